From an optimization exercise on the open Yosys and OpenROAD flow, aimed at small area and a short achievable clock period; shortcuts taken in it are not production practice. RTL that was checked went through simulation tests only; none was proved equivalent to the original. Runs are listed by start time; runs that overlapped did not see each other's results, and the first one shown may already differ from the original design. The series may have gaps, and a smaller design here may also do less where the tests do not look. No functional check of the RTL was part of runs 2, 3 and 6 to 10.

==> flow/design.v <==
`timescale 1ns/1ps
module costas #
    (
        parameter integer C_S00_AXIS_TDATA_WIDTH    = 32,
        parameter integer C_M00_AXIS_TDATA_WIDTH    = 32
    )
    (
        input  wire                          s00_axis_aclk,
        input  wire                          s00_axis_aresetn,
        input  wire                          s00_axis_tlast,
        input  wire                          s00_axis_tvalid,
        input  wire [C_S00_AXIS_TDATA_WIDTH-1 : 0] s00_axis_tdata,
        input  wire [(C_S00_AXIS_TDATA_WIDTH/8)-1: 0] s00_axis_tstrb,
        output reg                           s00_axis_tready,
        input  wire                          m00_axis_aclk,
        input  wire                          m00_axis_aresetn,
        input  wire                          m00_axis_tready,
        output reg                           m00_axis_tvalid,
        output reg                           m00_axis_tlast,
        output reg [C_M00_AXIS_TDATA_WIDTH-1 : 0] m00_axis_tdata,
        output reg [(C_M00_AXIS_TDATA_WIDTH/8)-1: 0] m00_axis_tstrb
    );
    localparam integer STAGES = 16;
    function automatic logic signed [15:0] CORDIC_ANGLES(input integer idx);
        case (idx)
            0: CORDIC_ANGLES = 16'd8192;
            1: CORDIC_ANGLES = 16'd4836;
            2: CORDIC_ANGLES = 16'd2555;
            3: CORDIC_ANGLES = 16'd1297;
            4: CORDIC_ANGLES = 16'd651;
            5: CORDIC_ANGLES = 16'd326;
            6: CORDIC_ANGLES = 16'd163;
            7: CORDIC_ANGLES = 16'd81;
            8: CORDIC_ANGLES = 16'd41;
            9: CORDIC_ANGLES = 16'd20;
            10: CORDIC_ANGLES = 16'd10;
            11: CORDIC_ANGLES = 16'd5;
            12: CORDIC_ANGLES = 16'd3;
            13: CORDIC_ANGLES = 16'd1;
            14: CORDIC_ANGLES = 16'd1;
            default: CORDIC_ANGLES = 16'd0;
        endcase
    endfunction
    logic signed [31:0] freq;
    logic signed [31:0] error;
    logic signed [31:0] beta_error;
    logic signed [15:0] phase;
    logic signed [31:0] new_freq;
    logic signed [15:0] new_phase;
    logic signed [15:0] phase_inc;
    logic signed [31:0] unscaled_new_phase;
    logic signed [31:0] px [0:STAGES];
    logic signed [31:0] py [0:STAGES];
    logic signed [15:0] pz [0:STAGES];
    logic pvalid [0:STAGES];
    logic plast  [0:STAGES];
    logic [3:0] pstrb  [0:STAGES];
    logic signed [15:0] x0;
    logic signed [15:0] y0;
    assign x0 = s00_axis_tdata[15:0];
    assign y0 = s00_axis_tdata[31:16];
    always @(posedge s00_axis_aclk) begin
        if (!s00_axis_aresetn) begin
            for (integer i=0; i <= STAGES; i=i+1) begin
                px[i] <= 0;
                py[i] <= 0;
                pz[i] <= 0;
                pvalid[i] <= 0;
                plast[i] <= 0;
                pstrb[i] <= 0;
            end
            phase <= 0;
            freq <= 0;
        end else begin
            if (s00_axis_tvalid && s00_axis_tready) begin
                if ($signed(-phase) > $signed(16384) || $signed(-phase) < $signed(-16384)) begin
                    px[0] <= $signed(-x0 * $signed(39796));
                    py[0] <= $signed(-y0 * $signed(39796));
                    pz[0] <= -phase + 32768;
                end else begin
                    px[0] <= $signed(x0 * $signed(39796));
                    py[0] <= $signed(y0 * $signed(39796));
                    pz[0] <= -phase;
                end
                pvalid[0] <= 1;
                plast[0]  <= s00_axis_tlast;
                pstrb[0]  <= s00_axis_tstrb;
            end else begin
                pvalid[0] <= 0;
                plast[0]  <= 0;
                pstrb[0]  <= 0;
            end
            for (integer i = 0; i < STAGES; i = i + 1) begin
                if (pz[i] > 0) begin
                    px[i+1] <= $signed(px[i] - $signed(py[i] >>> i));
                    py[i+1] <= $signed(py[i] + $signed(px[i] >>> i));
                    pz[i+1] <= $signed($signed(pz[i]) - $signed(CORDIC_ANGLES(i)));
                end else begin
                    px[i+1] <= $signed(px[i] + $signed(py[i] >>> i));
                    py[i+1] <= $signed(py[i] - $signed(px[i] >>> i));
                    pz[i+1] <= $signed($signed(pz[i]) + $signed(CORDIC_ANGLES(i)));
                end
                pvalid[i+1] <= pvalid[i];
                plast[i+1] <= plast[i];
                pstrb[i+1] <= pstrb[i];
            end
            if(pvalid[STAGES]) begin
                freq <= new_freq;
                phase <= new_phase;
            end
        end
    end
    logic signed [31:0] final_x;
    logic signed [31:0] final_y;
    always_comb begin
        s00_axis_tready = m00_axis_tready;
        final_x = px[STAGES] >>> 16;
        final_y = py[STAGES] >>> 16;
        error = final_x * final_y;
        beta_error = ((error * 20) >>> 10);
        new_freq = (freq + beta_error);
        unscaled_new_phase = new_freq + (error >>> 1);
        phase_inc = ($signed({{6{unscaled_new_phase[31]}}, unscaled_new_phase}) * 11) >>> 10;
        new_phase = phase + phase_inc[15:0];
        m00_axis_tdata = {final_y[15:0], final_x[15:0]};
        m00_axis_tvalid = pvalid[STAGES];
        m00_axis_tstrb = pstrb[STAGES];
        m00_axis_tlast = plast[STAGES];
    end
endmodule
==> flow/run.sh <==
#!/bin/bash
# synth_recipe.tcl (not shown) runs the flow's synth.tcl, then flattens the netlist and writes it again
# the make line also repeats each setting of config.mk as NAME=value (left out here)
make -C /OpenROAD-flow-scripts/flow DESIGN_CONFIG=/design/flow/config.mk WORK_HOME=/design/flow/orfs CLKGATE_MAP_FILE= SYNTH_SCRIPT=/design/flow/synth_recipe.tcl finish
==> flow/config.mk <==
export PLATFORM = sky130hd
export DESIGN_NAME = costas
export DESIGN_NICKNAME = costas
export VERILOG_FILES = /design/flow/design.v
export SDC_FILE = /design/flow/constraint.sdc
export NUM_CORES = 4
export LEC_CHECK = 0
export CAP_MARGIN = 20
export CORE_MARGIN = 2
export CORE_UTILIZATION = 40
export SLEW_MARGIN = 20
==> flow/constraint.sdc <==
create_clock -name core_clock -period 14.5 [get_ports {s00_axis_aclk}]
set_input_delay 2.9000 -clock core_clock [delete_from_list [all_inputs] [get_ports {s00_axis_aclk}]]
set_output_delay 2.9000 -clock core_clock [all_outputs]
set_load 0.01 [all_outputs]
==> impl_metrics.toml, run 1 <==
[detailed_routing]
wire_per_inst_um = 16.6
viasPerCell = 5.21
antenna_left = 0
firstDrtPassIters = 6
drc = 0
drt-total-wl_um = 362000
vias = 114000
drt_iter0_drc = 6166

[synth]
synth_xor_area_share_pct = 11.3
yosys_register_bits = 1444
synthesis.area_sq_mm = 0.142
synth.top_cell.area_share_pct = 20.4
yosys.area.top_type = "dfxtp_1"
synth_enable_flop_cells = 0
yosys-top-cells-count = "1,942 x ha_1, 1,815 x nor2_1, 1,748 x inv_1, 1,444 x dfxtp_1, 1,307 x a21oi_1"
synth_nets = 19700
synth_ff_type = "dfxtp_1"
ys_seq_area_share_pct = 20.4
synthTopCellsByArea = "dfxtp_1 20%, ha_1 17%, fa_1 11%"
yosysUniqueCellTypes = 106
synth.avg_cell_area_sq_um = 8.36
ys_warn_count = 7
synthMuxAreaShare_pct = 1.23
synth_cells = 16900
synthAdderAreaFrac_pct = 28.6
synth_top_family_by_area = "adder cells"
synth-simple-area-share_pct = 17.1
ys_async_sr_fraction_pct = 0
synth_compound_area_share_pct = 15.5
synth.most_common_cell = "ha_1"

[sta]
slew_headroom_pct = 24.7
period_share_pct = 95.5
worst_pin_slew_ns = 1.12
slew_violations = 0
finalHoldViolCount = 0
min_period_ns = 13.85
skew_ns = 0.0539
final-setup-viol-count = 0
clock.fmax_ghz = 0.0722

[clocking]
cts-htree-levels = 4
path_clk_slew_ns = 0.06
numCtsBuffers = 178
clkLatencyLatePin_ns = 0.88
cts.sinks = 1444
root_buffer = "clkbuf_16"
clk_path_buf_depth = 4
cts_tree = "yes"
cts_hold_buf = 0

[layout]
fillers = 35500
drive_above_1_share_pct = 4.48
fin_area_sq_mm = 0.155
final_nets = 19800
syn2layout_area_growth_pct = 9.39

[grt]
grt_most_used_layer = "met2"
grt_first_pass_wirelength_um = 588000
grtUsageTotal_pct = 19.9
use_met3_pct = 2.11
use_met2_pct = 33.9
grt_pass1_vias = 110000
antenna_found_initial = 5
grt_max_degree = 185
grt-ovfl-total = 0
use_met1_pct = 27.0

[worst_setup_path]
critPathMaxStageDelay_ns = 0.55
required_ns = 15.24
worstSetupPathType = "register to register"
crit_slowest_cell = "fa_1"
start_kind = "register"
r2r-start = "py[16][20]"
reg2reg_to = "phase[15]"
rr_worst_depth = 66
critPathArrivalTime_ns = 14.59
endpoint_kind = "register"
rrSetupSlack_ns = 0.65
crit_fanout = 5

[floorplanning]
fp.dieH_um = 599
pin_count = 82
die_w_um = 599
initial_core_util_pct = 40.2
core_sq_mm = 0.352
die_area_sq_mm = 0.359
std_cell_rows = 218

[status]
outcome = "timing/DRC/antenna clean"

[worst_hold_path]
hold_class = "register to register"
hold_depth = 1
hp-start = "pstrb[14][3]"
min_to = "pstrb[15][3]"

[placed_design]
hpwl_um = 293000
place_congestion = 0.901
placed_area_sq_mm = 0.148
port_buffers = 79

[flow_run]
maxCapViolCount = 0
## logic make-up (layout without fill, tap and decap cells)
group,Yosys count,after routing
other,0,4
AND/OR/NAND/NOR,5087,5087
AO/OA/AOI/OAI,3507,3507
flip-flops,1444,1444
multiplexers,168,168
adder cells (fa/ha/maj),2753,2753
XOR/XNOR,1829,1829
buffers and inverters,2157,2356
## flip-flops by register name, indices dropped and copies added (netlist names)
register,cells
pstrb,68
py,523
phase,16
pz,256
plast,17
px,521
pvalid,17
freq,26
## stage by stage
stage	setup TNS, ns	setup slack [ns]	hold WS (ns)	instances	util [%]
6_report	0	0.649	0.420	21900	43.9
5_1_grt	-0.0374	-0.0374	0.436	21900	43.9
4_1_cts	0	0.0273	0.426	21900	43.8
3_5_place_dp	0	0.157	0.417	21500	42.1
3_3_place_gp	0	0.134	0.413	21500	42.1
2_1_floorplan	0	0.683	0.412	16900	-
## cell usage in the layout (no fill, tap or decap), types with 258 or more instances in the layout
cell type and instances:
nand2_1 1034, ha_1 1938, o21ai_0 644, inv_1 1748, nand2b_1 258, nor3_1 383
and2_1 431, xor2_1 804, dfxtp_1 1435, xnor2_1 1014, a21oi_1 1296, nand3_1 260
a21o_1 362, nor2_1 1811, fa_1 808
## how the worst max path moves through the flow
stage	from	endpoint	slack, ns	cells after the start
2_1_floorplan	py[16][17]	phase[15]	0.68	65
3_3_place_gp	px[16][21]	phase[15]	0.13	67
3_5_place_dp	px[16][21]	phase[15]	0.16	67
4_1_cts	px[16][21]	phase[15]	0.03	67
5_1_grt	py[16][20]	phase[15]	-0.04	68
6_report	py[16][20]	phase[15]	0.65	66
## final cells by class
class                           instances  area [sq um]  area share (%)
Multi-Input combinational cell      13300        105000            67.7
Inverter                             1755          6600            4.26
Antenna cell                            4          10.0         0.00646
Clock inverter                         91          1260           0.812
Tap cell                             4730          5920            3.82
Timing Repair Buffer                  277          2320            1.50
Clock buffer                          233          4980            3.22
Sequential cell                      1444         28900            18.7
## worst max-delay path: cells and delay by family (launching register included)
kind	cells	cell delay, ns
DFF	1	0.33
and+or+nand+nor	16	2.49
xor gates and xnor gates	7	1.26
buffers and inverters	10	0.81
muxes	1	0.15
adders and majority gates	15	5.57
AOI/OAI and AO/OA	17	3.13
## timing repair
| action | CTS | global route |
|---|---|---|
| setup endpoints to repair | 0 | 4 |
| setup buffers | 0 | 15 |
| gates resized for setup | 0 | 71 |
| endpoints found under the hold margin | 0 | 0 |
## layer usage
metal,wire length [um],part of all wire [%],vias up
met3,13500,3.7,444
li1,-,-,57600
met1,171000,47,54100
met4,7760,2.1,0
met2,170000,47,1756
met5,0,0,-
Power of run 1 is left out: the tool's default activity adds up to more than one toggle a clock period on the data nets, which glitch-free logic cannot reach.
--- run 2: outline of the changes from run 1 ---
flow/design.v: 130 -> 10191 lines; modules unchanged: 0
  costas: edited, 129 -> 10190 lines, shown in part
==> module costas as of run 2, first 41 of 10190 lines <==
module costas #
    (
        parameter integer C_S00_AXIS_TDATA_WIDTH    = 32,
        parameter integer C_M00_AXIS_TDATA_WIDTH    = 32
    )
    (
        input  wire                          s00_axis_aclk,
        input  wire                          s00_axis_aresetn,
        input  wire                          s00_axis_tlast,
        input  wire                          s00_axis_tvalid,
        input  wire [C_S00_AXIS_TDATA_WIDTH-1 : 0] s00_axis_tdata,
        input  wire [(C_S00_AXIS_TDATA_WIDTH/8)-1: 0] s00_axis_tstrb,
        output reg                           s00_axis_tready,
        input  wire                          m00_axis_aclk,
        input  wire                          m00_axis_aresetn,
        input  wire                          m00_axis_tready,
        output reg                           m00_axis_tvalid,
        output reg                           m00_axis_tlast,
        output reg [C_M00_AXIS_TDATA_WIDTH-1 : 0] m00_axis_tdata,
        output reg [(C_M00_AXIS_TDATA_WIDTH/8)-1: 0] m00_axis_tstrb
    );
    localparam integer STAGES = 16;
    wire clk = s00_axis_aclk;
    wire rst = !s00_axis_aresetn;
    always_comb s00_axis_tready = m00_axis_tready;
    logic       v  [0:STAGES];
    logic       l  [0:STAGES];
    logic [3:0] sb [0:STAGES];
    always_ff @(posedge clk) begin
        if (rst) begin
            for (integer i = 0; i <= STAGES; i = i + 1) v[i] <= 1'b0;
        end else begin
            v[0] <= s00_axis_tvalid & m00_axis_tready;
            for (integer i = 0; i < STAGES; i = i + 1) v[i+1] <= v[i];
        end
    end
    always_ff @(posedge clk) begin
        l[0]  <= s00_axis_tlast;
        sb[0] <= s00_axis_tstrb;
        for (integer i = 0; i < STAGES; i = i + 1) begin
            l[i+1]  <= l[i];
==> run 2 against run 1 <==
Compared with the run above: synthesized area fell by 26%; hold slack worse by 0.10 ns; critical path depth shrank 30; die area fell by 26%; cell area shrank 25%; maximum frequency rose by 41%; synthesized cell count shrank 34%; clock skew increased by 0.011 ns; via count decreased by 36%; worst setup slack gained 4.1 ns; global-route usage fell by 2.7 points.
==> impl_metrics.toml, run 2 <==
[grt]
grt_pass1_vias = 75500
grt-ovfl-total = 0
grtUsageTotal_pct = 17.2
antenna_found_initial = 2
grt_first_pass_wirelength_um = 381000
use_met1_pct = 21.7
use_met2_pct = 31.1
grt_max_degree = 92
use_met3_pct = 1.96
grt_most_used_layer = "met2"

[layout]
largest_register_ffs = 68
drive_above_1_share_pct = 4.15
syn2layout_area_growth_pct = 9.90
multi_input_area_sq_mm = 0.0699
register_area_sq_mm = 0.0270
final_nets = 13300
largest_register = "sb"
final_common_cell = "inv_1"
final_cell_mix = "1,929 x inv_1, 1,342 x dfxtp_1, 1,281 x xnor2_1"
fillers = 24900

[worst_setup_path]
crit_slowest_cell = "o21bai_2"
start_kind = "register"
critPathMaxStageDelay_ns = 0.63
endpoint_kind = "register"
worstSetupPathType = "register to register"
cp_num_buf_inv = 4
crit_fanout = 59
critPathArrivalTime_ns = 10.46
crit_family = "compound AO/OA/AOI/OAI gates"
required_ns = 15.17

[detailed_routing]
vias = 72800
firstDrtPassIters = 6
wire_per_inst_um = 15.5
drc = 0
antenna_left = 0
drt-total-wl_um = 229000
viasPerCell = 4.91
drt_iter0_drc = 3143

[sta]
final-setup-viol-count = 0
min_period_ns = 9.79
tns_ns = 0
worst_pin_slew_ns = 1.08
finalHoldViolCount = 0
slew_headroom_pct = 28.2
period_share_pct = 67.5
rsz0062_at_grt = "false"
slew_violations = 0
clock.fmax_ghz = 0.102
fin_hold_ws_ns = 0.318
skew_ns = 0.0649

[synth]
synth.most_common_cell = "inv_1"
yosysUniqueCellTypes = 97
synth_cells = 11200
yosys-top-cells-count = "1,930 x inv_1, 1,349 x dfxtp_1, 1,283 x xnor2_1, 1,267 x ha_1, 845 x fa_1"
ys_seq_area_share_pct = 25.7
yosys_register_bits = 1349
yosys.area.top_type = "dfxtp_1"
synth_ff_type = "dfxtp_1"
synth.avg_cell_area_sq_um = 9.41
synth_nets = 13300
ys_async_sr_fraction_pct = 0
synthTopCellsByArea = "dfxtp_1 26%, fa_1 16%, ha_1 15%"
ys_warn_count = 4
synthesis.area_sq_mm = 0.105
synth.top_cell.area_share_pct = 25.7
synth_enable_flop_cells = 0

[clocking]
cts_tree = "yes"
cts.sinks = 1349
numCtsBuffers = 166
cts_hold_buf = 0
clkLatencyLatePin_ns = 0.83
cts_resized = 0
path_clk_slew_ns = 0.06
postCtsSetupBuffers = 0
clk_path_buf_depth = 4
root_buffer = "clkbuf_16"
cts-htree-levels = 4

[floorplanning]
core_sq_mm = 0.262
pin_count = 82
die_w_um = 517
fp.dieH_um = 517
initial_core_util_pct = 40.1
die_area_sq_mm = 0.267
std_cell_rows = 188

[placed_design]
place_congestion = 0.889
port_buffers = 79
hpwl_um = 186000

[flow_run]
maxCapViolCount = 0

[worst_hold_path]
hold_class = "register to register"

[status]
outcome = "timing/DRC/antenna clean"
-- run 2: kinds of logic after synthesis --
family                   after synthesis  synth area share, %
flip-flops                          1349                 25.7
multiplexers                          62                0.615
XOR/XNOR                            1656                 13.8
AND/OR/NAND/NOR                     1804                 8.29
AO/OA/AOI/OAI                       1907                 11.8
adder cells (fa/ha/maj)             2171                 31.7
buffers and inverters               2223                 8.01
-- run 2: path summary, 6_finish.rpt --
kind                  from  endpoint  slack, ns  depth (start not counted)
hold reg to reg   sb[7][3]  sb[8][3]       0.32                          0
setup / recovery  phase[0]   py2[31]       4.71                         36
hold / removal    sb[7][3]  sb[8][3]       0.32                          0
setup reg to reg  phase[0]   py2[31]       4.71                         36
-- run 2: area by class of cell --
class                   count  area share (%)
flip-flops and latches   1349            23.4
repair buffers            144            1.10
inverters                1932            6.28
diodes                      2         0.00433
clock buffers             201            3.93
well taps                3515            3.81
multi-input cells        7600            60.5
clock inverters            87           0.999
-- run 2: worst register-to-register path: cells and delay by family (launching register included) --
kind / cells / cell delay (ns)
AOI/OAI and AO/OA: 14 / 3.81
xor gates and xnor gates: 4 / 0.60
adders and majority gates: 6 / 2.32
DFF: 1 / 0.40
and+or+nand+nor: 8 / 1.76
buffers and inverters: 4 / 0.80
-- run 2: routing by layer --
layer / routed length [um] / part of all wire, %
met1: 102000 / 44
met2: 115000 / 50
met3: 7030 / 3.1
met4: 5720 / 2.5
met5: 0 / 0
-- run 2: metrics by stage --
| stage | cell area (sq um) | setup slack (ns) | utilization, % | instances |
|---|---|---|---|---|
| detailed placement | 110000 | 4.63 | 41.9 | 14500 |
| global placement | 110000 | 4.65 | 41.9 | 14500 |
| CTS | 116000 | 4.59 | 44.1 | 14800 |
| floorplan | 105000 | 6.26 | - | 11200 |
| global route | 116000 | 4.02 | 44.1 | 14800 |
| finish | 116000 | 4.71 | 44.1 | 14800 |
Power of run 2 is left out for the same reason.
--- run 3: outline of the changes from run 2 ---
flow/design.v: 10191 -> 10278 lines; modules unchanged: 0
  costas: edited, 10190 -> 10277 lines, shown in part
==> module costas, changes in run 3, first 50 of 16205 lines <==
@@ -62,21 +62,19 @@
     logic signed [2:0]  z14;
-    logic               z15;                
+    logic rd2, rd3, rd4, rd5, rd6, rd7, rd8, rd9, rd10, rd11, rd12, rd13, rd14, rd15;
     logic [15:0] fx, fy;                    
-    logic [29:0] err;                       
-    logic [25:0] bq, wq;
+    logic [29:0] es, ec;                    
+    logic [25:0] bq, e1q;                   
     logic ve, vq;
     logic [15:0] phase;
-    logic [25:0] freq;
-    wire [15:0] np = -phase;
-    wire fold = ($signed(np) > 16'sd16384) || ($signed(np) < -16'sd16384);
-    wire [15:0] z0 = fold ? (np ^ 16'h8000) : np;
-    wire d0 = $signed(z0) > 0;
-    wire [15:0] z1 = d0 ? z0 - 16'd8192 : z0 + 16'd8192;
-    wire d1 = $signed(z1) > 0;
-    wire [15:0] z2f = d1 ? z1 - 16'd4836 : z1 + 16'd4836;
-    wire a3 = d0 ^ d1;
+    logic [25:0] gq;                        
+    logic c_fold, c_d0, c_d1, c_a3;         
+    wire fold = c_fold;
+    wire d0 = c_d0;
+    wire d1 = c_d1;
+    wire [13:0] z2f = ~phase[13:0] + (d1 ? 14'h0d1d : 14'h32e5);
+    wire a3 = c_a3;
     wire b3 = ~a3;
     wire nx_x = fold;
-    wire ny_x = fold ^ d0;
-    wire nx_y = ~(fold ^ d0);
+    wire ny_x = phase[15];
+    wire nx_y = ~phase[15];
     wire ny_y = fold;
@@ -86,16 +84,2 @@
     wire [16:0] dxy = {xr[15], xr} - {yr[15], yr};
-    wire rd2  = $signed(z2)  > 0;
-    wire rd3  = $signed(z3)  > 0;
-    wire rd4  = $signed(z4)  > 0;
-    wire rd5  = $signed(z5)  > 0;
-    wire rd6  = $signed(z6)  > 0;
-    wire rd7  = $signed(z7)  > 0;
-    wire rd8  = $signed(z8)  > 0;
-    wire rd9  = $signed(z9)  > 0;
-    wire rd10 = $signed(z10) > 0;
-    wire rd11 = $signed(z11) > 0;
-    wire rd12 = $signed(z12) > 0;
-    wire rd13 = $signed(z13) > 0;
-    wire rd14 = $signed(z14) > 0;
-    wire rd15 = z15;
removed: flow/run.sh
==> flow/flow/run.sh (new file) <==
#!/bin/bash
# Own layout flow: the standard ORFS flow (standard.sh), unchanged synthesis
# script, with these differences in how the layout is made:
#  - port buffers are plain buffers (buf_2) instead of the default choice, so the
#    combinational m00_axis_tready -> s00_axis_tready path is not slowed by delay cells;
#  - ABC maps for a 6 ns delay target, and timing repair aims for the clock
#    period the design can reach (setup margin), not just for the 14.5 ns constraint.
# The clock, its period and the I/O constraints are the standard flow's (constraint.sdc).
# Each tool's output is in orfs/logs/; make's own output is in flow_make.log.
set -euo pipefail
export BUFFER_PORTS_ARGS="-buffer_cell sky130_fd_sc_hd__buf_2"
export ABC_CLOCK_PERIOD_IN_PS=${ABC_CLOCK_PERIOD_IN_PS:-6000}
export SETUP_SLACK_MARGIN=${SETUP_SLACK_MARGIN:-8.4}
bash standard.sh > flow_make.log 2>&1
==> flow/standard.sh (new file) <==
#!/bin/bash
# synth_recipe.tcl (not shown) runs the flow's synth.tcl, then flattens the netlist and writes it again
# the make line also repeats each setting of config.mk as NAME=value (left out here)
make -C /OpenROAD-flow-scripts/flow DESIGN_CONFIG=/design/flow/config.mk WORK_HOME=/design/flow/orfs CLKGATE_MAP_FILE= SYNTH_SCRIPT=/design/flow/synth_recipe.tcl "${@:-finish}"
--- a/flow/config.mk
+++ b/flow/config.mk
@@ -9,3 +9,3 @@
 export CORE_MARGIN = 2
-export CORE_UTILIZATION = 40
+export CORE_UTILIZATION = 50
 export SLEW_MARGIN = 20
==> run 3 against run 2 <==
Compared with the run above: final cell count decreased by 1.7%; clock skew decreased by 0.038 ns; synthesized cell count increased by 3.6%; worst setup slack improved by 3.7 ns; cell area increased by 2.6%; sequential cell count increased by 36; non-clock buffer count increased by 13; global-route usage increased by 5.4 points; maximum frequency increased by 61%.
==> impl_metrics.toml, run 3 <==
[detailed_routing]
antenna_left = 0
wire_per_inst_um = 17.1
viasPerCell = 5.19
drt-total-wl_um = 249000
firstDrtPassIters = 5
drt_iter0_drc = 3257
drc = 0
vias = 75600

[grt]
grt-ovfl-total = 0
grt_max_degree = 89
grt_pass1_vias = 78800
grt_first_pass_wirelength_um = 408000
antenna_found_initial = 2
grtUsageTotal_pct = 22.6

[clocking]
clkLatencyLatePin_ns = 0.82
clk_path_buf_depth = 3
path_clk_slew_ns = 0.06
cts.sinks = 1385
root_buffer = "clkbuf_16"
numCtsBuffers = 161
cts_tree = "yes"
cts-htree-levels = 4
cts_hold_buf = 0

[layout]
post-route-util_pct = 54.6
fillers = 19400
drive_above_1_share_pct = 4.64
register_area_sq_mm = 0.0278
final_common_cell = "inv_1"
syn2layout_area_growth_pct = 8.51
multi_input_area_sq_mm = 0.0727
largest_register_ffs = 68
largest_register = "sb"
final_cell_mix = "2,087 x inv_1, 1,347 x dfxtp_1, 1,281 x ha_1"
final_nets = 13900
stdcell_count = 14600

[status]
outcome = "timing/DRC/antenna clean"

[flow_run]
maxCapViolCount = 0

[floorplanning]
std_cell_rows = 171
core_sq_mm = 0.217
pin_count = 82
die_area_sq_mm = 0.222
initial_core_util_pct = 50.3
fp.dieH_um = 471
die_w_um = 471

[worst_setup_path]
required_ns = 15.15
crit_fanout = 5
start_kind = "register"
critPathMaxStageDelay_ns = 0.54
worstSetupPathType = "register to register"
critPathMostFrequentCell = "inv_1"
critPathArrivalTime_ns = 6.74
crit_slowest_cell = "fa_2"
endpoint_kind = "register"

[synth]
ys_seq_area_share_pct = 25.4
synth_nets = 13900
synthTopCellsByArea = "dfxtp_1 25%, fa_1 18%, ha_1 15%"
yosysUniqueCellTypes = 90
yosys_register_bits = 1385
synth.avg_cell_area_sq_um = 9.44
synth.top_cell.area_share_pct = 25.4
synth_enable_flop_cells = 0
synth.most_common_cell = "inv_1"
ys_warn_count = 4
synth_cells = 11600
yosys.area.top_type = "dfxtp_1"
ys_async_sr_fraction_pct = 0
synthesis.area_sq_mm = 0.109
yosys-top-cells-count = "2,100 x inv_1, 1,385 x dfxtp_1, 1,290 x ha_1, 1,160 x xnor2_1, 968 x fa_1"
synth_ff_type = "dfxtp_1"

[sta]
finalHoldViolCount = 0
worst_pin_slew_ns = 1.03
slew_headroom_pct = 31.4
min_period_ns = 6.09
slew_violations = 0
period_share_pct = 42.0
tns_ns = 0
rsz0062_at_grt = "true"
clock.fmax_ghz = 0.164
skew_ns = 0.0266
final-setup-viol-count = 0

[placed_design]
port_buffers = 79
hpwl_um = 202000
dp.cells = 14300
place_congestion = 0.882

[worst_hold_path]
hold_class = "register to register"
==> run 3: area by class of cell <==
| cell class | count | area share (%) |
|---|---|---|
| repair buffers | 157 | 0.871 |
| diodes | 1 | 0.00211 |
| flip-flops and latches | 1385 | 23.4 |
| clock inverters | 72 | 0.827 |
| multi-input cells | 7785 | 61.3 |
| well taps | 2854 | 3.01 |
| inverters | 2105 | 6.66 |
| clock buffers | 220 | 3.87 |
==> run 3: what timing repair did <==
| item | in CTS | in global routing |
|---|---|---|
| setup endpoints to repair | 10 | 8 |
| cloned | 0 | 0 |
| setup buffers | 7 | 9 |
| pin swaps | 9 | 11 |
| gates resized for setup | 40 | 25 |
==> run 3: metal layers <==
| layer | vias up | part of all wire [%] | global-route usage, % |
|---|---|---|---|
| met5 | - | 0 | 0 |
| met4 | 0 | 3.2 | 7.25 |
| met3 | 408 | 2.9 | 2.54 |
| met2 | 1116 | 51 | 41.1 |
| met1 | 36700 | 43 | 27.7 |
| li1 | 37400 | - | - |
==> run 3: kinds of logic (layout without fill, tap and decap cells) <==
logic type                 after synthesis  after routing  share of synthesized area [%]
adders and majority gates             2302           2302                           32.9
muxes                                   47             47                          0.432
and+or+nand+nor                       1745           1745                           7.87
DFF                                   1385           1385                           25.4
buffers and inverters                 2404           2554                           8.27
other                                    0              1                              0
AOI/OAI and AO/OA                     2013           2013                           11.7
xor gates and xnor gates              1678           1678                           13.5
==> run 3: worst max-delay path, delay by kind of cell, from the launching register on <==
| kind | cells | cell delay, ns |
|---|---|---|
| adders and majority gates | 5 | 1.89 |
| AOI/OAI and AO/OA | 9 | 1.62 |
| and+or+nand+nor | 4 | 1.06 |
| buffers and inverters | 5 | 0.65 |
| DFF | 1 | 0.35 |
| muxes | 1 | 0.18 |
| xor gates and xnor gates | 1 | 0.15 |
==> run 3: final timing paths <==
check	startpoint	endpoint	slack, ns	cells past startpoint
setup / recovery	bq[8]	c_d0	8.41	25
hold / removal	sb[14][0]	sb[15][0]	0.31	0
setup reg to reg	bq[8]	c_d0	8.41	25
hold reg to reg	sb[14][0]	sb[15][0]	0.31	0
==> run 3: through the flow <==
step | instance area, sq um | worst slack, ns | hold WS, ns
global route | 119000 | 8.12 | 0.322
detailed placement | 113000 | 7.48 | 0.312
finish | 119000 | 8.41 | 0.313
floorplan | 109000 | 8.58 | 0.310
CTS | 118000 | 8.33 | 0.318
global placement | 113000 | 7.48 | 0.310
Power of run 3 is left out for the same reason.
==> run 4: changes to the inputs <==
--- a/flow/design.v
+++ b/flow/design.v
@@ -92,2 +92,3 @@
     wire [15:0] phase_d;
+    wire p4000_n;                           
     wire [13:0] z3n  = rd2  ? z2  - 14'sd2555 : z2  + 14'sd2555;
@@ -10214,2 +10215,125 @@
     assign phase_d = {_k10071, _k10070, _k10069, _k10068, _k10067, _k10066, _k10065, _k10064, _k10063, _k10062, _k10061, _k10060, _k10059, _k10058, _k10057, _k10056};
+    wire _k10072 = _k9745 ^ e1q[0];
+    wire _k10073 = _k9746 ^ _k9747;
+    wire _k10074 = _k9748 ^ _k9749;
+    wire _k10075 = _k9750 ^ _k9751;
+    wire _k10076 = _k9752 ^ _k9753;
+    wire _k10077 = _k9754 ^ _k9755;
+    wire _k10078 = _k9756 ^ _k9757;
+    wire _k10079 = _k9758 ^ _k9759;
+    wire _k10080 = _k9760 ^ _k9761;
+    wire _k10081 = _k9762 ^ _k9763;
+    wire _k10082 = 1'b0 ^ 1'b0;
+    wire _k10083 = _k9745 & e1q[0];
+    wire _k10084 = _k9746 & _k9747;
+    wire _k10085 = _k9748 & _k9749;
+    wire _k10086 = _k9750 & _k9751;
+    wire _k10087 = _k9752 & _k9753;
+    wire _k10088 = _k9754 & _k9755;
+    wire _k10089 = _k9756 & _k9757;
+    wire _k10090 = _k9758 & _k9759;
+    wire _k10091 = _k9760 & _k9761;
+    wire _k10092 = _k9762 & _k9763;
+    wire _k10093 = 1'b0 & 1'b0;
+    wire _k10094 = _k10084 | (_k10073 & _k10083);
+    wire _k10095 = _k10073 & _k10072;
+    wire _k10096 = _k10085 | (_k10074 & _k10084);
+    wire _k10097 = _k10074 & _k10073;
+    wire _k10098 = _k10086 | (_k10075 & _k10085);
+    wire _k10099 = _k10075 & _k10074;
+    wire _k10100 = _k10087 | (_k10076 & _k10086);
+    wire _k10101 = _k10076 & _k10075;
+    wire _k10102 = _k10088 | (_k10077 & _k10087);
+    wire _k10103 = _k10077 & _k10076;
+    wire _k10104 = _k10089 | (_k10078 & _k10088);
+    wire _k10105 = _k10078 & _k10077;
+    wire _k10106 = _k10090 | (_k10079 & _k10089);
+    wire _k10107 = _k10079 & _k10078;
+    wire _k10108 = _k10091 | (_k10080 & _k10090);
+    wire _k10109 = _k10080 & _k10079;
+    wire _k10110 = _k10092 | (_k10081 & _k10091);
+    wire _k10111 = _k10081 & _k10080;
+    wire _k10112 = _k10093 | (_k10082 & _k10092);
+    wire _k10113 = _k10082 & _k10081;
+    wire _k10114 = _k10096 | (_k10097 & _k10083);
+    wire _k10115 = _k10097 & _k10072;
+    wire _k10116 = _k10098 | (_k10099 & _k10094);
+    wire _k10117 = _k10099 & _k10095;
+    wire _k10118 = _k10100 | (_k10101 & _k10096);
+    wire _k10119 = _k10101 & _k10097;
+    wire _k10120 = _k10102 | (_k10103 & _k10098);
+    wire _k10121 = _k10103 & _k10099;
+    wire _k10122 = _k10104 | (_k10105 & _k10100);
+    wire _k10123 = _k10105 & _k10101;
+    wire _k10124 = _k10106 | (_k10107 & _k10102);
+    wire _k10125 = _k10107 & _k10103;
+    wire _k10126 = _k10108 | (_k10109 & _k10104);
+    wire _k10127 = _k10109 & _k10105;
+    wire _k10128 = _k10110 | (_k10111 & _k10106);
+    wire _k10129 = _k10111 & _k10107;
+    wire _k10130 = _k10112 | (_k10113 & _k10108);
+    wire _k10131 = _k10113 & _k10109;
+    wire _k10132 = _k10118 | (_k10119 & _k10083);
+    wire _k10133 = _k10119 & _k10072;
+    wire _k10134 = _k10120 | (_k10121 & _k10094);
+    wire _k10135 = _k10121 & _k10095;
+    wire _k10136 = _k10122 | (_k10123 & _k10114);
+    wire _k10137 = _k10123 & _k10115;
+    wire _k10138 = _k10124 | (_k10125 & _k10116);
+    wire _k10139 = _k10125 & _k10117;
+    wire _k10140 = _k10126 | (_k10127 & _k10118);
+    wire _k10141 = _k10127 & _k10119;
+    wire _k10142 = _k10128 | (_k10129 & _k10120);
+    wire _k10143 = _k10129 & _k10121;
+    wire _k10144 = _k10130 | (_k10131 & _k10122);
+    wire _k10145 = _k10131 & _k10123;
+    wire _k10146 = _k10140 | (_k10141 & _k10083);
+    wire _k10147 = _k10141 & _k10072;
+    wire _k10148 = _k10142 | (_k10143 & _k10094);
+    wire _k10149 = _k10143 & _k10095;
+    wire _k10150 = _k10144 | (_k10145 & _k10114);
+    wire _k10151 = _k10145 & _k10115;
+    wire _k10152 = _k10073 ^ _k10083;
+    wire _k10153 = _k10074 ^ _k10094;
+    wire _k10154 = _k10075 ^ _k10114;
+    wire _k10155 = _k10076 ^ _k10116;
+    wire _k10156 = _k10077 ^ _k10132;
+    wire _k10157 = _k10078 ^ _k10134;
+    wire _k10158 = _k10079 ^ _k10136;
+    wire _k10159 = _k10080 ^ _k10138;
+    wire _k10160 = _k10081 ^ _k10146;
+    wire _k10161 = _k10082 ^ _k10148;
+    wire _k10162 = _k9764 ^ _k9765;
+    wire _k10163 = _k9766 ^ _k9767;
+    wire _k10164 = _k9768 ^ _k9769;
+    wire _k10165 = _k9770 ^ _k9771;
+    wire _k10166 = _k9772 ^ _k9773;
+    wire _k10167 = _k9774 ^ _k9775;
+    wire _k10168 = _k9776 ^ _k9777;
+    wire _k10169 = _k9778 ^ _k9779;
+    wire _k10170 = _k9780 ^ _k9781;
+    wire _k10171 = _k9782 ^ _k9783;
+    wire _k10172 = _k9784 ^ _k9785;
+    wire _k10173 = _k9786 ^ _k9787;
+    wire _k10174 = _k9788 ^ _k9789;
+    wire _k10175 = _k9790 ^ _k9791;
+    wire _k10176 = _k9792 ^ _k9793 ^ 1'b1;
+    wire _k10177 = _k9794 ^ _k9795;
+    wire _k10178 = ~(_k10161 ^ _k10162);
+    wire _k10179 = ~(((_k9764 & _k9765) | (_k9764 & _k10162) | (_k9765 & _k10162)) ^ _k10163);
+    wire _k10180 = ~(((_k9766 & _k9767) | (_k9766 & _k10163) | (_k9767 & _k10163)) ^ _k10164);
+    wire _k10181 = ~(((_k9768 & _k9769) | (_k9768 & _k10164) | (_k9769 & _k10164)) ^ _k10165);
+    wire _k10182 = ~(((_k9770 & _k9771) | (_k9770 & _k10165) | (_k9771 & _k10165)) ^ _k10166);
+    wire _k10183 = ~(((_k9772 & _k9773) | (_k9772 & _k10166) | (_k9773 & _k10166)) ^ _k10167);
+    wire _k10184 = ~(((_k9774 & _k9775) | (_k9774 & _k10167) | (_k9775 & _k10167)) ^ _k10168);
+    wire _k10185 = ~(((_k9776 & _k9777) | (_k9776 & _k10168) | (_k9777 & _k10168)) ^ _k10169);
+    wire _k10186 = ~(((_k9778 & _k9779) | (_k9778 & _k10169) | (_k9779 & _k10169)) ^ _k10170);
+    wire _k10187 = ~(((_k9780 & _k9781) | (_k9780 & _k10170) | (_k9781 & _k10170)) ^ _k10171);
+    wire _k10188 = ~(((_k9782 & _k9783) | (_k9782 & _k10171) | (_k9783 & _k10171)) ^ _k10172);
+    wire _k10189 = ~(((_k9784 & _k9785) | (_k9784 & _k10172) | (_k9785 & _k10172)) ^ _k10173);
+    wire _k10190 = ~(((_k9786 & _k9787) | (_k9786 & _k10173) | (_k9787 & _k10173)) ^ _k10174);
+    wire _k10191 = ~(((_k9788 & _k9789) | (_k9788 & _k10174) | (_k9789 & _k10174)) ^ _k10175);
+    wire _k10192 = ~(((_k9790 & _k9791) | (_k9790 & _k10175) | (_k9791 & _k10175)) ^ _k10176);
+    wire _k10193 = ~(((_k9792 & _k9793) | (_k9792 & _k10176) | (_k9793 & _k10176)) ^ _k10177);
+    assign p4000_n = _k10178 & _k10179 & _k10180 & _k10181 & _k10182 & _k10183 & _k10184 & _k10185 & _k10186 & _k10187 & _k10188 & _k10189 & _k10190 & _k10191 & _k10192 & _k10193;
     always_ff @(posedge clk) begin
@@ -10244,3 +10368,2 @@
     end
-    wire p4000_n = (phase_d == 16'h4000);
     wire fold_n = (phase_d[15] ^ phase_d[14]) & ~p4000_n;
==> flow/flow/run.sh (replaced) <==
#!/bin/bash
# Own layout flow: the standard ORFS flow (standard.sh) with these changes in
# how the layout is made (the clock, its period and the I/O constraints stay
# the standard flow's constraint.sdc):
#  - synthesis is synth_recipe.tcl with Yosys's generic "abc -fast" skipped
#    (synth -noabc), so extract_fa sees the design's own adder structure; the
#    rest of the script (fsm/share skipped, flatten, renames) is unchanged;
#  - port buffers are plain buffers (buf_2) rather than delay cells, so the
#    combinational m00_axis_tready -> s00_axis_tready path stays short;
#  - ABC maps for a 6 ns delay target, and timing repair aims for the period
#    the design can reach (setup margin) rather than only the 14.5 ns clock.
# Every tool's output is in orfs/logs/ (one log per step); make's own output is
# in flow_make.log.
set -euo pipefail
sed '1s/-noshare/-noshare -noabc/' synth_recipe.tcl > flow_synth.tcl
sed "s#SYNTH_SCRIPT=[^ ]*synth_recipe.tcl#SYNTH_SCRIPT=$PWD/flow_synth.tcl#" standard.sh > flow_standard.sh
grep -q "SYNTH_SCRIPT=$PWD/flow_synth.tcl" flow_standard.sh
export BUFFER_PORTS_ARGS="-buffer_cell sky130_fd_sc_hd__buf_2"
export ABC_CLOCK_PERIOD_IN_PS=${ABC_CLOCK_PERIOD_IN_PS:-6000}
export SETUP_SLACK_MARGIN=${SETUP_SLACK_MARGIN:-8.45}

bash flow_standard.sh > flow_make.log 2>&1
--- a/flow/config.mk
+++ b/flow/config.mk
@@ -9,3 +9,3 @@
 export CORE_MARGIN = 2
-export CORE_UTILIZATION = 50
+export CORE_UTILIZATION = 55
 export SLEW_MARGIN = 20
==> run 4 against run 3 <==
Compared with the run above: register-to-register slack improved by 0.33 ns; non-clock buffer count fell by 4; utilization up 5.7 points; maximum frequency increased by 1.1%; synthesized cell count fell by 16%; global-route usage increased by 2.4 points; count of clock-buffer cells in the layout fell by 4; critical path depth decreased by 23; critical endpoint is now s00_axis_tready; first-iteration DRC count shrank 6.8%; worst setup slack better by 0.064 ns.
==> impl_metrics.toml, run 4 <==
[status]
outcome = "timing/DRC/antenna clean"

[synth]
synth.avg_cell_area_sq_um = 10.7
synth.top_cell.area_share_pct = 26.9
synthTopCellsByArea = "dfxtp_1 27%, fa_1 20%, ha_1 16%"
yosys.area.top_type = "dfxtp_1"
ys_async_sr_fraction_pct = 0
yosys_register_bits = 1385
yosysUniqueCellTypes = 85
ys_warn_count = 4
synth_nets = 12000
synthesis.area_sq_mm = 0.103
yosys-top-cells-count = "1,385 x dfxtp_1, 1,323 x ha_1, 1,006 x fa_1, 927 x xor2_1, 724 x xnor2_1"
synth.most_common_cell = "dfxtp_1"
synth_enable_flop_cells = 0
synth_ff_type = "dfxtp_1"
ys_seq_area_share_pct = 26.9
synth_cells = 9677

[floorplanning]
die_area_sq_mm = 0.191
std_cell_rows = 158
fp.dieH_um = 437
pin_count = 82
die_w_um = 437
core_sq_mm = 0.186
initial_core_util_pct = 55.5

[clocking]
cts.sinks = 1385
root_buffer = "clkbuf_16"
clkLatencyLatePin_ns = 0.82
clk_path_buf_depth = 3
cts_tree = "yes"
cts_hold_buf = 0
cts-htree-levels = 4
path_clk_slew_ns = 0.06
numCtsBuffers = 159

[grt]
use_met3_pct = 2.90
grt_pass1_vias = 71900
use_met1_pct = 30.2
grt-ovfl-total = 0
antenna_found_initial = 2
grt_first_pass_wirelength_um = 384000
grtUsageTotal_pct = 25.0
grt_max_degree = 81
grt_most_used_layer = "met2"
use_met2_pct = 45.7

[worst_setup_path]
critPathMaxStageDelay_ns = 0.13
cp-startpoint = "m00_axis_tready"
cp.depth = 2
critPathArrivalTime_ns = 3.13
crit_slowest_cell = "buf_2"
crit_family = "buffers and inverters"
path_cells = "buf_2 > buf_2"
rrSetupSlack_ns = 8.74
rr_worst_depth = 16
worstSetupPathType = "primary input to output port"
start_kind = "primary input"
critPathMostFrequentCell = "buf_2"
reg2reg_to = "px2[30]"
crit_fanout = 2
cp_num_buf_inv = 2
r2r-start = "c_fold"
required_ns = 11.60
endpoint_kind = "output port"

[detailed_routing]
antenna_left = 0
firstDrtPassIters = 6
drc = 0
drt-total-wl_um = 236000
wire_per_inst_um = 19.1
vias = 67700
viasPerCell = 5.49
drt_iter0_drc = 3034

[layout]
stdcell_count = 12300
final_common_cell = "dfxtp_1"
final_nets = 12100
final_cell_mix = "1,366 x dfxtp_1, 1,323 x ha_1, 1,006 x fa_1"
syn2layout_area_growth_pct = 8.57
fillers = 15600
diodes = 0
largest_register_ffs = 68
drive_above_1_share_pct = 5.41
largest_register = "sb"

[placed_design]
place_congestion = 0.889
hpwl_um = 193000
port_buffers = 79
dp.cells = 12000
dp_slack_ns = 8.36

[sta]
slew_headroom_pct = 31.2
tns_ns = 0
min_period_ns = 6.03
slew_violations = 0
skew_ns = 0.0279
finalHoldViolCount = 0
period_share_pct = 41.6
worst_pin_slew_ns = 1.03
rsz0062_at_grt = "true"
final-setup-viol-count = 0
clock.fmax_ghz = 0.166
worst_slack_ns = 8.47

[worst_hold_path]
hp-start = "l[9]"
hold_class = "register to register"
min_to = "l[10]"
hold_depth = 0

[flow_run]
maxCapViolCount = 0
[run 4: what timing repair did]
item | in CTS | in global routing
gates resized for setup | 2 | 3
setup buffers | 0 | 1
setup endpoints to repair | 2 | 10
[run 4: how the worst max path moves through the flow]
stage	to	slack (ns)
4_1_cts	px2[30]	8.43
3_3_place_gp	px2[30]	8.39
3_5_place_dp	px2[30]	8.36
5_1_grt	py2[30]	8.40
2_1_floorplan	s00_axis_tready	8.58
6_report	s00_axis_tready	8.47
[run 4: metal layers]
layer / vias up / routed length, um
li1: 33200 / -
met1: 33000 / 98300
met2: 1006 / 122000
met3: 420 / 6770
met4: 0 / 8940
met5: - / 0
[run 4: kinds of logic (layout without fill, tap and decap cells)]
| group | after synthesis | in the layout | share of synthesized area, % |
|---|---|---|---|
| compound gates | 1957 | 1957 | 12.9 |
| flops | 1385 | 1385 | 26.9 |
| mux | 26 | 26 | 0.255 |
| fa+ha+maj | 2349 | 2349 | 35.8 |
| xor+xnor | 1651 | 1651 | 14.0 |
| buf+inv | 793 | 964 | 2.90 |
| simple gates | 1516 | 1516 | 7.27 |
[run 4: final cells by class]
| class | instances | area, sq um | share of cell area (%) |
|---|---|---|---|
| well taps | 2480 | 3100 | 2.77 |
| clock buffers | 216 | 4540 | 4.05 |
| clock inverters | 79 | 1140 | 1.01 |
| flip-flops and latches | 1385 | 27800 | 24.8 |
| repair buffers | 153 | 975 | 0.870 |
| multi-input cells | 7499 | 72500 | 64.8 |
| inverters | 516 | 1940 | 1.73 |
[run 4: metrics by stage]
step,hold slack [ns],util (%),area (sq um)
floorplan,0.310,-,103000
global placement,0.310,57.2,106000
detailed placement,0.312,57.2,106000
CTS,0.323,60.2,112000
global route,0.331,60.3,112000
finish,0.324,60.3,112000
Power of run 4 is left out for the same reason.
==> run 5: changes to the inputs <==
--- a/flow/flow/run.sh
+++ b/flow/flow/run.sh
@@ -20,2 +20,4 @@
 export SETUP_SLACK_MARGIN=${SETUP_SLACK_MARGIN:-8.45}
+# clock tree: larger sink clusters, clkbuf_8 buffers, no dummy loads
+export CTS_ARGS="-sink_clustering_enable -repair_clock_nets -dont_use_dummy_load -sink_clustering_size 30 -buf_list sky130_fd_sc_hd__clkbuf_8"
 
==> run 5 against run 4 <==
Compared with the run above: critical path depth unchanged; sequential share of layout area grew 0.56 points; wire length shrank 0.33%; hold slack got worse by 0.018 ns; final cell count is 0.49% lower; die area is the same; non-clock buffer count stayed put; global-route usage decreased by 0.079 points; worst setup slack hardly changed.
==> impl_metrics.toml, run 5 <==
[worst_setup_path]
start_kind = "primary input"
cp_num_buf_inv = 2
crit_slowest_cell = "buf_2"
worstSetupPathType = "primary input to output port"
critPathMostFrequentCell = "buf_2"
path_cells = "buf_2 > buf_2"
endpoint_kind = "output port"
required_ns = 11.60
crit_fanout = 2
critPathArrivalTime_ns = 3.13
crit_family = "buffers and inverters"
critPathMaxStageDelay_ns = 0.13

[detailed_routing]
drt-total-wl_um = 235000
vias = 67600
firstDrtPassIters = 6
antenna_left = 0
drt_iter0_drc = 2768
wire_per_inst_um = 19.1
drc = 0
viasPerCell = 5.51

[grt]
grtUsageTotal_pct = 25.0
grt-ovfl-total = 0
use_met3_pct = 3.10
use_met1_pct = 30.0
use_met2_pct = 45.4
antenna_found_initial = 2
grt_max_degree = 81
grt_most_used_layer = "met2"
grt_first_pass_wirelength_um = 383000
grt_pass1_vias = 72000

[synth]
synth_ff_type = "dfxtp_1"
ys_async_sr_fraction_pct = 0
ys_seq_area_share_pct = 26.9
yosys.area.top_type = "dfxtp_1"
ys_warn_count = 4
synthesis.area_sq_mm = 0.103
synth.most_common_cell = "dfxtp_1"
yosysUniqueCellTypes = 85
synth_enable_flop_cells = 0
synth.top_cell.area_share_pct = 26.9
yosys-top-cells-count = "1,385 x dfxtp_1, 1,323 x ha_1, 1,006 x fa_1, 927 x xor2_1, 724 x xnor2_1"
synthTopCellsByArea = "dfxtp_1 27%, fa_1 20%, ha_1 16%"
yosys_register_bits = 1385
synth.avg_cell_area_sq_um = 10.7
synth_cells = 9677
synth_nets = 12000

[clocking]
clkLatencyLatePin_ns = 0.96
path_clk_slew_ns = 0.06
numCtsBuffers = 232
clk_path_buf_depth = 3
cts.sinks = 1385
cts-htree-levels = 4
root_buffer = "clkbuf_8"
cts_tree = "yes"

[floorplanning]
std_cell_rows = 158
die_w_um = 437
pin_count = 82
initial_core_util_pct = 55.5
die_area_sq_mm = 0.191
core_sq_mm = 0.186
fp.dieH_um = 437

[sta]
slew_violations = 0
worst_slack_ns = 8.47
worst_pin_slew_ns = 1.05
skew_ns = 0.0800
clock.fmax_ghz = 0.166
finalHoldViolCount = 0
slew_headroom_pct = 30.1
period_share_pct = 41.6
tns_ns = 0
rsz0062_at_grt = "true"
min_period_ns = 6.03
final-setup-viol-count = 0

[layout]
drive_above_1_share_pct = 5.09
final_nets = 12200
final_common_cell = "dfxtp_1"
largest_register_ffs = 68
fillers = 15900
post-route-util_pct = 58.9
syn2layout_area_growth_pct = 6.18
largest_register = "sb"
final_cell_mix = "1,366 x dfxtp_1, 1,323 x ha_1, 1,006 x fa_1"

[placed_design]
hpwl_um = 193000
dp_slack_ns = 8.36
port_buffers = 79
place_congestion = 0.889

[status]
outcome = "timing/DRC/antenna clean"

[flow_run]
maxCapViolCount = 0

[worst_hold_path]
hold_class = "register to register"
==> run 5: cell count changes in the layout (fill, tap and decap cells not counted) <==
cell,change
clkinv_8,-6
inv_16,-1
clkbuf_16,-164
clkinvlp_4,-12
clkbuf_8,+208
inv_4,-1
clkinv_4,-5
clkbuf_1,-28
bufinv_16,-23
inv_6,-2
diode_2,+3
clkinv_2,-28
clkinv_16,-1
==> run 5: area by class of cell <==
type                    count  area (sq um)  share of cell area, %
well taps                2480          3100                   2.83
multi-input cells        7499         72500                   66.2
clock buffers             232          3190                   2.92
inverters                 516          1940                   1.77
flip-flops and latches   1385         27800                   25.4
repair buffers            153           975                  0.890
diodes                      3          7.51                0.00685
==> run 5: per-stage QoR <==
step	instances	instance area, sq um	hold WS [ns]
final	12300	110000	0.306
after global routing	12300	110000	0.318
after CTS	12300	109000	0.312
after detailed placement	12000	106000	0.312
after global placement	12000	106000	0.310
after floorplan	9677	103000	0.310
==> run 5: cell families after synthesis <==
group                      after synthesis  share of synthesized area, %
xor gates and xnor gates              1651                          14.0
AOI/OAI and AO/OA                     1957                          12.9
buffers and inverters                  793                          2.90
and+or+nand+nor                       1516                          7.27
muxes                                   26                         0.255
adders and majority gates             2349                          35.8
DFF                                   1385                          26.9
==> run 5: final timing paths <==
path              startpoint               to  slack [ns]  cells after the start
max reg2reg           c_fold          px2[30]        8.77                     16
min                     l[4]             l[5]        0.31                      0
min reg2reg             l[4]             l[5]        0.31                      0
max          m00_axis_tready  s00_axis_tready        8.47                      2
==> run 5: worst register-to-register path, cell delays in order, from the launching register on <==
cell and delay, ns:
dfxtp_4 0.69, ha_1 0.41, inv_1 0.07, fa_1 0.44, fa_1 0.57, fa_1 0.46
ha_1 0.32, a211oi_1 0.24, nor2_1 0.11, o41a_1 0.38, o31ai_1 0.40, a31oi_1 0.18
a221oi_1 0.54, o2111ai_1 0.22, a21oi_1 0.26, o21ai_0 0.16, xor2_1 0.16
==> run 5: layer usage <==
layer	wire length, um	vias up	share of wire [%]
met5	0	-	0
met4	9030	0	3.8
met3	7100	456	3.0
met2	121000	1061	52
met1	97800	32900	42
li1	-	33200	-
==> run 5: repair_timing <==
| action | 4_1_cts | 5_1_grt |
|---|---|---|
| endpoints found under the setup margin | 2 | 10 |
| resized for setup | 2 | 3 |
| pin swaps | 0 | 0 |
| hold buffers | 0 | 0 |
| endpoints found under the hold margin | 0 | 0 |
| setup buffers | 0 | 1 |
| gates cloned | 0 | 0 |
Power of run 5 is left out for the same reason.
--- run 6: outline of the changes from run 5 ---
flow/design.v: 10401 -> 9477 lines; modules unchanged: 0
  costas: edited, 10400 -> 9476 lines, shown in part
==> module costas as of run 6, first 41 of 9476 lines <==
module costas #
    (
        parameter integer C_S00_AXIS_TDATA_WIDTH    = 32,
        parameter integer C_M00_AXIS_TDATA_WIDTH    = 32
    )
    (
        input  wire                          s00_axis_aclk,
        input  wire                          s00_axis_aresetn,
        input  wire                          s00_axis_tlast,
        input  wire                          s00_axis_tvalid,
        input  wire [C_S00_AXIS_TDATA_WIDTH-1 : 0] s00_axis_tdata,
        input  wire [(C_S00_AXIS_TDATA_WIDTH/8)-1: 0] s00_axis_tstrb,
        output reg                           s00_axis_tready,
        input  wire                          m00_axis_aclk,
        input  wire                          m00_axis_aresetn,
        input  wire                          m00_axis_tready,
        output reg                           m00_axis_tvalid,
        output reg                           m00_axis_tlast,
        output reg [C_M00_AXIS_TDATA_WIDTH-1 : 0] m00_axis_tdata,
        output reg [(C_M00_AXIS_TDATA_WIDTH/8)-1: 0] m00_axis_tstrb
    );
    localparam integer STAGES = 16;
    wire clk = s00_axis_aclk;
    wire rst = !s00_axis_aresetn;
    always_comb s00_axis_tready = m00_axis_tready;
    logic       v  [0:STAGES];
    logic       l  [0:STAGES];
    logic [3:0] sb [0:STAGES];
    always_ff @(posedge clk) begin
        if (rst) begin
            for (integer i = 0; i <= STAGES; i = i + 1) v[i] <= 1'b0;
        end else begin
            v[0] <= s00_axis_tvalid & m00_axis_tready;
            for (integer i = 0; i < STAGES; i = i + 1) v[i+1] <= v[i];
        end
    end
    always_ff @(posedge clk) begin
        l[0]  <= s00_axis_tlast;
        sb[0] <= s00_axis_tstrb;
        for (integer i = 0; i < STAGES; i = i + 1) begin
            l[i+1]  <= l[i];
--- a/flow/flow/run.sh
+++ b/flow/flow/run.sh
@@ -7,3 +7,3 @@
 #    rest of the script (fsm/share skipped, flatten, renames) is unchanged;
-#  - port buffers are plain buffers (buf_2) rather than delay cells, so the
+#  - port buffers are plain buffers (buf_4) rather than delay cells, so the
 #    combinational m00_axis_tready -> s00_axis_tready path stays short;
@@ -17,3 +17,3 @@
 grep -q "SYNTH_SCRIPT=$PWD/flow_synth.tcl" flow_standard.sh
-export BUFFER_PORTS_ARGS="-buffer_cell sky130_fd_sc_hd__buf_2"
+export BUFFER_PORTS_ARGS="-buffer_cell sky130_fd_sc_hd__buf_4"
 export ABC_CLOCK_PERIOD_IN_PS=${ABC_CLOCK_PERIOD_IN_PS:-6000}
==> run 6 against run 5 <==
Compared with the run above: final cell count rose by 0.51%; utilization is 0.23 points lower; still clean; via count increased by 1.5%; worst setup slack worse by 0.014 ns; wire length shrank 0.15%; count of clock-buffer cells in the layout increased by 7; sequential cell count unchanged.
==> impl_metrics.toml, run 6 <==
[clocking]
cts_hold_buf = 0
root_buffer = "clkbuf_8"
clkLatencyLatePin_ns = 0.98
cts.sinks = 1385
cts_tree = "yes"
clk_path_buf_depth = 3
path_clk_slew_ns = 0.06
cts-htree-levels = 4
numCtsBuffers = 239

[worst_setup_path]
reg2reg_to = "px11[31]"
cp_num_buf_inv = 2
crit_fanout = 2
rr_worst_depth = 20
worstSetupPathType = "primary input to output port"
crit_slowest_cell = "buf_4"
critPathArrivalTime_ns = 3.14
required_ns = 11.60
critPathMostFrequentCell = "buf_4"
critPathMaxStageDelay_ns = 0.13
start_kind = "primary input"
endpoint_kind = "output port"
r2r-start = "rd10"
path_cells = "buf_4 > buf_4"
crit_family = "buffers and inverters"
rrSetupSlack_ns = 8.76

[synth]
yosys-top-cells-count = "1,385 x dfxtp_1, 1,104 x ha_1, 925 x xor2_1, 896 x xnor2_1, 880 x fa_1"
yosysUniqueCellTypes = 102
synth.most_common_cell = "dfxtp_1"
synthesis.area_sq_mm = 0.101
synth.avg_cell_area_sq_um = 10.2
ys_warn_count = 4
synth_ff_type = "dfxtp_1"
yosys_register_bits = 1385
synth.top_cell.area_share_pct = 27.5
synth_nets = 11900
ys_async_sr_fraction_pct = 0
synth_enable_flop_cells = 0
synthTopCellsByArea = "dfxtp_1 28%, fa_1 17%, ha_1 14%"
synth_cells = 9913
yosys.area.top_type = "dfxtp_1"
ys_seq_area_share_pct = 27.5

[floorplanning]
initial_core_util_pct = 55.2
core_sq_mm = 0.183
fp.dieH_um = 432
die_area_sq_mm = 0.187
std_cell_rows = 157
die_w_um = 432
pin_count = 82

[layout]
multi_input_area_sq_mm = 0.0701
final_nets = 12000
fillers = 15700
final_common_cell = "dfxtp_1"
drive_above_1_share_pct = 5.37
largest_register = "sb"
largest_register_ffs = 68
final_cell_mix = "1,366 x dfxtp_1, 1,104 x ha_1, 924 x xor2_1"
syn2layout_area_growth_pct = 6.39
register_area_sq_mm = 0.0278
fin_area_sq_mm = 0.107

[status]
outcome = "timing/DRC/antenna clean"

[sta]
slew_headroom_pct = 26.5
period_share_pct = 41.7
worst_pin_slew_ns = 1.10
fin_hold_ws_ns = 0.300
final-setup-viol-count = 0
worst_slack_ns = 8.46
min_period_ns = 6.04
skew_ns = 0.106
tns_ns = 0
clock.fmax_ghz = 0.166
slew_violations = 0
finalHoldViolCount = 0
rsz0062_at_grt = "false"

[grt]
grt_max_degree = 81
grt-ovfl-total = 0
antenna_found_initial = 3
grtUsageTotal_pct = 25.2
grt_pass1_vias = 70700
grt_first_pass_wirelength_um = 377000

[placed_design]
dp_slack_ns = 7.57
placed_area_sq_mm = 0.104
hpwl_um = 188000
place_congestion = 0.885
port_buffers = 79

[worst_hold_path]
hold_depth = 0
hp-start = "sb[2][0]"
min_to = "sb[3][0]"
hold_class = "register to register"

[detailed_routing]
drc = 0
viasPerCell = 5.57
wire_per_inst_um = 19.0
drt_iter0_drc = 2977
antenna_left = 0
vias = 68600
firstDrtPassIters = 6
drt-total-wl_um = 235000

[flow_run]
maxCapViolCount = 0
[run 6: changes by cell type after synthesis, sizes merged, moves of 45 or more]
cell    previous run  this run
nor2             288       446
inv              515       466
nand3            108       173
or3               27        72
nor3              49       185
nor2b            172       117
a21o             509       327
fa              1006       880
nand2            511       576
ha              1323      1104
clkbuf           202       273
and3              21        94
xnor2            724       896
[run 6: logic make-up after synthesis]
| kind of cell | Yosys count | share of synthesized area, % |
|---|---|---|
| AND/OR/NAND/NOR | 2047 | 9.88 |
| flip-flops | 1385 | 27.5 |
| AO/OA/AOI/OAI | 1753 | 11.5 |
| XOR/XNOR | 1821 | 15.8 |
| multiplexers | 77 | 0.777 |
| adder cells (fa/ha/maj) | 2005 | 31.4 |
| buffers and inverters | 825 | 3.10 |
[run 6: cell type report]
cell class | instances | area share (%)
inverter | 467 | 1.64
tap | 2385 | 2.78
timing repair buffer | 149 | 1.23
sequential | 1385 | 25.9
antenna | 3 | 0.00700
multi-input combinational | 7703 | 65.4
clock buffer | 239 | 3.07
[run 6: layer usage]
layer	vias up	GRT usage [%]	wire [um]
li1	33700	-	-
met1	33400	30.2	97300
met2	1180	46.2	121000
met3	411	3.00	7250
met4	0	9.15	8700
met5	-	0	0
[run 6: worst register-to-register path, stage by stage (launching register included)]
cell	delay, ns
dfxtp_4	0.41
buf_12	0.18
xor2_1	0.18
fa_1	0.39
fa_1	0.45
a21o_1	0.19
a21o_1	0.20
a21o_1	0.22
a2111oi_4	0.40
o311ai_2	0.20
a21o_1	0.25
a21oi_2	0.17
o21ai_1	0.13
nor4_2	0.37
o41ai_2	0.18
fa_2	0.44
or3_1	0.39
nor3_1	0.13
a31oi_1	0.06
or4_1	0.51
xnor2_1	0.14
[run 6: through the flow]
stage	std cells	utilization, %
after floorplan	9913	-
after global placement	12100	56.7
after detailed placement	12100	56.7
after CTS	12300	58.5
after global routing	12300	58.7
final	12300	58.7
[run 6: worst max path at each step]
stage,from,to,slack (ns),depth (start not counted)
after global routing,m00_axis_tready,s00_axis_tready,8.45,2
after CTS,rd8,px9[28],8.46,20
final,m00_axis_tready,s00_axis_tready,8.46,2
after floorplan,rd10,px11[31],8.42,22
after detailed placement,rd10,px11[31],7.57,20
after global placement,rd10,px11[31],7.63,20
[run 6: repair_timing]
item	4_1_cts	5_1_grt
gates resized for setup	22	41
setup buffers	1	5
gates cloned	1	3
pin swaps	0	2
setup endpoints to repair	48	52
Power of run 6 is left out for the same reason.
==> run 7: changes to the inputs <==
--- a/flow/config.mk
+++ b/flow/config.mk
@@ -7,2 +7,3 @@
 export LEC_CHECK = 0
+export ABC_AREA = 1
 export CAP_MARGIN = 20
==> run 7 against run 6 <==
Compared with the run above: critical path depth unchanged; maximum frequency about the same; final cell count up 14%; hold slack worse by 0.016 ns; still clean; count of clock-buffer cells in the layout down 5; cell area up 1.6%; synthesized area up 1.8%.
==> impl_metrics.toml, run 7 <==
[status]
outcome = "timing/DRC/antenna clean"

[worst_setup_path]
critPathMostFrequentCell = "buf_4"
critPathMaxStageDelay_ns = 0.13
reg2reg_to = "px2[24]"
critPathArrivalTime_ns = 3.14
path_cells = "buf_4 > buf_4"
crit_family = "buffers and inverters"
rr_worst_depth = 15
crit_fanout = 2
r2r-start = "c_a3"
required_ns = 11.60
worstSetupPathType = "primary input to output port"
rrSetupSlack_ns = 8.97
crit_slowest_cell = "buf_4"
endpoint_kind = "output port"
cp_num_buf_inv = 2
start_kind = "primary input"

[floorplanning]
fp.dieH_um = 436
std_cell_rows = 158
die_w_um = 436
die_area_sq_mm = 0.190
pin_count = 82
core_sq_mm = 0.185
initial_core_util_pct = 55.4

[synth]
synth.most_common_cell = "nand2_1"
yosysUniqueCellTypes = 68
synthTopCellsByArea = "dfxtp_1 27%, fa_1 17%, ha_1 13%"
yosys.area.top_type = "dfxtp_1"
synth_ff_type = "dfxtp_1"
synth_nets = 13500
ys_async_sr_fraction_pct = 0
synth_enable_flop_cells = 0
synth.top_cell.area_share_pct = 27.0
synthesis.area_sq_mm = 0.103
yosys-top-cells-count = "2,290 x nand2_1, 1,385 x dfxtp_1, 1,185 x xor2_1, 1,104 x ha_1, 1,094 x inv_1"
synth_cells = 11400
yosys_register_bits = 1385
ys_warn_count = 4
ys_seq_area_share_pct = 27.0
synth.avg_cell_area_sq_um = 8.97

[clocking]
cts_tree = "yes"
root_buffer = "clkbuf_8"
clk_path_buf_depth = 3
cts-htree-levels = 4
postCtsSetupBuffers = 0
path_clk_slew_ns = 0.05
cts_hold_buf = 0
numCtsBuffers = 234
cts.sinks = 1385
cts_resized = 0
clkLatencyLatePin_ns = 0.98

[detailed_routing]
wire_per_inst_um = 18.3
viasPerCell = 5.34
antenna_left = 0
drt-total-wl_um = 257000
firstDrtPassIters = 7
drc = 0
vias = 75000
drt_iter0_drc = 4344

[worst_hold_path]
hp-start = "l[15]"
hold_class = "register to register"
hold_depth = 0
min_to = "l[16]"

[grt]
grt-ovfl-total = 0
grt_first_pass_wirelength_um = 412000
grt_pass1_vias = 76400
grt_max_degree = 64
grtUsageTotal_pct = 27.2
antenna_found_initial = 2

[sta]
slew_headroom_pct = 29.7
rsz0062_at_grt = "false"
clock.fmax_ghz = 0.165
finalHoldViolCount = 0
worst_pin_slew_ns = 1.05
final-setup-viol-count = 0
slew_violations = 0
min_period_ns = 6.04
period_share_pct = 41.7
skew_ns = 0.105
tns_ns = 0

[layout]
largest_register_ffs = 68
final_nets = 13600
final_cell_mix = "2,290 x nand2_1, 1,367 x dfxtp_1, 1,185 x xor2_1"
syn2layout_area_growth_pct = 6.15
final_common_cell = "nand2_1"
drive_above_1_share_pct = 5.16
largest_register = "sb"
fillers = 16800

[placed_design]
hpwl_um = 212000
port_buffers = 79
place_congestion = 0.917

[flow_run]
maxCapViolCount = 0
[run 7: cell types whose count changed in the layout (fill, tap and decap cells not counted), moves of 117 or more]
cell,change
xor2_1,+261
inv_1,+627
nand2_1,+1715
a21o_1,-260
nor2b_1,-117
xnor2_1,-423
nand3_1,+305
[run 7: worst max path at each step]
stage / start / to / slack, ns / cells after the start
after global routing: m00_axis_tready / s00_axis_tready / 8.45 / 2
after detailed placement: m00_axis_tready / s00_axis_tready / 8.46 / 2
after CTS: m00_axis_tready / s00_axis_tready / 8.46 / 2
after floorplan: m00_axis_tready / s00_axis_tready / 8.58 / 1
after global placement: m00_axis_tready / s00_axis_tready / 8.46 / 2
final: m00_axis_tready / s00_axis_tready / 8.46 / 2
[run 7: cells by family (layout without fill, tap and decap cells)]
family / count (synthesis) / count (layout) / synth area share (%)
other cells: 0 / 2 / 0
flops: 1385 / 1385 / 27.0
compound gates: 1373 / 1373 / 7.75
xor+xnor: 1666 / 1666 / 14.3
fa+ha+maj: 1984 / 1984 / 30.6
buf+inv: 1349 / 1487 / 5.09
simple gates: 3684 / 3684 / 15.2
[run 7: through the flow]
stage                     instances  util [%]  hold WS [ns]  cell area (sq um)  setup slack, ns
after detailed placement      13800      57.0         0.312             106000             8.46
after floorplan               11400         -         0.310             103000             8.58
after global routing          14100      58.8         0.296             109000             8.45
final                         14100      58.8         0.284             109000             8.46
after global placement        13800      57.0         0.310             106000             8.46
after CTS                     14100      58.7         0.289             109000             8.46
[run 7: final cells by class]
class,count,area [sq um],area share (%)
Antenna cell,2,5.00,0.00459
Clock buffer,234,3220,2.96
Inverter,1133,4260,3.91
Multi-Input combinational cell,8707,69700,64.0
Sequential cell,1385,27800,25.5
Tap cell,2480,3100,2.85
Timing Repair Buffer,120,901,0.827
[run 7: layer usage]
layer	GRT usage, %	routed length (um)	up-vias
met5	0	0	-
met4	8.94	8400	0
met3	3.57	10300	415
met2	48.3	129000	1474
met1	34.1	110000	35900
li1	-	-	37200
Power of run 7 is left out for the same reason.
==> run 8: changes to the inputs <==
--- a/flow/flow/run.sh
+++ b/flow/flow/run.sh
@@ -7,3 +7,3 @@
 #    rest of the script (fsm/share skipped, flatten, renames) is unchanged;
-#  - port buffers are plain buffers (buf_4) rather than delay cells, so the
+#  - port buffers are clkbuf_2 cells rather than delay cells, so the
 #    combinational m00_axis_tready -> s00_axis_tready path stays short;
@@ -17,3 +17,3 @@
 grep -q "SYNTH_SCRIPT=$PWD/flow_synth.tcl" flow_standard.sh
-export BUFFER_PORTS_ARGS="-buffer_cell sky130_fd_sc_hd__buf_4"
+export BUFFER_PORTS_ARGS="-buffer_cell sky130_fd_sc_hd__clkbuf_2"
 export ABC_CLOCK_PERIOD_IN_PS=${ABC_CLOCK_PERIOD_IN_PS:-6000}
@@ -21,3 +21,3 @@
 # clock tree: larger sink clusters, clkbuf_8 buffers, no dummy loads
-export CTS_ARGS="-sink_clustering_enable -repair_clock_nets -dont_use_dummy_load -sink_clustering_size 30 -buf_list sky130_fd_sc_hd__clkbuf_8"
+export CTS_ARGS="-sink_clustering_enable -repair_clock_nets -dont_use_dummy_load -sink_clustering_size 20 -sink_clustering_max_diameter 80 -buf_list sky130_fd_sc_hd__clkbuf_8"
 
--- a/flow/config.mk
+++ b/flow/config.mk
@@ -7,3 +7,2 @@
 export LEC_CHECK = 0
-export ABC_AREA = 1
 export CAP_MARGIN = 20
==> run 8 against run 7 <==
Compared with the run above: wire length fell by 10%; sequential cell count did not move; maximum frequency rose by 0.73%; register-to-register slack got worse by 0.32 ns; final cell count fell by 13%; die area fell by 1.8%.
==> impl_metrics.toml, run 8 <==
[worst_setup_path]
endpoint_kind = "output port"
critPathArrivalTime_ns = 3.10
path_cells = "clkbuf_2 > clkbuf_2"
critPathMostFrequentCell = "clkbuf_2"
start_kind = "primary input"
crit_fanout = 2
cp_num_buf_inv = 2
critPathMaxStageDelay_ns = 0.12
crit_slowest_cell = "clkbuf_2"
rr_worst_depth = 20
worstSetupPathType = "primary input to output port"
required_ns = 11.60
cp.depth = 2
crit_family = "buffers and inverters"

[sta]
rsz0062_at_grt = "true"
skew_ns = 0.0915
clock.fmax_ghz = 0.167
period_share_pct = 41.4
tns_ns = 0
min_period_ns = 6.00
slew_violations = 0
slew_headroom_pct = 27.7
finalHoldViolCount = 0
worst_pin_slew_ns = 1.08
final-setup-viol-count = 0

[grt]
grt-ovfl-total = 0
antenna_found_initial = 1
grt_pass1_vias = 69200
grt_max_degree = 91
grt_first_pass_wirelength_um = 372000
grtUsageTotal_pct = 24.8

[synth]
ys_seq_area_share_pct = 27.5
synth.top_cell.area_share_pct = 27.5
synth_ff_type = "dfxtp_1"
synth.avg_cell_area_sq_um = 10.2
synth_nets = 11900
synthesis.area_sq_mm = 0.101
synthTopCellsByArea = "dfxtp_1 28%, fa_1 17%, ha_1 14%"
synth.most_common_cell = "dfxtp_1"
ys_warn_count = 4
yosys-top-cells-count = "1,385 x dfxtp_1, 1,104 x ha_1, 925 x xor2_1, 896 x xnor2_1, 880 x fa_1"
ys_async_sr_fraction_pct = 0
yosys.area.top_type = "dfxtp_1"
yosys_register_bits = 1385
yosysUniqueCellTypes = 102
synth_cells = 9913
synth_enable_flop_cells = 0

[detailed_routing]
drc = 0
drt_iter0_drc = 2884
drt-total-wl_um = 231000
vias = 67400
viasPerCell = 5.53
antenna_left = 0
wire_per_inst_um = 18.9
firstDrtPassIters = 8

[clocking]
clkLatencyLatePin_ns = 0.85
cts-htree-levels = 3
clk_path_buf_depth = 3
cts.sinks = 1385
numCtsBuffers = 102
cts_tree = "yes"
path_clk_slew_ns = 0.12
root_buffer = "clkbuf_8"
cts_hold_buf = 0

[floorplanning]
std_cell_rows = 157
core_sq_mm = 0.183
die_w_um = 432
pin_count = 82
initial_core_util_pct = 55.2
fp.dieH_um = 432
die_area_sq_mm = 0.187

[layout]
final_common_cell = "dfxtp_1"
largest_register_ffs = 68
syn2layout_area_growth_pct = 4.27
largest_register = "sb"
fillers = 16000
drive_above_1_share_pct = 4.02
final_cell_mix = "1,365 x dfxtp_1, 1,104 x ha_1, 924 x xor2_1"
final_nets = 11800

[placed_design]
place_congestion = 0.869
port_buffers = 79
hpwl_um = 188000

[worst_hold_path]
hold_class = "register to register"
hold_depth = 0

[status]
outcome = "timing/DRC/antenna clean"

[flow_run]
maxCapViolCount = 0
[run 8: worst paths after layout]
kind | start | to | slack (ns)
worst min-delay path | sb[15][1] | sb[16][1] | 0.30
worst max register to register | rd10 | px11[31] | 8.65
worst min register to register | sb[15][1] | sb[16][1] | 0.30
worst max-delay path | m00_axis_tready | s00_axis_tready | 8.50
[run 8: metal layers]
metal	part of all wire, %	vias to the layer above	track usage, %
met3	2.3	309	2.20
met5	0	-	0
met1	42	32800	30.3
met2	52	857	46.0
met4	3.3	0	7.50
li1	-	33400	-
[run 8: cells by family after synthesis]
family | Yosys count | synth area share (%)
multiplexers | 77 | 0.777
adder cells (fa/ha/maj) | 2005 | 31.4
XOR/XNOR | 1821 | 15.8
buffers and inverters | 825 | 3.10
AO/OA/AOI/OAI | 1753 | 11.5
AND/OR/NAND/NOR | 2047 | 9.88
flip-flops | 1385 | 27.5
[run 8: cell type report]
type                    count  area [sq um]  share of cell area (%)
well taps                2385          2980                    2.84
clock buffers             102          1400                    1.34
multi-input cells        7703         70100                    66.7
repair buffers            149          1090                    1.04
inverters                 467          1750                    1.67
diodes                      1          2.50                 0.00238
flip-flops and latches   1385         27800                    26.4
[run 8: stage by stage]
| stage | cell area (sq um) | util, % | hold WS (ns) | instances | setup slack [ns] |
|---|---|---|---|---|---|
| after global routing | 105000 | 57.5 | 0.333 | 12200 | 8.31 |
| after floorplan | 101000 | - | 0.310 | 9913 | 8.42 |
| after detailed placement | 103000 | 56.6 | 0.312 | 12100 | 7.45 |
| after global placement | 103000 | 56.6 | 0.310 | 12100 | 7.57 |
| final | 105000 | 57.5 | 0.297 | 12200 | 8.50 |
| after CTS | 105000 | 57.4 | 0.298 | 12200 | 8.30 |
[run 8: what timing repair did]
action                     4_1_cts  5_1_grt
setup endpoints to repair       38       51
pin swaps                        0        1
buffers inserted                 0        4
resized for setup               22       38
gates cloned                     0        2
[run 8: worst reg2reg max path, stage by stage (launching register included)]
cell and delay [ns]:
dfxtp_4 0.41, buf_16 0.19, xor2_1 0.21, fa_1 0.40, fa_1 0.45, a21o_1 0.20, a21o_1 0.20, a21o_1 0.23
a2111oi_4 0.42, o311ai_2 0.21, a21o_1 0.25, a21oi_1 0.19, o21ai_0 0.19, nor4_2 0.23, o41ai_1 0.19, fa_2 0.50
or3_1 0.39, nor3_1 0.16, a31oi_1 0.06, or4_1 0.49, xnor2_1 0.13
Power of run 8 is left out for the same reason.
==> run 9: changes to the inputs <==
--- a/flow/flow/run.sh
+++ b/flow/flow/run.sh
@@ -21,3 +21,3 @@
 # clock tree: larger sink clusters, clkbuf_8 buffers, no dummy loads
-export CTS_ARGS="-sink_clustering_enable -repair_clock_nets -dont_use_dummy_load -sink_clustering_size 20 -sink_clustering_max_diameter 80 -buf_list sky130_fd_sc_hd__clkbuf_8"
+export CTS_ARGS="-sink_clustering_enable -repair_clock_nets -dont_use_dummy_load -sink_clustering_size 30 -sink_clustering_max_diameter 80 -buf_list sky130_fd_sc_hd__clkbuf_16"
 
==> run 9 against run 8 <==
Compared with the run above: maximum frequency unchanged; hold slack worse by 0.027 ns; synthesized cell count unchanged; global-route usage about the same; count of clock-buffer cells in the layout down 4; critical path depth unchanged; synthesized area unchanged; register-to-register slack better by 0.03 ns; via count up 0.21%; wire length up 0.24%; critical path type unchanged; critical endpoint unchanged.
==> impl_metrics.toml, run 9 <==
[clocking]
numCtsBuffers = 98
clk_path_buf_depth = 3
cts-htree-levels = 3
cts_hold_buf = 0
cts.sinks = 1385
path_clk_slew_ns = 0.11
cts_tree = "yes"
clkLatencyLatePin_ns = 0.76
root_buffer = "clkbuf_16"

[synth]
synth_top_family_by_area = "adder cells"
synth_compound_area_share_pct = 11.5
yosys-top-cells-count = "1,385 x dfxtp_1, 1,104 x ha_1, 925 x xor2_1, 896 x xnor2_1, 880 x fa_1"
ys_warn_count = 4
synthTopCellsByArea = "dfxtp_1 28%, fa_1 17%, ha_1 14%"
synth_cells = 9913
synth_enable_flop_cells = 0
synth.avg_cell_area_sq_um = 10.2
synth.top_cell.area_share_pct = 27.5
synth_xor_area_share_pct = 15.8
yosysUniqueCellTypes = 102
synthMuxAreaShare_pct = 0.777
synth-simple-area-share_pct = 9.88
yosys_register_bits = 1385
ys_seq_area_share_pct = 27.5
yosys.area.top_type = "dfxtp_1"
synth.most_common_cell = "dfxtp_1"
ys_async_sr_fraction_pct = 0
synth_ff_type = "dfxtp_1"
synthesis.area_sq_mm = 0.101
synthAdderAreaFrac_pct = 31.4
synth_nets = 11900

[grt]
use_met3_pct = 2.15
grt-ovfl-total = 0
grt_most_used_layer = "met2"
grtUsageTotal_pct = 24.8
grt_first_pass_wirelength_um = 372000
use_met2_pct = 46.1
use_met1_pct = 30.2
grt_pass1_vias = 69200
antenna_found_initial = 0
grt_max_degree = 91

[worst_setup_path]
critPathMaxStageDelay_ns = 0.12
path_cells = "clkbuf_2 > clkbuf_2"
critPathArrivalTime_ns = 3.10
rr_worst_depth = 16
crit_fanout = 2
start_kind = "primary input"
required_ns = 11.60
endpoint_kind = "output port"
cp_num_buf_inv = 2
worstSetupPathType = "primary input to output port"
critPathMostFrequentCell = "clkbuf_2"
crit_slowest_cell = "clkbuf_2"
crit_family = "buffers and inverters"
cp.depth = 2

[sta]
worst_pin_slew_ns = 1.06
finalHoldViolCount = 0
slew_violations = 0
rsz0062_at_grt = "true"
slew_headroom_pct = 28.7
tns_ns = 0
min_period_ns = 6.00
final-setup-viol-count = 0
clock.fmax_ghz = 0.167
period_share_pct = 41.4
skew_ns = 0.0836

[layout]
largest_register_ffs = 68
syn2layout_area_growth_pct = 5.41
largest_register = "sb"
drive_above_1_share_pct = 4.07
final_nets = 11800
diodes = 0
final_common_cell = "dfxtp_1"
final_cell_mix = "1,365 x dfxtp_1, 1,104 x ha_1, 924 x xor2_1"

[placed_design]
place_congestion = 0.869
hpwl_um = 188000
port_buffers = 79

[floorplanning]
initial_core_util_pct = 55.2
fp.dieH_um = 432
die_w_um = 432
std_cell_rows = 157
core_sq_mm = 0.183
die_area_sq_mm = 0.187
pin_count = 82

[flow_run]
maxCapViolCount = 0

[detailed_routing]
drt_iter0_drc = 2898
drc = 0
wire_per_inst_um = 19.0
vias = 67500
antenna_left = 0
drt-total-wl_um = 231000
firstDrtPassIters = 5
viasPerCell = 5.54

[worst_hold_path]
hold_depth = 0
hold_class = "register to register"

[status]
outcome = "timing/DRC/antenna clean"
==> run 9: cell counts after synthesis <==
No cell type changed its count.
==> run 9: metrics by stage <==
step                hold WS [ns]  cells  area (sq um)  setup slack [ns]  utilization (%)
floorplan                  0.310   9913        101000              8.42                -
global placement           0.310  12100        103000              7.57             56.6
detailed placement         0.312  12100        103000              7.45             56.6
CTS                        0.272  12200        106000              8.45             58.0
global route               0.290  12200        106000              8.32             58.2
finish                     0.270  12200        106000              8.50             58.2
==> run 9: cells by family (layout without fill, tap and decap cells) <==
family,after synthesis,in the layout
flops,1385,1385
fa+ha+maj,2005,2005
compound gates,1753,1753
xor+xnor,1821,1821
buf+inv,825,720
mux,77,77
simple gates,2047,2047
==> run 9: worst reg2reg max path, delay by kind of cell (launching register included) <==
| family | cells | cell delay, ns |
|---|---|---|
| xor+xnor | 1 | 0.29 |
| flops | 1 | 0.57 |
| buf+inv | 1 | 0.62 |
| compound gates | 8 | 1.98 |
| fa+ha+maj | 4 | 1.68 |
| simple gates | 2 | 0.59 |
==> run 9: final cells by class <==
type | instances | area [sq um]
timing repair buffer | 155 | 1170
tap | 2385 | 2980
multi-input combinational | 7703 | 70100
sequential | 1385 | 27800
inverter | 467 | 1750
fill | 15800 | 76400
clock buffer | 98 | 2450
==> run 9: path summary, 6_finish.rpt <==
check	end	slack [ns]	start
max	s00_axis_tready	8.50	m00_axis_tready
min	sb[16][1]	0.27	sb[15][1]
max reg2reg	px2[31]	8.68	c_fold
min reg2reg	sb[16][1]	0.27	sb[15][1]
==> run 9: repair_timing <==
action | in CTS | in global routing
buffers inserted | 0 | 8
resized for setup | 22 | 38
endpoints found under the setup margin | 39 | 51
pin swaps | 0 | 4
cloned | 1 | 3
==> run 9: routing by layer <==
metal / vias to the layer above / wire length (um)
met1: 32900 / 96900
li1: 33400 / -
met5: - / 0
met2: 892 / 121000
met3: 311 / 5620
met4: 0 / 7660
Power of run 9 is left out for the same reason.
==> run 10: too many edits to list; what changed since run 9 <==
flow/design.v: 9477 -> 8085 lines; modules unchanged: 0
  costas: edited, 9476 -> 8084 lines, shown in part
==> module costas as of run 10, first 41 of 8084 lines <==
module costas #
    (
        parameter integer C_S00_AXIS_TDATA_WIDTH    = 32,
        parameter integer C_M00_AXIS_TDATA_WIDTH    = 32
    )
    (
        input  wire                          s00_axis_aclk,
        input  wire                          s00_axis_aresetn,
        input  wire                          s00_axis_tlast,
        input  wire                          s00_axis_tvalid,
        input  wire [C_S00_AXIS_TDATA_WIDTH-1 : 0] s00_axis_tdata,
        input  wire [(C_S00_AXIS_TDATA_WIDTH/8)-1: 0] s00_axis_tstrb,
        output reg                           s00_axis_tready,
        input  wire                          m00_axis_aclk,
        input  wire                          m00_axis_aresetn,
        input  wire                          m00_axis_tready,
        output reg                           m00_axis_tvalid,
        output reg                           m00_axis_tlast,
        output reg [C_M00_AXIS_TDATA_WIDTH-1 : 0] m00_axis_tdata,
        output reg [(C_M00_AXIS_TDATA_WIDTH/8)-1: 0] m00_axis_tstrb
    );
    localparam integer STAGES = 16;
    wire clk = s00_axis_aclk;
    wire rst = !s00_axis_aresetn;
    always_comb s00_axis_tready = m00_axis_tready;
    logic       v  [0:STAGES];
    logic       l  [0:STAGES];
    logic [3:0] sb [0:STAGES];
    always_ff @(posedge clk) begin
        if (rst) begin
            for (integer i = 0; i <= STAGES; i = i + 1) v[i] <= 1'b0;
        end else begin
            v[0] <= s00_axis_tvalid & m00_axis_tready;
            for (integer i = 0; i < STAGES; i = i + 1) v[i+1] <= v[i];
        end
    end
    always_ff @(posedge clk) begin
        l[0]  <= s00_axis_tlast;
        sb[0] <= s00_axis_tstrb;
        for (integer i = 0; i < STAGES; i = i + 1) begin
            l[i+1]  <= l[i];
--- a/flow/flow/run.sh
+++ b/flow/flow/run.sh
@@ -21,3 +21,3 @@
 # clock tree: larger sink clusters, clkbuf_8 buffers, no dummy loads
-export CTS_ARGS="-sink_clustering_enable -repair_clock_nets -dont_use_dummy_load -sink_clustering_size 30 -sink_clustering_max_diameter 80 -buf_list sky130_fd_sc_hd__clkbuf_16"
+export CTS_ARGS="-sink_clustering_enable -repair_clock_nets -dont_use_dummy_load -sink_clustering_size 18 -sink_clustering_max_diameter 70 -buf_list sky130_fd_sc_hd__clkbuf_8"
 
==> run 10 against run 9 <==
Compared with the run above: critical endpoint unchanged; global-route usage grew 0.13 points; die area decreased by 5.6%; utilization down 0.37 points; synthesized area shrank 5.6%; count of clock-buffer cells in the layout increased by 12; sequential share of layout area is 1.8 points higher; still clean; sequential cell count did not move; critical path depth unchanged; final cell count down 2.7%; cell area decreased by 6.6%.
==> impl_metrics.toml, run 10 <==
[status]
outcome = "timing/DRC/antenna clean"

[clocking]
numCtsBuffers = 110
cts-htree-levels = 3
root_buffer = "clkbuf_8"
clk_path_buf_depth = 3
clkLatencyLatePin_ns = 0.89
postCtsSetupBuffers = 0
path_clk_slew_ns = 0.10
cts.sinks = 1385
cts_tree = "yes"

[worst_setup_path]
path_cells = "clkbuf_2 > clkbuf_2"
endpoint_kind = "output port"
critPathMaxStageDelay_ns = 0.12
worstSetupPathType = "primary input to output port"
start_kind = "primary input"
crit_fanout = 2
crit_family = "buffers and inverters"
critPathArrivalTime_ns = 3.10
required_ns = 11.60
cp_num_buf_inv = 2
crit_slowest_cell = "clkbuf_2"
critPathMostFrequentCell = "clkbuf_2"

[layout]
multi_input_area_sq_mm = 0.0643
syn2layout_area_growth_pct = 4.32
final_nets = 11300
largest_register_ffs = 68
drive_above_1_share_pct = 4.37
register_area_sq_mm = 0.0278
fillers = 15200
final_common_cell = "dfxtp_1"
final_cell_mix = "1,365 x dfxtp_1, 1,047 x ha_1, 962 x xnor2_1"
largest_register = "sb"

[floorplanning]
die_w_um = 420
die_area_sq_mm = 0.176
initial_core_util_pct = 55.4
std_cell_rows = 152
fp.dieH_um = 420
core_sq_mm = 0.172
pin_count = 82

[sta]
slew_headroom_pct = 27.0
tns_ns = 0
min_period_ns = 6.00
period_share_pct = 41.4
finalHoldViolCount = 0
worst_pin_slew_ns = 1.09
skew_ns = 0.0861
clock.fmax_ghz = 0.167
final-setup-viol-count = 0
slew_violations = 0
rsz0062_at_grt = "false"

[synth]
synth.top_cell.area_share_pct = 29.1
synth_xor_area_share_pct = 15.8
synth_enable_flop_cells = 0
synth.most_common_cell = "dfxtp_1"
synth_nets = 11400
synthMuxAreaShare_pct = 1.50
ys_warn_count = 4
synth-simple-area-share_pct = 11.1
yosysUniqueCellTypes = 105
synth_ff_type = "dfxtp_1"
yosys_register_bits = 1385
yosys-top-cells-count = "1,385 x dfxtp_1, 1,047 x ha_1, 963 x xnor2_1, 747 x xor2_1, 638 x fa_1"
synthAdderAreaFrac_pct = 27.4
ys_async_sr_fraction_pct = 0
synth.avg_cell_area_sq_um = 9.87
synthTopCellsByArea = "dfxtp_1 29%, ha_1 14%, fa_1 13%"
yosys.area.top_type = "dfxtp_1"
synth_compound_area_share_pct = 11.7
synth_cells = 9643
ys_seq_area_share_pct = 29.1
synth_top_family_by_area = "adder cells"
synthesis.area_sq_mm = 0.0952

[placed_design]
port_buffers = 79
hpwl_um = 177000
place_congestion = 0.887

[detailed_routing]
wire_per_inst_um = 18.4
vias = 65300
drt-total-wl_um = 218000
firstDrtPassIters = 6
drc = 0
viasPerCell = 5.50
antenna_left = 0
drt_iter0_drc = 3074

[flow_run]
maxCapViolCount = 0

[grt]
antenna_found_initial = 3
grt_pass1_vias = 66500
grtUsageTotal_pct = 25.0
grt-ovfl-total = 0
grt_max_degree = 81
grt_first_pass_wirelength_um = 352000

[worst_hold_path]
hold_class = "register to register"
## run 10: changes by cell type after synthesis, sizes merged, moves of 57 or more
cell,previous run,this run
xnor2,896,966
fa,880,638
a21o,327,212
nor2,446,586
nand2,576,495
ha,1104,1047
xor2,925,748
inv,466,528
## run 10: final timing paths
kind,startpoint,cells after the start,slack (ns),to
worst max-delay path,m00_axis_tready,2,8.50,s00_axis_tready
worst min-delay path,sb[11][2],0,0.31,sb[12][2]
worst max register to register,rd5,17,8.74,px6[29]
worst min register to register,sb[11][2],0,0.31,sb[12][2]
## run 10: layout make-up
cell class | instances | area share, %
Clock buffer | 110 | 1.53
Inverter | 529 | 2.00
Sequential cell | 1385 | 28.0
Multi-Input combinational cell | 7407 | 64.8
Antenna cell | 1 | 0.00252
Timing Repair Buffer | 126 | 0.794
Tap cell | 2310 | 2.91
## run 10: timing repair
action,in CTS,in global routing
gates resized for setup,3,24
pin swaps,0,0
setup endpoints to repair,3,71
hold buffers,0,0
## run 10: cells by family (layout without fill, tap and decap cells)
kind of cell               after synthesis  in the layout
adders and majority gates             1705           1705
other                                    0              1
DFF                                   1385           1385
muxes                                  134            134
buffers and inverters                  851            765
AOI/OAI and AO/OA                     1694           1694
and+or+nand+nor                       2160           2160
xor gates and xnor gates              1714           1714
## run 10: metal layers
layer	vias to the layer above	routed length [um]	track usage [%]	part of all wire [%]
li1	32500	-	-	-
met4	0	8140	9.10	3.7
met2	926	112000	45.9	52
met1	31400	91700	29.9	42
met5	-	0	0	0
met3	376	5670	2.50	2.6
## run 10: metrics by stage
step	cells	utilization (%)	setup slack (ns)	area [sq um]	hold slack, ns
global placement	11800	56.8	8.45	97600	0.309
detailed placement	11800	56.8	8.41	97600	0.312
finish	11900	57.8	8.50	99300	0.312
floorplan	9643	-	8.52	95200	0.310
CTS	11900	57.7	8.49	99100	0.327
global route	11900	57.8	8.44	99300	0.321
Power of run 10 is left out for the same reason.
==> run 11: changes to the inputs <==
--- a/flow/design.v
+++ b/flow/design.v
@@ -48,4 +48,8 @@
     logic f1, f2;                           
-    logic [31:0] px2, px3, px4, px5, px6, px7, px8, px9, px10, px11, px12, px13, px14, px15;
-    logic [31:0] py2, py3, py4, py5, py6, py7, py8, py9, py10, py11, py12, py13, py14, py15;
+    logic [31:1] px2r;
+    logic [31:2] py2r;
+    wire  [31:0] px2 = {px2r, 1'b0};
+    wire  [31:0] py2 = {py2r, px2r[1], 1'b0};
+    logic [31:0] px3, px4, px5, px6, px7, px8, px9, px10, px11, px12, px13, px14, px15;
+    logic [31:0] py3, py4, py5, py6, py7, py8, py9, py10, py11, py12, py13, py14, py15;
     logic signed [13:0] z2;
@@ -8029,4 +8033,4 @@
         f2 <= ($signed(sxy) > 17'sd53962) || ($signed(sxy) < -17'sd53962);
-        px2 <= {hx[30:0], 1'b0} ^ {wb, 31'b0};
-        py2 <= {hy[30:0], 1'b0} ^ {wa, 31'b0};
+        px2r <= {hx[30:0] ^ {wb, 30'b0}};
+        py2r <= {hy[30:1] ^ {wa, 29'b0}};
         z2  <= z2f;                 rd2  <= $signed(z2f)  > 0;
==> flow/flow/run.sh (replaced) <==
#!/bin/bash
# Own layout flow: the standard ORFS flow (standard.sh) with these changes in
# how the layout is made (the clock, its period and the I/O constraints stay
# the standard flow's constraint.sdc):
#  - synthesis is synth_recipe.tcl with Yosys's generic "abc -fast" skipped
#    (synth -noabc), so extract_fa sees the design's own adder structure; the
#    rest of the script (fsm/share skipped, flatten, renames) is unchanged.
#    The flow also runs the standard synthesis and, should the two keep
#    different registers, lays out the standard synthesis instead;
#  - port buffers are clkbuf_2 cells rather than delay cells, so the
#    combinational m00_axis_tready -> s00_axis_tready path stays short;
#  - ABC maps for a 6 ns delay target, and timing repair aims for the period
#    the design can reach (setup margin) rather than only the 14.5 ns clock;
set -euo pipefail
W=$PWD
sed '1s/-noshare/-noshare -noabc/' synth_recipe.tcl > flow_synth.tcl
sed "s#SYNTH_SCRIPT=[^ ]*synth_recipe.tcl#SYNTH_SCRIPT=$W/flow_synth.tcl#" standard.sh > flow_standard.sh
grep -q "SYNTH_SCRIPT=$W/flow_synth.tcl" flow_standard.sh
sed "s#WORK_HOME=[^ ]*#WORK_HOME=$W/refsyn#" standard.sh > flow_refsyn.sh
grep -q "WORK_HOME=$W/refsyn" flow_refsyn.sh

export BUFFER_PORTS_ARGS="-buffer_cell sky130_fd_sc_hd__clkbuf_2"
export SETUP_SLACK_MARGIN=${SETUP_SLACK_MARGIN:-8.45}
export CTS_ARGS="-sink_clustering_enable -repair_clock_nets -dont_use_dummy_load -sink_clustering_size 18 -sink_clustering_max_diameter 70 -buf_list sky130_fd_sc_hd__clkbuf_8"

(unset BUFFER_PORTS_ARGS SETUP_SLACK_MARGIN CTS_ARGS; bash flow_refsyn.sh synth) > flow_refsyn.log 2>&1
# this flow's synthesis
ABC_CLOCK_PERIOD_IN_PS=6000 bash flow_standard.sh synth > flow_synth.log 2>&1
regs() { grep -oE '\\[^ ]+\$_[A-Z0-9_]+_ ' "$1" | sort -u; }
R=results/sky130hd/costas/base/1_2_yosys.v
if ! cmp -s <(regs refsyn/$R) <(regs orfs/$R); then
  echo "register sets differ: using the standard synthesis" | tee flow_regs.log
  rm -rf orfs
  ABC_CLOCK_PERIOD_IN_PS=6000 bash standard.sh > flow_make.log 2>&1
else
  echo "register sets match ($(regs orfs/$R | wc -l))" | tee flow_regs.log
  ABC_CLOCK_PERIOD_IN_PS=6000 bash flow_standard.sh > flow_make.log 2>&1
fi
==> run 11 against run 10 <==
Compared with the run above: wire length down 1.5%; final cell count fell by 1.5%; die area shrank 0.81%; critical path depth did not move; synthesized area decreased by 0.81%; worst setup slack about the same; via count down 1.6%; hold slack got worse by 0.0066 ns; maximum frequency about the same; sequential cell count decreased by 1; count of clock-buffer cells in the layout shrank 1.
==> impl_metrics.toml, run 11 <==
[layout]
final_nets = 11200
drive_above_1_share_pct = 4.68
final_common_cell = "dfxtp_1"
largest_register = "sb"
largest_register_ffs = 68
fillers = 15000
final_cell_mix = "1,361 x dfxtp_1, 1,042 x ha_1, 944 x xnor2_1"
post-route-util_pct = 57.7
syn2layout_area_growth_pct = 4.48

[synth]
synth.avg_cell_area_sq_um = 9.91
synth_cells = 9526
yosys-top-cells-count = "1,384 x dfxtp_1, 1,042 x ha_1, 945 x xnor2_1, 753 x xor2_1, 650 x nor2_1"
synth_enable_flop_cells = 0
yosys.area.top_type = "dfxtp_1"
ys_seq_area_share_pct = 29.4
synth.most_common_cell = "dfxtp_1"
yosys_register_bits = 1384
synth.top_cell.area_share_pct = 29.4
ys_warn_count = 4
yosysUniqueCellTypes = 100
synthesis.area_sq_mm = 0.0944
synth_ff_type = "dfxtp_1"
synthTopCellsByArea = "dfxtp_1 29%, ha_1 14%, fa_1 14%"
ys_async_sr_fraction_pct = 0
synth_nets = 11200

[worst_setup_path]
start_kind = "primary input"
critPathMostFrequentCell = "clkbuf_2"
critPathMaxStageDelay_ns = 0.12
required_ns = 11.60
critPathArrivalTime_ns = 3.10
worstSetupPathType = "primary input to output port"
r2r-start = "bq[6]"
crit_fanout = 2
reg2reg_to = "c_a3"
cp_num_buf_inv = 2
crit_slowest_cell = "clkbuf_2"
rr_worst_depth = 16
rrSetupSlack_ns = 8.70
crit_family = "buffers and inverters"
endpoint_kind = "output port"
path_cells = "clkbuf_2 > clkbuf_2"

[flow_run]
maxCapViolCount = 0

[clocking]
cts_tree = "yes"
path_clk_slew_ns = 0.10
cts.sinks = 1384
cts-htree-levels = 3
numCtsBuffers = 109
clkLatencyLatePin_ns = 0.91
cts_hold_buf = 0
clk_path_buf_depth = 3
root_buffer = "clkbuf_8"

[floorplanning]
die_w_um = 418
initial_core_util_pct = 55.2
core_sq_mm = 0.171
pin_count = 82
die_area_sq_mm = 0.175
fp.dieH_um = 418
std_cell_rows = 152

[sta]
final-setup-viol-count = 0
min_period_ns = 6.00
worst_pin_slew_ns = 1.09
tns_ns = 0
period_share_pct = 41.4
clock.fmax_ghz = 0.167
rsz0062_at_grt = "false"
slew_violations = 0
slew_headroom_pct = 27.1
skew_ns = 0.0932
finalHoldViolCount = 0

[placed_design]
place_congestion = 0.891
port_buffers = 79
hpwl_um = 176000

[worst_hold_path]
min_to = "sb[9][3]"
hold_class = "register to register"
hold_depth = 0
hp-start = "sb[8][3]"

[detailed_routing]
viasPerCell = 5.49
drc = 0
firstDrtPassIters = 6
wire_per_inst_um = 18.4
drt-total-wl_um = 215000
drt_iter0_drc = 3041
antenna_left = 0
vias = 64200

[grt]
use_met1_pct = 29.5
grt_most_used_layer = "met2"
grt_max_degree = 80
grt_pass1_vias = 65100
use_met3_pct = 2.21
grtUsageTotal_pct = 24.7
grt-ovfl-total = 0
use_met2_pct = 46.0
antenna_found_initial = 4
grt_first_pass_wirelength_um = 346000

[status]
outcome = "timing/DRC/antenna clean"
[run 11: cell count changes after synthesis, moves of 13 or more]
cell / change
o211a_1: -19
nor2_1: +64
o21ai_1: -44
or4_1: -14
nand4_1: -28
nor2b_1: -22
xnor2_1: -18
nor3_1: -35
mux2i_1: +26
and2_1: -15
nand2_1: -13
[run 11: worst register-to-register path, cell delays in order (launching register included)]
cell and delay [ns]:
dfxtp_1 0.47, fa_1 0.48, fa_1 0.61, fa_1 0.46, fa_1 0.44, ha_1 0.31
nand4_1 0.15, or2_2 0.35, a41oi_1 0.36, xor2_1 0.23, or4_4 0.64, o21ai_1 0.22
o221ai_1 0.15, nor3b_1 0.20, mux2i_1 0.20, nor4b_2 0.31, a41oi_1 0.08
[run 11: how the worst max path moves through the flow]
stage | start | endpoint | slack, ns | depth (start not counted)
floorplan | rd10 | py11[25] | 8.47 | 21
global placement | rd3 | px4[31] | 8.20 | 18
detailed placement | rd3 | px4[31] | 8.14 | 18
CTS | rd3 | px4[31] | 8.42 | 18
global route | yr[2] | yk[28] | 8.41 | 17
finish | m00_axis_tready | s00_axis_tready | 8.50 | 2
[run 11: cells by family after synthesis]
logic type / share of synthesized area [%]
flops: 29.4
fa+ha+maj: 27.6
mux: 1.87
simple gates: 10.5
buf+inv: 3.38
xor+xnor: 15.8
compound gates: 11.5
[run 11: cell type report]
cell class                      instances  area [sq um]  area share [%]
Multi-Input combinational cell       7297         63600            64.5
Sequential cell                      1384         27800            28.1
Tap cell                             2233          2790            2.83
Inverter                              525          1970            2.00
Clock buffer                          109          1500            1.52
Timing Repair Buffer                  136           957           0.971
Antenna cell                            1          2.50         0.00254
[run 11: through the flow]
stage	hold WS, ns	setup WS (ns)	instances	area (sq um)
finish	0.305	8.50	11700	98600
global route	0.292	8.41	11700	98600
CTS	0.293	8.42	11700	98300
detailed placement	0.312	8.14	11600	96800
global placement	0.310	8.20	11600	96800
floorplan	0.310	8.47	9526	94400
[run 11: per-layer routing]
layer  up-vias  share of wire, %
li1      32000                 -
met1     30900                42
met2       924                52
met3       339               2.7
met4         2               3.6
met5         -            0.0042
[run 11: what timing repair did]
| item | CTS | global route |
|---|---|---|
| setup buffers | 0 | 7 |
| gates resized for setup | 13 | 52 |
| endpoints found under the setup margin | 45 | 113 |
| pin swaps | 0 | 3 |
Power of run 11 is left out for the same reason.
--- run 12: outline of the changes from run 11 ---
flow/design.v: 8089 -> 8134 lines; modules unchanged: 0
  costas: edited, 8088 -> 8133 lines, shown in part
==> module costas, changes in run 12, first 28 of 2887 lines <==
@@ -68,3 +68,3 @@
     logic [15:0] fx, fy;                    
-    logic [29:0] es, ec;                    
+    logic [29:0] es;                        
     logic [25:0] bq, e1q;                   
@@ -92,3 +92,3 @@
     wire [31:0] yn2, yn3, yn4, yn5, yn6, yn7, yn8, yn9, yn10, yn11, yn12, yn13, yn14, yn15;
-    wire [29:0] es_d, ec_d;
+    wire [29:0] es_d;
     wire [25:0] beta_d, e1_d, gq_d;
@@ -6613,1414 +6613,1460 @@
     wire _k6472 = (_k6416 & (~_k6216)) | (_k6416 & _k6234) | ((~_k6216) & _k6234);
-    assign es_d = {_k6470, _k6468, _k6466, _k6464, _k6462, _k6460, _k6458, _k6456, _k6454, _k6452, _k6450, _k6448, _k6446, _k6444, _k6442, _k6440, _k6438, _k6436, _k6434, _k6432, _k6430, _k6428, _k6426, _k6424, _k6422, _k6420, _k6418, _k6417, _k6080, _k6079};
-    assign ec_d = {_k6471, _k6469, _k6467, _k6465, _k6463, _k6461, _k6459, _k6457, _k6455, _k6453, _k6451, _k6449, _k6447, _k6445, _k6443, _k6441, _k6439, _k6437, _k6435, _k6433, _k6431, _k6429, _k6427, _k6425, _k6423, _k6421, _k6419, fy[3], 1'b0, fy[1]};
-    wire _k6473 = es[2] ^ es[0];
-    wire _k6474 = es[2] & es[0];
-    wire _k6475 = es[3] ^ es[1] ^ ec[3];
-    wire _k6476 = (es[3] & es[1]) | (es[3] & ec[3]) | (es[1] & ec[3]);
-    wire _k6477 = es[4] ^ es[2] ^ ec[4];
-    wire _k6478 = (es[4] & es[2]) | (es[4] & ec[4]) | (es[2] & ec[4]);
-    wire _k6479 = es[5] ^ es[3] ^ ec[5];
-    wire _k6480 = (es[5] & es[3]) | (es[5] & ec[5]) | (es[3] & ec[5]);
-    wire _k6481 = es[6] ^ es[4] ^ ec[6];
-    wire _k6482 = (es[6] & es[4]) | (es[6] & ec[6]) | (es[4] & ec[6]);
-    wire _k6483 = es[7] ^ es[5] ^ ec[7];
-    wire _k6484 = (es[7] & es[5]) | (es[7] & ec[7]) | (es[5] & ec[7]);
-    wire _k6485 = es[8] ^ es[6] ^ ec[8];
-    wire _k6486 = (es[8] & es[6]) | (es[8] & ec[8]) | (es[6] & ec[8]);
==> run 12 against run 11 <==
Compared with the run above: final cell count is 0.41% lower; critical path depth stayed put; synthesized cell count is 0.22% lower; sequential cell count is 29 lower; die area is 1.6% lower; synthesized area is 1.6% lower; non-clock buffer count is 6 higher; hold slack worse by 0.049 ns; register-to-register slack hardly changed; worst setup slack worse by 0.00088 ns; still clean on timing, DRC and antenna.
==> impl_metrics.toml, run 12 <==
[sta]
min_period_ns = 6.00
worst_pin_slew_ns = 1.08
tns_ns = 0
final-setup-viol-count = 0
finalHoldViolCount = 0
slew_headroom_pct = 27.7
skew_ns = 0.123
clock.fmax_ghz = 0.167
fin_hold_ws_ns = 0.257
period_share_pct = 41.4
slew_violations = 0
rsz0062_at_grt = "true"

[layout]
largest_register_ffs = 68
drive_above_1_share_pct = 4.67
syn2layout_area_growth_pct = 4.56
post-route-util_pct = 58.0
largest_register = "sb"
multi_input_area_sq_mm = 0.0628
register_area_sq_mm = 0.0272
final_nets = 11100
final_common_cell = "dfxtp_1"
fillers = 14800
final_cell_mix = "1,335 x dfxtp_1, 1,047 x ha_1, 982 x xnor2_1"

[clocking]
root_buffer = "clkbuf_8"
cts-htree-levels = 3
clkLatencyLatePin_ns = 0.92
cts.sinks = 1355
cts_tree = "yes"
numCtsBuffers = 105
path_clk_slew_ns = 0.10
cts_hold_buf = 0
clk_path_buf_depth = 3

[worst_setup_path]
path_cells = "clkbuf_2 > clkbuf_2"
worstSetupPathType = "primary input to output port"
crit_fanout = 2
rrSetupSlack_ns = 8.71
critPathArrivalTime_ns = 3.10
critPathMaxStageDelay_ns = 0.12
crit_family = "buffers and inverters"
endpoint_kind = "output port"
reg2reg_to = "c_a3"
critPathMostFrequentCell = "clkbuf_2"
rr_worst_depth = 18
cp_num_buf_inv = 2
r2r-start = "bq[21]"
crit_slowest_cell = "clkbuf_2"
start_kind = "primary input"
cp-startpoint = "m00_axis_tready"
required_ns = 11.60

[synth]
synth.top_cell.area_share_pct = 29.2
yosys_register_bits = 1355
synth.avg_cell_area_sq_um = 9.77
yosys.area.top_type = "dfxtp_1"
yosys-top-cells-count = "1,355 x dfxtp_1, 1,047 x ha_1, 984 x xnor2_1, 731 x xor2_1, 628 x nor2_1"
synth_enable_flop_cells = 0
yosysUniqueCellTypes = 90
synth_cells = 9505
synth.most_common_cell = "dfxtp_1"
synthTopCellsByArea = "dfxtp_1 29%, ha_1 14%, fa_1 12%"
synth_ff_type = "dfxtp_1"
ys_warn_count = 4
synth_nets = 11200
ys_seq_area_share_pct = 29.2
ys_async_sr_fraction_pct = 0
synthesis.area_sq_mm = 0.0928

[placed_design]
hpwl_um = 173000
port_buffers = 79
place_congestion = 0.882

[grt]
grt_first_pass_wirelength_um = 344000
grt-ovfl-total = 0
grt_pass1_vias = 64900
antenna_found_initial = 2
grtUsageTotal_pct = 24.7
grt_max_degree = 82

[status]
outcome = "timing/DRC/antenna clean"

[worst_hold_path]
hold_depth = 0
min_to = "l[1]"
hold_class = "register to register"
hp-start = "l[0]"

[floorplanning]
die_w_um = 415
std_cell_rows = 150
die_area_sq_mm = 0.172
core_sq_mm = 0.167
initial_core_util_pct = 55.5
pin_count = 82
fp.dieH_um = 415

[detailed_routing]
wire_per_inst_um = 18.4
viasPerCell = 5.51
vias = 64100
antenna_left = 0
firstDrtPassIters = 6
drt_iter0_drc = 3157
drc = 0
drt-total-wl_um = 214000

[flow_run]
maxCapViolCount = 0
## run 12: changes by cell type after synthesis, sizes merged, moves of 23 or more
cell,delta
nand2,+27
inv,-25
mux2i,-30
fa,-64
o21ai,+23
xnor2,+37
a21oi,+24
dfxtp,-29
## run 12: how the worst max path moves through the flow
stage	end	slack, ns	cells past startpoint
2_1_floorplan	py10[29]	8.47	22
3_3_place_gp	es[28]	8.23	19
3_5_place_dp	px9[27]	8.22	18
4_1_cts	c_a3	8.40	16
5_1_grt	c_a3	8.33	18
6_report	s00_axis_tready	8.50	2
## run 12: area by class of cell
cell class	count	area share, %
Inverter	499	1.93
Multi-Input combinational cell	7330	64.7
Antenna cell	2	0.00516
Clock buffer	105	1.49
Tap cell	2204	2.84
Sequential cell	1355	28.0
Timing Repair Buffer	142	1.02
## run 12: kinds of logic (layout without fill, tap and decap cells)
group,after synthesis,after routing,share of synthesized area (%)
and+or+nand+nor,2144,2144,11.0
adders and majority gates,1641,1641,26.7
AOI/OAI and AO/OA,1691,1691,11.9
buffers and inverters,820,746,3.33
muxes,137,137,1.59
xor gates and xnor gates,1717,1717,16.2
DFF,1355,1355,29.2
other,0,2,0
## run 12: timing repair
action	4_1_cts	5_1_grt
gates resized for setup	17	60
endpoints found under the setup margin	58	120
pin swaps	0	3
setup buffers	0	6
## run 12: metal layers
metal | wire length (um) | GRT usage [%] | vias up
li1 | - | - | 32000
met1 | 91600 | 29.9 | 30800
met2 | 110000 | 45.7 | 911
met3 | 5760 | 2.47 | 337
met4 | 6690 | 8.07 | 0
met5 | 0 | 0 | -
## run 12: metrics by stage
| stage | cell area (sq um) | std cells | worst slack [ns] |
|---|---|---|---|
| 3_3_place_gp | 95300 | 11500 | 8.23 |
| 4_1_cts | 96800 | 11600 | 8.40 |
| 6_report | 97100 | 11600 | 8.50 |
| 2_1_floorplan | 92800 | 9505 | 8.47 |
| 5_1_grt | 97100 | 11600 | 8.33 |
| 3_5_place_dp | 95300 | 11500 | 8.22 |
Power of run 12 is left out for the same reason.
==> run 13: changes to the inputs <==
--- a/flow/config.mk
+++ b/flow/config.mk
@@ -9,3 +9,4 @@
 export CORE_MARGIN = 2
-export CORE_UTILIZATION = 55
+export CORE_UTILIZATION = 60
+export PLACE_DENSITY = 0.66
 export SLEW_MARGIN = 20
==> run 13 against run 12 <==
Compared with the run above: register-to-register slack improved by 0.02 ns; global-route usage increased by 1.9 points; worst setup slack got worse by 0.0068 ns; still clean; critical path type unchanged.
==> impl_metrics.toml, run 13 <==
[worst_setup_path]
r2r-start = "rd3"
rrSetupSlack_ns = 8.73
crit_family = "buffers and inverters"
critPathMostFrequentCell = "clkbuf_2"
endpoint_kind = "output port"
crit_slowest_cell = "clkbuf_2"
required_ns = 11.60
worstSetupPathType = "primary input to output port"
critPathArrivalTime_ns = 3.11
crit_fanout = 2
critPathMaxStageDelay_ns = 0.12
reg2reg_to = "py4[31]"
cp_num_buf_inv = 2
start_kind = "primary input"
path_cells = "clkbuf_2 > clkbuf_2"
rr_worst_depth = 19

[synth]
ys_async_sr_fraction_pct = 0
yosysUniqueCellTypes = 90
synth.avg_cell_area_sq_um = 9.77
synth_cells = 9505
ys_warn_count = 4
yosys_register_bits = 1355
synth_top_family_by_area = "adder cells"
synth_xor_area_share_pct = 16.2
synthMuxAreaShare_pct = 1.59
synth_nets = 11200
synthTopCellsByArea = "dfxtp_1 29%, ha_1 14%, fa_1 12%"
synth_enable_flop_cells = 0
synthAdderAreaFrac_pct = 26.7
synth_ff_type = "dfxtp_1"
ys_seq_area_share_pct = 29.2
synth.top_cell.area_share_pct = 29.2
synth-simple-area-share_pct = 11.0
yosys-top-cells-count = "1,355 x dfxtp_1, 1,047 x ha_1, 984 x xnor2_1, 731 x xor2_1, 628 x nor2_1"
synth.most_common_cell = "dfxtp_1"
synthesis.area_sq_mm = 0.0928
yosys.area.top_type = "dfxtp_1"
synth_compound_area_share_pct = 11.9

[layout]
stdcell_count = 11500
syn2layout_area_growth_pct = 4.35
final_nets = 11100
drive_above_1_share_pct = 4.65
fillers = 13000
register_area_sq_mm = 0.0272
final_common_cell = "dfxtp_1"
largest_register_ffs = 68
largest_register = "sb"
post-route-util_pct = 63.0
final_cell_mix = "1,334 x dfxtp_1, 1,047 x ha_1, 980 x xnor2_1"
multi_input_area_sq_mm = 0.0628

[sta]
final-setup-viol-count = 0
slew_headroom_pct = 27.6
min_period_ns = 6.01
finalHoldViolCount = 0
period_share_pct = 41.4
rsz0062_at_grt = "true"
slew_violations = 0
tns_ns = 0
clock.fmax_ghz = 0.166
skew_ns = 0.104
worst_pin_slew_ns = 1.08

[clocking]
root_buffer = "clkbuf_8"
path_clk_slew_ns = 0.10
cts.sinks = 1355
cts_tree = "yes"
clk_path_buf_depth = 3
clkLatencyLatePin_ns = 0.85
cts_hold_buf = 0
numCtsBuffers = 109
cts-htree-levels = 3

[detailed_routing]
drt-total-wl_um = 209000
wire_per_inst_um = 18.3
vias = 64300
antenna_left = 0
drt_iter0_drc = 3271
firstDrtPassIters = 6
viasPerCell = 5.60
drc = 0

[placed_design]
port_buffers = 79
place_congestion = 0.906
hpwl_um = 170000
dp.cells = 11400

[floorplanning]
fp.dieH_um = 397
die_area_sq_mm = 0.158
std_cell_rows = 144
die_w_um = 397
pin_count = 82
core_sq_mm = 0.154
initial_core_util_pct = 60.3

[status]
outcome = "timing/DRC/antenna clean"

[grt]
grt_pass1_vias = 65100
grtUsageTotal_pct = 26.6
grt-ovfl-total = 0
grt_max_degree = 82
grt_first_pass_wirelength_um = 339000
antenna_found_initial = 3

[worst_hold_path]
hold_class = "register to register"
hold_depth = 0
min_to = "sb[13][2]"
hp-start = "sb[12][2]"

[flow_run]
maxCapViolCount = 0
[run 13: timing repair]
item | CTS | global route
cloned | 0 | 0
buffers inserted | 0 | 3
gates resized for setup | 14 | 64
endpoints found under the setup margin | 32 | 118
pin swaps | 0 | 2
[run 13: cell type report]
cell class,instances,share of cell area [%]
diodes,6,0.0155
clock buffers,109,1.55
inverters,499,1.94
multi-input cells,7330,64.9
flip-flops and latches,1355,28.0
well taps,2044,2.64
repair buffers,135,0.944
[run 13: worst max path at each step]
stage	slack [ns]	start	to	depth (start not counted)
after detailed placement	7.81	c_fold	px2r[29]	17
final	8.49	m00_axis_tready	s00_axis_tready	2
after floorplan	8.47	rd9	py10[29]	22
after global routing	8.28	c_fold	px2r[29]	17
after CTS	8.33	c_fold	px2r[29]	17
after global placement	7.97	c_fold	px2r[29]	17
[run 13: kinds of logic after synthesis]
group	after synthesis
adder cells (fa/ha/maj)	1641
multiplexers	137
buffers and inverters	820
AO/OA/AOI/OAI	1691
AND/OR/NAND/NOR	2144
XOR/XNOR	1717
flip-flops	1355
[run 13: routing by layer]
layer  vias to the layer above  part of all wire, %  track usage (%)
met5                         -                    0                0
met4                         0                  3.5             8.58
met3                       348                  2.8             2.38
met2                      1029                   51             48.8
met1                     30900                   42             32.7
li1                      32100                    -                -
[run 13: stage by stage]
| stage | area [sq um] | hold WS [ns] | worst slack [ns] |
|---|---|---|---|
| 3_3_place_gp | 95000 | 0.310 | 7.97 |
| 5_1_grt | 96900 | 0.296 | 8.28 |
| 6_report | 96900 | 0.294 | 8.49 |
| 4_1_cts | 96600 | 0.290 | 8.33 |
| 3_5_place_dp | 95000 | 0.312 | 7.81 |
| 2_1_floorplan | 92800 | 0.310 | 8.47 |
Power of run 13 is left out for the same reason.

re-timing with driven ports:
Ports are ideal in the flow. The routed layouts listed here were re-timed in OpenROAD.
Step 1: set_driving_cell puts a clkbuf_16 on s00_axis_aclk and a buf_2 on each other input, an assumption about the parent block.
Step 2, shift: input delay + t, output delay - t, t = (earliest + latest rising clock arrival at the registers) / 2. This alone moves slack from input paths to output paths.
Three values: ideal, step 1, step 2; two values: the first two.
| run | t (ns) | slack for setup (ns) | pins driven straight from the clock port |
|---|---|---|---|
| run 1 | 0.953 | 0.649 / 0.649 / 0.649 | 1 |
| run 2 | 0.900 | 4.708 / 4.708 / 4.708 | 1 |
| run 3 | 0.899 | 8.408 / 8.408 / 8.408 | 1 |
| run 4 | 0.885 | 8.473 / 8.452 / 8.452 | 1 |
| run 5 | 0.996 | 8.472 / 8.452 / 8.452 | 1 |
| run 6 | 1.019 | 8.458 / 8.435 / 8.435 | 1 |
| run 7 | 1.013 | 8.456 / 8.434 / 8.434 | 1 |
| run 8 | 0.895 | 8.500 / 8.475 / 8.475 | 1 |
| run 9 | 0.791 | 8.500 / 8.475 / 8.475 | 1 |
| run 10 | 0.932 | 8.498 / 8.473 / 8.473 | 1 |
| run 11 | 0.941 | 8.498 / 8.472 / 8.472 | 1 |
| run 12 | 0.935 | 8.497 / 8.470 / 8.470 | 1 |
| run 13 | 0.881 | 8.490 / 8.457 / 8.457 | 1 |
After both steps setup and hold are still met in every run listed. For run 13, which loses most, drivers alone change the setup slack by -0.033 ns; drivers and shift together by -0.033 ns.
